This design comes from an exercise in tuning for small area, a short achievable clock period and few clock cycles on the open sky130 flow, not from production work. The RTL was checked by simulation tests, not by an equivalence proof against the original design. Order is by start time. A run may have started before the one above it ended, and the first run may already hold edits. The series may have gaps, and a smaller design here may also do less where the tests do not look.

==> design.v <==
localparam LUI      = 7'b0110111;
localparam AUIPC    = 7'b0010111;
localparam JAL      = 7'b1101111;
localparam JALR     = 7'b1100111;
localparam BRANCH   = 7'b1100011;
localparam LOAD     = 7'b0000011;
localparam STORE    = 7'b0100011;
localparam IMM_OP   = 7'b0010011;
localparam REG_OP   = 7'b0110011;
localparam ADD = 6'b 000_000;
localparam SUB = 6'b 001_000;
localparam SLL = 6'b 000_001;
localparam SLT = 6'b 000_010;
localparam SLTU= 6'b 000_011;
localparam XOR = 6'b 000_100;
localparam SRL = 6'b 000_101;
localparam SRA = 6'b 001_101;
localparam OR  = 6'b 000_110;
localparam AND = 6'b 000_111;
localparam ANDN= 6'b 001_111;
localparam ORN = 6'b 001_110;
localparam XNOR= 6'b 001_100;
localparam MIN = 6'b 001_010;
localparam MINU= 6'b 001_011;
localparam MAX = 6'b 011_110;
localparam MAXU= 6'b 011_111;
localparam ROR = 6'b 101_100;
localparam ROL = 6'b 101_110;
localparam CLZ   = 6'b 011_000;
localparam CTZ   = 6'b 011_001;
localparam CPOP  = 6'b 011_010;
localparam SEXTB = 6'b 011_100;
localparam SEXTH = 6'b 011_101;
localparam ZEXTH = 6'b 111_101;
localparam ORCB  = 6'b 010_111;
localparam REV8  = 6'b 011_011;
localparam CLMUL = 6'b 100_001;
localparam CLMULH= 6'b 100_011;
localparam CLMULR= 6'b 100_010;
localparam BCLR  = 6'b 101_001;
localparam BEXT  = 6'b 101_101;
localparam BINV  = 6'b 111_001;
localparam BSET  = 6'b 110_001;
    localparam BEQ   = 6'b 000000;
    localparam BNE   = 6'b 000001;
    localparam BLT   = 6'b 000100;
    localparam BGE   = 6'b 000101;
    localparam BLTU  = 6'b 000110;
    localparam BGEU  = 6'b 000111;
    localparam BNONE = 6'b 000010;
function logic [31:0] orcb32(logic [31:0] x);
    logic [31:0] out;
    for(int i =0; i < 32; i+= 8)
        out[i +:8] = x[i +:8] == 0 ? 8'h00 : 8'hff;
    orcb32 = out;
endfunction
function logic [31:0] rev8_32(logic [31:0] x);
    logic [31:0] out;
    for(int i =0; i < 32; i+= 8)
        out[i +:8] = x[24 - i +:8];
    rev8_32 = out;
endfunction
module IF   (
    input logic clk,
    input logic reset_n,
    input logic stall,
    input logic jump,
    input logic[31:0] jumpaddr,
    input logic[31:0] pc_id,
    output logic[31:0] i_addr
);
     localparam LUI      = 7'b0110111;
localparam AUIPC    = 7'b0010111;
localparam JAL      = 7'b1101111;
localparam JALR     = 7'b1100111;
localparam BRANCH   = 7'b1100011;
localparam LOAD     = 7'b0000011;
localparam STORE    = 7'b0100011;
localparam IMM_OP   = 7'b0010011;
localparam REG_OP   = 7'b0110011;
    logic [31:0] PC;
    always @(*)
        if (jump)
            i_addr = jumpaddr;
        else if (stall)
            i_addr = pc_id;
        else
            i_addr = PC;
    always @(posedge clk)
        if(!reset_n)
            PC <= 32'h00000000;
        else begin
            if(!stall)
                PC <= i_addr + 32'd4;
        end
endmodule
module ID   (
    input logic[31:0] instr,
    output logic[4:0] rs1,
    output logic[4:0] rs2,
    output logic[4:0] rd,
    output logic[31:0] imm,
    output logic[6:0] opcode,
    output logic[5:0] op,
    output logic[1:0] barrel_shift,
    output logic [1:0] ldsz,
    output logic       ldsx,
    output logic      ill
);
     localparam LUI      = 7'b0110111;
localparam AUIPC    = 7'b0010111;
localparam JAL      = 7'b1101111;
localparam JALR     = 7'b1100111;
localparam BRANCH   = 7'b1100011;
localparam LOAD     = 7'b0000011;
localparam STORE    = 7'b0100011;
localparam IMM_OP   = 7'b0010011;
localparam REG_OP   = 7'b0110011;
     localparam ADD = 6'b 000_000;
localparam SUB = 6'b 001_000;
localparam SLL = 6'b 000_001;
localparam SLT = 6'b 000_010;
localparam SLTU= 6'b 000_011;
localparam XOR = 6'b 000_100;
localparam SRL = 6'b 000_101;
localparam SRA = 6'b 001_101;
localparam OR  = 6'b 000_110;
localparam AND = 6'b 000_111;
localparam ANDN= 6'b 001_111;
localparam ORN = 6'b 001_110;
localparam XNOR= 6'b 001_100;
localparam MIN = 6'b 001_010;
localparam MINU= 6'b 001_011;
localparam MAX = 6'b 011_110;
localparam MAXU= 6'b 011_111;
localparam ROR = 6'b 101_100;
localparam ROL = 6'b 101_110;
localparam CLZ   = 6'b 011_000;
localparam CTZ   = 6'b 011_001;
localparam CPOP  = 6'b 011_010;
localparam SEXTB = 6'b 011_100;
localparam SEXTH = 6'b 011_101;
localparam ZEXTH = 6'b 111_101;
localparam ORCB  = 6'b 010_111;
localparam REV8  = 6'b 011_011;
localparam CLMUL = 6'b 100_001;
localparam CLMULH= 6'b 100_011;
localparam CLMULR= 6'b 100_010;
localparam BCLR  = 6'b 101_001;
localparam BEXT  = 6'b 101_101;
localparam BINV  = 6'b 111_001;
localparam BSET  = 6'b 110_001;
    assign opcode = instr[6:0];
    wire [2:0] func3 = instr[14:12];
    wire [6:0] func7 = instr[31:25];
    wire [4:0] func5 = instr[24:20];
    always_comb begin
        ill = 0;
        case(opcode)
            LUI   : ;
            AUIPC : ;
            JAL   : ;
            JALR  : ill = (func3 != 3'b0);
            BRANCH: ill = (func3 == 3'b010 || func3 == 3'b011);
            LOAD  : ill = (func3 == 3'b011 || func3 == 3'b111 || func3 == 3'b110);
            STORE : ill = (func3 >  3'b010);
            IMM_OP: begin
                case(func3)
                    3'b001: ill = (func7 != 7'b0000000);
                    3'b101: ill = (func7 != 7'b0000000 && func7 != 7'b0100000);
                    default: ;
                endcase
            end
            REG_OP: begin
                    ill = 1;
                case(func3)
                    3'b000: ill  = (func7 != 7'b0000000 && func7 != 7'b0100000);
                    3'b101: ill  = (func7 != 7'b0000000 && func7 != 7'b0100000);
                    default:ill  = (func7 != 7'b0000000);
                endcase
            end
            default: ill = 1;
        endcase
        barrel_shift = 0;
        if(opcode == REG_OP && func7 == 7'b0010000) begin
            ill = 0;
            case(func3) 
                3'b010: barrel_shift = 1;
                3'b100: barrel_shift = 2;
                3'b110: barrel_shift = 3;
                default: ill = 1;
            endcase
        end
        if(opcode == REG_OP && func7 == 7'b 0100000) begin
            ill = 0;
            case(func3)
                3'b111:   ;
                3'b110:   ;
                3'b100:   ;
                3'b000:   ;
                3'b101:   ;
                default: ill = 1;
            endcase
        end
        else if(opcode == IMM_OP && func3[1:0] == 2'b01) begin
            if(func7 == 7'b 0010100) begin
                ill = 0;
                casez({func5, func3})
                    8'b 00111_101:   ;
                    8'b zzzzz_001:   ;
                    default: ill = 1;
                endcase
            end
            else if(func7 == 7'b 0110100) begin
                ill = 0;
                casez({func5, func3})
                    8'b 11000_101:   ;
                    8'b zzzzz_001:  ;
                    default: ill = 1;
                endcase
            end
            else if(func7 == 7'b 0110000) begin
                ill = 0;
                if(func3 == 3'b 001)
                    case(func5)
                        5'b 00000:  ;
                        5'b 00001:  ;
                        5'b 00010:  ;
                        5'b 00100:  ;
                        5'b 00101:  ;
                        default: ill = 1;
                    endcase
                else if(func3 == 3'b 101)
                    ill = 0; 
                else
                    ill = 1;
            end
            else if(func7 == 7'b 0100100) begin
                ill = 0;
                case(func3)
                    3'b 001:  ;
                    3'b 101:  ;
                    default: ill = 1;
                endcase
            end
        end
        else if(opcode == REG_OP) begin
            if(func7 == 7'b 0000101) begin
                ill = 0;
                case(func3)
                    3'b 001:  ;
                    3'b 011:  ;
                    3'b 010:  ;
                    3'b 110:  ;
                    3'b 111:  ;
                    3'b 100:  ;
                    3'b 101:  ;
                    default: ill = 1;
                endcase
            end
            else if(func7 == 7'b 0100100) begin
                ill = 0;
                case(func3)
                    3'b 001:  ;
                    3'b 101:  ;
                    default: ill = 1;
                endcase 
            end
            else if(func7 == 7'b 0010100) begin
                ill = 0;
                case(func3)
                    3'b 001:  ;
                    default: ill = 1;
                endcase
            end
            else if(func7 == 7'b 0110100) begin
                ill = 0;
                case(func3) 
                    3'b 001:  ;
                    default: ill = 1;
                endcase
            end
            else if(func7 == 7'b 0110000) begin
                ill = 0;
                case(func3) 
                    3'b 001:  ;
                    3'b 101:  ;
                    default: ill = 1;
                endcase
            end
            else if(func7 == 7'b 0000100) begin
                if(func3 == 3'b 100 && rs2 == 5'b0)
                    ill = 0;
                else
                    ill = 1;
            end
        end
    end
    always_comb begin
        case(func3)
            3'b 000:   {ldsx,ldsz} = 3'b1_00;
            3'b 001:   {ldsx,ldsz} = 3'b1_01;
            3'b 010:   {ldsx,ldsz} = 3'b0_11;
            3'b 100:   {ldsx,ldsz} = 3'b0_00;
            3'b 101:   {ldsx,ldsz} = 3'b0_01;
            default: {ldsx,ldsz} = 3'b0_00;
        endcase
    end
    always @(*) begin
        if (opcode == IMM_OP) begin
            if(func3[1:0] == 2'b01)
                op = {1'b0, func7[4], func7[5], func3};
            else
                op = {3'b0, func3};
        end
        else if(opcode == REG_OP) begin
            op = {1'b0, func7[4], func7[5], func3};
        end
        else
            op = {3'b0, func3};
        if((opcode == IMM_OP && func3[1:0] == 2'b01) || opcode == REG_OP) begin
            if(func7 == 7'b 0010000)
                op = 0;  
            else if(func7 == 7'b 0110000) begin
                casez ({opcode == IMM_OP, func3, func5})
                    9'b z_101_zzzzz: op = ROR;  
                    9'b 0_001_zzzzz: op = ROL;  
                    9'b 1_001_00000: op = CLZ;   
                    9'b 1_001_00001: op = CTZ;   
                    9'b 1_001_00010: op = CPOP;  
                    9'b 1_001_00100: op = SEXTB;
                    9'b 1_001_00101: op = SEXTH;
                    default: op = ADD;
                endcase
            end
            else if(func7 == 7'b 0010100) begin
                if(func3[2]) 
                    op[2:0] = 3'b111;
                else begin  
                    op[2:0] = 3'b001;
                    op[5] = 1'b1;
                end
            end
            else if(func7 == 7'b 0110100) begin
                if(func3[2])  
                    op[2:0] = 3'b011;
                else begin 
                    op[2:0] = 3'b001;
                    op[5] = 1'b1;
                end
            end
            else if(func7 == 7'b 0000101) begin
                casez (func3)
                    7'b 001: op = CLMUL;
                    7'b 011: op = CLMULH;
                    7'b 010: op = CLMULR;
                    7'b 110: op = MAX;
                    7'b 111: op = MAXU;
                    7'b 100: op = MIN;
                    7'b 101: op = MINU;
                    default: op = ADD;
                endcase 
            end
            else if(func7 == 7'b 0000100) begin
                op = ZEXTH;
            end
            if(func7 == 7'b 0100100)
                op[5] = 1'b1;  
        end
    end
    always @(*)
        if (!(opcode == LUI || opcode == AUIPC || opcode == JAL))
            rs1 = instr[19:15];
        else
            rs1 = 5'h00;
    always @(*)
        if (opcode == BRANCH || opcode == STORE || opcode == REG_OP)
            rs2 = instr[24:20];
        else
            rs2 = 5'h00;
    always @(*)
        if (!(opcode == BRANCH || opcode == STORE))
            rd = instr[11:7];
        else
            rd = 5'h00;
    always @(*)
        if (opcode == LUI || opcode == AUIPC)
            imm = {instr[31:12], 12'h000};
        else if (opcode == JAL)
            imm = {{12{instr[31]}}, instr[19:12], instr[20], instr[30:21], 1'b0};
        else if (opcode == BRANCH)
            imm = {{20{instr[31]}}, instr[7], instr[30:25], instr[11:8], 1'b0};
        else if (opcode == STORE)
            imm = {{21{instr[31]}}, instr[30:25], instr[11:7]};
        else if (opcode == LOAD || opcode == JALR || opcode == IMM_OP)
            imm = {{21{instr[31]}}, instr[30:20]};
        else
            imm = 32'd0;
endmodule
module clmul(
    input  clk,
    input  resetn,
    input  start,
    input  stall,
    output eoc,
    input [31:0] A, 
    input [31:0] B,
    output [63:0] res
);
wire [63:0] A_ext = {32'b0, A};
logic [63:0] its [0:31];
localparam IT_PER_CYCLE = 8;
localparam STALL_CYC_COUNT = 32 / IT_PER_CYCLE;
localparam STATE_BITS = $clog2(STALL_CYC_COUNT + 1);
wire [63:0] mul_parts [0:IT_PER_CYCLE - 1];
logic [63:0] acc;
logic [63:0] acc_A;
logic [31:0] acc_B;
logic [STATE_BITS - 1:0] state;
generate
    genvar i;
    for(i = 0; i < IT_PER_CYCLE; i++) begin: gen_mul_parts
        assign mul_parts[i] = acc_A << i;
    end
endgenerate
logic [63:0] acc_next;
always_comb begin
    acc_next = acc;
    for(int i = 0; i < IT_PER_CYCLE; i++)
        acc_next = acc_B[i] ? acc_next ^ mul_parts[i] : acc_next;
end
always_ff @(posedge clk)
    if(!resetn) begin
        acc   <= '0;
        acc_A <= '0;
        acc_B <= '0;
        state <= '0;
    end else begin
        if(!stall)  begin
            if(start) begin
                acc   <= '0;
                acc_A <= {32'h0, A};
                acc_B <= B;
                state <= STALL_CYC_COUNT;
            end
            else begin
                acc   <= acc_next;
                acc_A <= acc_A << IT_PER_CYCLE;
                acc_B <= acc_B >> IT_PER_CYCLE;
                if(state != 0)
                    state <= state - 1;
            end
        end
    end
assign eoc = state == 0 && !start;
assign res = acc_next;
endmodule
module cpop(
    input [31:0] x,
    output [5:0] res
);
logic [2:0] add_part0 [0:7];
logic [3:0] add_part1 [0:3];
logic [4:0] add_part2 [0:1];
logic [5:0] bitsum;
wire  [3:0] x_parts  [0:7];
generate
    genvar i;
    for(i = 0; i < 8; i++) begin: gen_x_parts
        assign x_parts[i] = x[4 * i +:4];
    end
endgenerate
assign res = bitsum;
always_comb begin
    for(int i = 0; i < 8; i++)
        add_part0[i] = (x_parts[i][0] + x_parts[i][1])
                     + (x_parts[i][2] + x_parts[i][3]);
    for(int i = 0; i < 4; i++)
        add_part1[i] = add_part0[2 * i]
                     + add_part0[2 * i + 1];
    for(int i = 0; i < 2; i++)
        add_part2[i] = add_part1[2 * i]
                     + add_part1[2 * i + 1];
    bitsum = add_part2[0] + add_part2[1];
end 
endmodule
module ctz(
    input  [31:0] x,
    output [ 5:0] res
);
logic [2:0] ctz0[0: 7];  
logic [3:0] ctz1[0: 3];  
logic [4:0] ctz2[0: 1];  
logic [5:0] ctz3;        
wire  [3:0] x_parts  [0:7];
generate
    genvar i;
    for(i = 0; i < 8; i++) begin: gen_x_parts
        assign x_parts[i] = x[4 * i +:4];
    end
endgenerate
assign res = ctz3;
always_comb begin
    for(int i = 0; i < 8; i++)
        case(x_parts[i])
            4'b 0000:   ctz0[i] = 3'b 100;
            4'b 0001:   ctz0[i] = 3'b 000;
            4'b 0010:   ctz0[i] = 3'b 001;
            4'b 0011:   ctz0[i] = 3'b 000;
            4'b 0100:   ctz0[i] = 3'b 010;
            4'b 0101:   ctz0[i] = 3'b 000;
            4'b 0110:   ctz0[i] = 3'b 001;
            4'b 0111:   ctz0[i] = 3'b 000;
            4'b 1000:   ctz0[i] = 3'b 011;
            4'b 1001:   ctz0[i] = 3'b 000;
            4'b 1010:   ctz0[i] = 3'b 001;
            4'b 1011:   ctz0[i] = 3'b 000;
            4'b 1100:   ctz0[i] = 3'b 010;
            4'b 1101:   ctz0[i] = 3'b 000;
            4'b 1110:   ctz0[i] = 3'b 001;
            4'b 1111:   ctz0[i] = 3'b 000;
        endcase
    for(int i = 0; i < 4; i++)
        if(ctz0[2 * i] == 3'h4)
            ctz1[i] = ctz0[2 * i + 1] + 3'h4;
        else
            ctz1[i] = {1'b0, ctz0[2 * i]};
    for(int i = 0; i < 2; i++)
        if(ctz1[2 * i] == 4'h8)
            ctz2[i] = ctz1[2 * i + 1] + 4'h8;
        else
            ctz2[i] = {1'b0, ctz1[2 * i]};
    if(ctz2[0] == 5'h10)
        ctz3 = ctz2[1] + 5'h10;
    else
        ctz3 = {1'b0, ctz2[0]};
end
endmodule
module EX(
          input clk, reset_n,
          input logic[4:0] rs1,
          input logic[4:0] rs2,
          output logic[31:0] rs1_value,
          output logic[31:0] rs2_value,
          input            ext_stall,
          input logic[4:0] rd_WB,
          input logic[31:0] res_WB,
          input logic[31:0] imm,
          input logic[5:0] op_EX,
          input logic[6:0] opcode_EX,
          input logic[1:0] barrel_shift,
          input logic[31:0] PC,
          input logic[4:0] rd_MEM,  
          input logic[31:0] res_MEM,
          input      [ 1:0] ldsz,
          output     [ 1:0] ldshift,
          output logic[31:0] res,
          output logic[31:0] x2_EX,
          output logic       stall_req,
          output logic       trap
        );
    reg [31:0] regs[31:0];
    logic [31:0] Op1;
    logic [31:0] Op2;
    logic [31:0] x1;
     localparam LUI      = 7'b0110111;
localparam AUIPC    = 7'b0010111;
localparam JAL      = 7'b1101111;
localparam JALR     = 7'b1100111;
localparam BRANCH   = 7'b1100011;
localparam LOAD     = 7'b0000011;
localparam STORE    = 7'b0100011;
localparam IMM_OP   = 7'b0010011;
localparam REG_OP   = 7'b0110011;
function logic [31:0] orcb32(logic [31:0] x);
    logic [31:0] out;
    for(int i =0; i < 32; i+= 8)
        out[i +:8] = x[i +:8] == 0 ? 8'h00 : 8'hff;
    orcb32 = out;
endfunction
function logic [31:0] rev8_32(logic [31:0] x);
    logic [31:0] out;
    for(int i =0; i < 32; i+= 8)
        out[i +:8] = x[24 - i +:8];
    rev8_32 = out;
endfunction
    assign rs1_value = x1;
    assign rs2_value = x2_EX;
    always @(*)
    begin
        if (rs1 != 5'd0)
        begin
            if (rd_MEM == rs1)
                x1 = res_MEM;
            else if (rd_WB == rs1)
                x1 = res_WB;
            else 
                x1 = regs[rs1];
        end
        else 
            x1 = regs[rs1];
        if (rs2 != 5'd0)
        begin
            if (rd_MEM == rs2)
                x2_EX = res_MEM;
            else if (rd_WB == rs2)
                x2_EX = res_WB;
            else 
                x2_EX = regs[rs2];
        end
        else 
            x2_EX = regs[rs2];
    end
    always @(*)
        if(opcode_EX == IMM_OP 
        || opcode_EX == LUI 
        || opcode_EX == AUIPC
        || opcode_EX == JALR 
        || opcode_EX == LOAD 
        || opcode_EX == STORE)
                Op2 = imm;
            else
                Op2 = x2_EX;
    assign Op1 = (opcode_EX == AUIPC) ? PC : x1;
    always @(posedge clk) begin
        if(!reset_n) begin
            int i;
            for(i = 0; i < 32; i++)
                regs [i] <= '0;
        end
        else begin
            if (rd_WB != 0)
            regs [rd_WB] <= res_WB;
        end
    end
    wire [31:0] sum = (Op1 << barrel_shift) + Op2;
         localparam BEQ   = 6'b 000000;
    localparam BNE   = 6'b 000001;
    localparam BLT   = 6'b 000100;
    localparam BGE   = 6'b 000101;
    localparam BLTU  = 6'b 000110;
    localparam BGEU  = 6'b 000111;
    localparam BNONE = 6'b 000010;
     localparam ADD = 6'b 000_000;
localparam SUB = 6'b 001_000;
localparam SLL = 6'b 000_001;
localparam SLT = 6'b 000_010;
localparam SLTU= 6'b 000_011;
localparam XOR = 6'b 000_100;
localparam SRL = 6'b 000_101;
localparam SRA = 6'b 001_101;
localparam OR  = 6'b 000_110;
localparam AND = 6'b 000_111;
localparam ANDN= 6'b 001_111;
localparam ORN = 6'b 001_110;
localparam XNOR= 6'b 001_100;
localparam MIN = 6'b 001_010;
localparam MINU= 6'b 001_011;
localparam MAX = 6'b 011_110;
localparam MAXU= 6'b 011_111;
localparam ROR = 6'b 101_100;
localparam ROL = 6'b 101_110;
localparam CLZ   = 6'b 011_000;
localparam CTZ   = 6'b 011_001;
localparam CPOP  = 6'b 011_010;
localparam SEXTB = 6'b 011_100;
localparam SEXTH = 6'b 011_101;
localparam ZEXTH = 6'b 111_101;
localparam ORCB  = 6'b 010_111;
localparam REV8  = 6'b 011_011;
localparam CLMUL = 6'b 100_001;
localparam CLMULH= 6'b 100_011;
localparam CLMULR= 6'b 100_010;
localparam BCLR  = 6'b 101_001;
localparam BEXT  = 6'b 101_101;
localparam BINV  = 6'b 111_001;
localparam BSET  = 6'b 110_001;
    wire [63:0] clmul;
    wire [ 5:0] cpop;
    wire [ 5:0] ctz;
    wire [ 5:0] clz;
    wire clmul_stall_req;
    wire clmul_comp = opcode_EX == REG_OP && 
                        (op_EX == CLMUL 
                      || op_EX == CLMULH 
                      || op_EX == CLMULR);
    (* keep *) wire clmul_done;
    logic clmul_running;
    always_ff @(posedge clk)
        if(!reset_n)
            clmul_running <= 0;
        else begin
            if(!ext_stall) begin
                if(clmul_comp)
                    clmul_running <= 1;
                if(!clmul_stall_req)
                    clmul_running <= 0;
            end
        end
    wire clmul_start = clmul_comp && !clmul_running;
    assign clmul_stall_req = clmul_comp && !clmul_done;
    clmul clmul_i(
        .clk   (clk    ),
        .resetn(reset_n),
        .start (clmul_start),
        .stall (ext_stall),
        .eoc   (clmul_done),
        .A     (Op1    ),
        .B     (Op2    ),
        .res   (clmul  )
    );
    cpop cpop_i(
        .x  (Op1 ),
        .res(cpop)
    );
    ctz ctz_0(
        .x  (Op1),
        .res(ctz)
    );
    assign stall_req = clmul_stall_req;
    wire [31:0] Op1_rev;
    ctz ctz_1(
        .x  (Op1_rev),  
        .res(clz)
    );
    generate
        genvar i;
        for(i = 0; i < 32; i++) begin: gen_Op1_rev
            assign Op1_rev[i] = Op1[31 - i];
        end
    endgenerate
    wire less          = $signed(Op1) <  $signed(Op2);
    wire greater_or_eq = $signed(Op1) >= $signed(Op2);
    wire less_u          = Op1 <  Op2;
    wire greater_or_eq_u = Op1 >= Op2;
    wire [4:0] shl_op2 = (op_EX == ROR) ? (32 - Op2[4:0]) : Op2[4:0];
    wire [4:0] shr_op2 = (op_EX == ROL) ? (32 - Op2[4:0]) : Op2[4:0];
    wire shr_arithmetic = op_EX == SRA;
    wire [31:0] shl_op1 = (op_EX == BCLR ||
                           op_EX == BINV ||
                           op_EX == BSET) ? 1 : Op1;
    wire [31:0] shl = shl_op1 << shl_op2;
    logic [31:0] shr;
    always_comb
        if(shr_arithmetic)
            shr = $signed(Op1) >>> shr_op2;
        else
            shr = Op1 >> shr_op2;
    always @(*) begin
        trap = 0;
        if (opcode_EX == BRANCH) begin
            res = (op_EX == BEQ && Op1 == Op2 ||
                   op_EX == BNE && Op1 != Op2 ||
                   op_EX == BLT && less  ||
                   op_EX == BGE && greater_or_eq  ||
                   op_EX == BLTU && less_u ||
                   op_EX == BGEU && greater_or_eq_u) ? 1 : 0;
            trap = (imm[1:0] != 0) && res[0];
        end
        else if (opcode_EX == IMM_OP || opcode_EX == REG_OP)
            begin
                case(op_EX)
                    SUB :  res = Op1 - Op2;
                    SLL :  res = shl;
                    SLT :  res = less ? 1 : 0;
                    SLTU:  res = (less_u) ? 1 : 0;
                    XOR :  res = Op1 ^ Op2;
                    SRL :  res = shr;
                    SRA :  res = shr;
                    OR  :  res = Op1 | Op2;
                    AND :  res = Op1 & Op2;
                    ORN  : res = Op1 |~Op2;
                    ANDN : res = Op1 &~Op2;
                    XNOR : res = ~(Op1 ^ Op2);
                    CLZ  : res = {26'h0, clz};
                    CTZ  : res = {26'h0, ctz};
                    CPOP : res = {26'h0, cpop};
                    SEXTB: res = $signed(Op1[ 7:0]);
                    SEXTH: res = $signed(Op1[15:0]);
                    ZEXTH: res = {16'h0, Op1[15:0]};
                    ORCB : res = orcb32(Op1);
                    REV8 : res = rev8_32(Op1);
                    CLMUL: res = clmul[31: 0];
                    CLMULH:res = clmul[63:32];
                    CLMULR:res = clmul[62:31];
                    MAX  : res = less   ? Op2 : Op1;
                    MAXU : res = less_u ? Op2 : Op1;
                    MIN  : res = less   ? Op1 : Op2;
                    MINU : res = less_u ? Op1 : Op2;
                    ROR  : res = shl | shr;
                    ROL  : res = shl | shr;
                    BCLR : res = Op1 & ~shl;
                    BEXT : res = {31'b0, shr[0]};
                    BINV : res = Op1 ^ shl;
                    BSET : res = Op1 | shl;
                    default   : res = sum;
                endcase
            end
        else if(opcode_EX == AUIPC)
            res = sum;
        else if (opcode_EX == LUI)
            begin
                res  = sum;
                trap = res[1:0] != 0;
            end
        else if(opcode_EX == LOAD || opcode_EX == STORE) begin
            res = sum & ~32'b11;
            trap = (ldsz == 2'b01) && (sum[0:0] != 0)   
                || (ldsz == 2'b11) && (sum[1:0] != 0);  
        end
        else if(opcode_EX == JALR)
            begin
                res = sum & ~32'b01;
                trap = res[1:0] != 0;
            end
        else if(opcode_EX == JAL) begin
            res  = imm;
            trap = imm[1:0] != 0;
        end
        else
            res = imm;
    end
    assign ldshift = sum[1:0];
endmodule
module MEM  (
        input logic[31:0] x2,
        input logic[31:0] res,
        input logic[6:0] opcode,
        input [1:0] load_shift,
        output logic[31:0] d_data_write,
        output logic[31:0] d_address,
        output logic d_write_enable
    );
     localparam LUI      = 7'b0110111;
localparam AUIPC    = 7'b0010111;
localparam JAL      = 7'b1101111;
localparam JALR     = 7'b1100111;
localparam BRANCH   = 7'b1100011;
localparam LOAD     = 7'b0000011;
localparam STORE    = 7'b0100011;
localparam IMM_OP   = 7'b0010011;
localparam REG_OP   = 7'b0110011;
    always @(*) begin
        d_data_write = x2 << (8 * load_shift);
        d_address = res;
        d_write_enable = (opcode == STORE);
    end
endmodule
module WB   (
    input [31:0] d_data_read,
    input [31:0] res,
    input [31:0] PC,
    input [6:0] opcode,
    input [1:0] load_shift,
    input [1:0] load_size,
    input       load_sign_extend,
    output logic[31:0] xd
);
     localparam LUI      = 7'b0110111;
localparam AUIPC    = 7'b0010111;
localparam JAL      = 7'b1101111;
localparam JALR     = 7'b1100111;
localparam BRANCH   = 7'b1100011;
localparam LOAD     = 7'b0000011;
localparam STORE    = 7'b0100011;
localparam IMM_OP   = 7'b0010011;
localparam REG_OP   = 7'b0110011;
    (* keep *) wire [31:0] load_val = d_data_read >> ({load_shift, 3'b000});
    (* keep *) wire [31:0] lw_val   = load_val;
    (* keep *) wire [15:0] lh_val   = load_val[15:0];
    (* keep *) wire [ 7:0] lb_val   = load_val[ 7:0];
    always @(*)
        if (opcode == JAL || opcode == JALR)
            xd = PC + 32'd4;
        else if(opcode == LOAD) begin
            casez({load_sign_extend, load_size})
                3'b1_01:   xd = $signed(lh_val);
                3'b0_01:   xd = {16'h0, lh_val};
                3'b1_00:   xd = $signed(lb_val);
                3'b0_00:   xd = {24'h0, lb_val};
                3'bZ_11:   xd =         lw_val ;
                default:   xd =   lw_val ;
            endcase
        end
        else
            xd = res;
endmodule
module RISC (
    input logic            clk,
    input logic            reset_n,
    output logic [31:0] d_address,
    input logic [31:0]  d_data_read,
    output logic [31:0] d_data_write,
    output logic [ 3:0] d_data_wstrb,
    output logic        d_write_enable,
    input logic         d_data_valid,
    output logic [31:0] i_address,
    input logic [31:0]  i_data_read,
    input logic         i_data_valid
    );
localparam NRET = 1;
localparam ILEN = 32;
localparam XLEN = 32;
localparam LUI      = 7'b0110111;
localparam AUIPC    = 7'b0010111;
localparam JAL      = 7'b1101111;
localparam JALR     = 7'b1100111;
localparam BRANCH   = 7'b1100011;
localparam LOAD     = 7'b0000011;
localparam STORE    = 7'b0100011;
localparam IMM_OP   = 7'b0010011;
localparam REG_OP   = 7'b0110011;
    logic kill_to_EX;
    logic kill_to_EX_q;
    wire ex_stall;
    wire ext_ex_stall;
    wire stall_req_EX;
    wire ill_ID;
    logic ill_EX;
    wire trap_EX;
    logic trap;
    wire trap_trigger_EX = (ill_EX || trap_EX) && !ex_stall && !kill_to_EX_q;
    always_ff @(posedge clk) begin
        if(!reset_n)
            trap <= 0;
        else begin
            if(trap_trigger_EX)
                trap <= 1;
        end
    end
    always_ff @(posedge clk) begin
        if(!reset_n)
            kill_to_EX_q <= '0;
        else
            kill_to_EX_q <= kill_to_EX;
    end
    logic started;
    always_ff @(posedge clk) begin
        if(!reset_n)
            started <= 1'b0;
        else
            started <= 1'b1;
    end
    logic[31:0] PC_IF;
    logic[31:0] PC_ID;
    logic[31:0] PC_EX;
    logic[31:0] PC_MEM;
    logic[31:0] PC_WB;
    logic[4:0] rd_ID;
    logic[4:0] rd_EX;
    logic[4:0] rd_MEM;
    logic[4:0] rd_WB;
    logic[6:0] opcode_ID;
    logic[6:0] opcode_EX;
    logic[6:0] opcode_MEM;
    logic[6:0] opcode_WB;
    logic[5:0] op_ID;
    logic[5:0] op_EX;
    wire [1:0] barrel_shift_ID;
    logic[1:0] barrel_shift_EX;
    wire [1:0] ldsz_ID;
    wire       ldsx_ID;
    wire  [1:0] ldshift_EX;
    logic [1:0] ldsz_EX;
    logic       ldsx_EX;
    logic [1:0] ldshift_MEM;
    logic [1:0] ldsz_MEM;
    logic       ldsx_MEM;
    logic [1:0] ldshift_WB;
    logic [1:0] ldsz_WB;
    logic       ldsx_WB;
    always @(posedge clk) begin
        if(!reset_n) begin
            PC_ID  <= '0;
            {ill_EX, opcode_EX, PC_EX,  rd_EX}  <= '0;
            {opcode_MEM, PC_MEM, rd_MEM} <= '0;
            {opcode_WB, PC_WB,  rd_WB}  <= '0;
            {ldsz_EX, ldsx_EX}     <= '0;
            {ldshift_MEM, ldsz_MEM, ldsx_MEM}  <= '0;
            {ldshift_WB, ldsz_WB, ldsx_WB}     <= '0;
        end else begin
            if(!ex_stall) begin
                PC_ID <= PC_IF;
                {ldsz_EX, ldsx_EX}     <= {ldsz_ID, ldsx_ID};
                if(kill_to_EX)
                    {barrel_shift_EX, ill_EX, opcode_EX, op_EX, PC_EX, rd_EX}  <= '0;
                else
                    {barrel_shift_EX, ill_EX, opcode_EX, op_EX, PC_EX, rd_EX} 
                 <= {barrel_shift_ID, ill_ID, opcode_ID, op_ID, PC_ID, rd_ID};
                {opcode_MEM, PC_MEM, rd_MEM} <= {opcode_EX, PC_EX,  rd_EX};
            end
            else
                {opcode_MEM, PC_MEM, rd_MEM} <= '0;
            {ldshift_MEM, ldsz_MEM, ldsx_MEM}  <= {ldshift_EX, ldsz_EX, ldsx_EX};
            {ldshift_WB, ldsz_WB, ldsx_WB}     <= {ldshift_MEM, ldsz_MEM, ldsx_MEM};
            {opcode_WB, PC_WB,  rd_WB}  <= {opcode_MEM, PC_MEM, rd_MEM};
        end
    end
    logic[4:0] rs1_ID;
    logic[4:0] rs1_EX;
    wire [31:0] rs1_value_EX;
    wire [31:0] rs2_value_EX;
    logic[4:0] rs2_ID;
    logic[4:0] rs2_EX;
    logic[31:0] imm_ID;
    logic[31:0] imm_IFEX;
    logic[31:0] x2_EX;
    logic[31:0] x2_MEM;
    logic[31:0] res_EX;
    logic[31:0] res_MEM;
    logic[31:0] res_WB;
    always @(posedge clk) begin
        if(!reset_n) begin
            rs1_EX  <= '0;
            rs2_EX  <= '0;
            imm_IFEX<= '0;
            x2_MEM  <= '0;
            res_MEM <= '0;
            res_WB <= '0;
        end else begin
            if(kill_to_EX)
                {rs1_EX, rs2_EX, imm_IFEX} <= '0;
            else if(!ex_stall) begin
                rs1_EX   <= rs1_ID;
                rs2_EX   <= rs2_ID;
                imm_IFEX <= imm_ID;
            end
            if(!ex_stall)
            {x2_MEM, res_MEM} <= {x2_EX, res_EX};
            else
                {x2_MEM, res_MEM} <= '0;
            res_WB  <= res_MEM;
        end
    end
    wire [31:0] jump_addr_EX;
    wire jump_EX;
    assign jump_addr_EX = (opcode_EX == JALR) ? res_EX : PC_EX + imm_IFEX;
    assign jump_EX = !ex_stall && !trap && (
       opcode_EX == JAL
     || opcode_EX == JALR
     ||(opcode_EX == BRANCH && res_EX[0]));
    logic ex_stall_q;
    always @(posedge clk) begin
        if(!reset_n)
            ex_stall_q <= '0;
        else
            ex_stall_q <= ex_stall;
    end
    assign ext_ex_stall = (opcode_MEM == LOAD) && (rs1_EX == rd_MEM || rs2_EX == rd_MEM);
    assign ex_stall = stall_req_EX || ext_ex_stall;
    assign kill_to_EX = jump_EX || trap || trap_trigger_EX || !started;
    IF IF_module    (
            .clk(clk),
            .reset_n(reset_n),
            .stall(ex_stall),
            .jump(jump_EX),
            .jumpaddr(jump_addr_EX),
            .pc_id(PC_ID),
            .i_addr(PC_IF)
    );
    assign i_address = PC_IF;
    ID ID_module    (
            .instr(i_data_read),
            .rs1(rs1_ID),
            .rs2(rs2_ID),
            .rd(rd_ID),
            .imm(imm_ID),
            .opcode(opcode_ID),
            .op(op_ID),
            .barrel_shift(barrel_shift_ID),
            .ldsz(ldsz_ID), 
            .ldsx(ldsx_ID),
            .ill(ill_ID)
    );
    logic[31:0] xd_WB;
    EX EX_module    (
            .clk(clk),
            .reset_n(reset_n),
            .rs1(rs1_EX),
            .rs2(rs2_EX),
            .rs1_value(rs1_value_EX),
            .rs2_value(rs2_value_EX),
            .ext_stall(ext_ex_stall),
            .barrel_shift(barrel_shift_EX),
            .rd_WB(rd_WB),
            .rd_MEM(rd_MEM),
            .res_MEM(res_MEM),
            .res_WB(xd_WB),
            .imm(imm_IFEX),
            .op_EX(op_EX),
            .opcode_EX(opcode_EX),
            .PC(PC_EX),
            .ldsz(ldsz_EX), 
            .ldshift(ldshift_EX),
            .res(res_EX),
            .x2_EX(x2_EX),
            .stall_req(stall_req_EX),
            .trap(trap_EX)
    );
    MEM MEM_module  (
            .x2(x2_MEM),
            .res(res_MEM),
            .opcode(opcode_MEM),
            .load_shift(ldshift_MEM),
            .d_data_write(d_data_write),
            .d_address(d_address),
            .d_write_enable(d_write_enable)
    );
    WB WB_module    (
            .d_data_read(d_data_read),
            .res(res_WB),
            .PC(PC_WB),
            .opcode(opcode_WB),
            .load_shift(ldshift_WB),
            .load_size(ldsz_WB),
            .load_sign_extend(ldsx_WB),
            .xd(xd_WB)
    );
    assign d_data_wstrb = (opcode_MEM == STORE) ?
        {ldsz_MEM[1], ldsz_MEM[1], ldsz_MEM[0], 1'b1} << ldshift_MEM : 4'b0;
endmodule
==> run.sh <==
#!/bin/bash
# synth_recipe.tcl (not shown) runs the flow's synth.tcl, then flattens the netlist and writes it again
# the make line also repeats each setting of config.mk as NAME=value (left out here)
make -C /OpenROAD-flow-scripts/flow DESIGN_CONFIG=/design/flow/config.mk WORK_HOME=/design/flow/orfs CLKGATE_MAP_FILE= SYNTH_SCRIPT=/design/flow/synth_recipe.tcl finish
==> config.mk <==
export PLATFORM = sky130hd
export DESIGN_NAME = RISC
export DESIGN_NICKNAME = RISC
export VERILOG_FILES = /design/flow/design.v
export SDC_FILE = /design/flow/constraint.sdc
export NUM_CORES = 4
export LEC_CHECK = 0
export CAP_MARGIN = 20
export CORE_MARGIN = 2
export CORE_UTILIZATION = 40
export SLEW_MARGIN = 20
==> constraint.sdc <==
create_clock -name core_clock -period 16.0 [get_ports {clk}]
set_input_delay 3.2000 -clock core_clock [delete_from_list [all_inputs] [get_ports {clk}]]
set_output_delay 3.2000 -clock core_clock [all_outputs]
set_load 0.01 [all_outputs]
==> results of run 1 <==
## metrics by stage
step	util	worst slack, ns
finish	0.4505	1.061
global route	0.4504	0.9536
global placement	0.4265	1.310
CTS	0.4502	1.243
floorplan	-	3.515
detailed placement	0.4266	1.265
## cell type report
| class | count | area [um2] |
|---|---|---|
| fill | 23560 | 135400 |
| clock inverter | 84 | 1003 |
| clock buffer | 239 | 4811 |
| timing repair buffer | 558 | 4718 |
| tap | 3312 | 4144 |
| inverter | 167 | 636.9 |
| antenna | 12 | 30.03 |
| sequential | 1555 | 41500 |
| multi-input combinational | 7773 | 54160 |
## critical path: cells and delay by family
family / cells / cell delay, ns
AND/OR/NAND/NOR: 7 / 1.45
adder cells (fa/ha/maj): 1 / 0.49
multiplexers: 1 / 0.57
AO/OA/AOI/OAI: 14 / 3.66
buffers and inverters: 8 / 2.32
## worst paths after layout
check                  start       endpoint  slack (ns)  cells after the start
max          d_data_read[31]  i_address[22]        1.06                     31
min reg2reg       PC_MEM[30]      PC_WB[30]        0.41                      1
max reg2reg     opcode_WB[2]     res_MEM[1]        3.92                     34
min               PC_MEM[30]      PC_WB[30]        0.41                      1
## layout by cell type (no fill, tap or decap), types with 61 or more instances in the layout
cell type	instances
clkbuf_16	176
and3_1	105
dfxtp_1	506
nor2b_1	62
buf_4	383
inv_1	147
mux4_2	375
mux2i_1	551
a21oi_1	481
a22o_1	70
and2_1	183
o22ai_1	80
a221oi_1	63
nand2_1	1116
o21ai_0	340
a211oi_1	136
clkdlybuf4s50_1	165
xor2_1	159
xnor2_1	464
nand3_1	249
nor2_1	1620
nand4_1	61
nor3_1	155
ha_1	113
o211ai_1	97
edfxtp_1	1032
a22oi_1	285
## per-layer routing
| metal | track usage | routed length (um) | up-vias |
|---|---|---|---|
| li1 | - | - | 37480 |
| met1 | 0.4805 | 181400 | 44870 |
| met2 | 0.5748 | 213100 | 6647 |
| met3 | 0.1125 | 62380 | 1738 |
| met4 | 0.2704 | 43050 | 18 |
| met5 | 0 | 123 | - |
==> flow_metrics.env, run 1 <==
export IMPL_status="timing/DRC/antenna clean"
export IMPL_placedCellCount=13360
export IMPL_tritoncts="done"
export IMPL_criticalPathCategory="in2out"
export IMPL_clk_path_buf_depth=3
export IMPL_slowest_stage="a21oi_1"
export IMPL_fin_cells=13700
export IMPL_cts_clk_slew_worst_paths_ns=0.06
export IMPL_cp_max_fo=33
export IMPL_rsz0062_at_grt="no"
export IMPL_cp_end_kind="output port"
export IMPL_clk_latency_ns=0.89
export IMPL_numPortBuffers=166
export IMPL_crit_path_start_kind="input port"
export IMPL_placed_cell_area_um2=105100
export IMPL_wl_per_cell_um=36.50
export IMPL_clock_sinks=1555
export IMPL_finClkSkew_ns=0.1006
export IMPL_grt_pass1_vias=86480
export IMPL_place_hpwl_mm=341.8
export IMPL_slew_headroom=0.1473
export IMPL_syn_area_um2=99260
export IMPL_totalNegativeSetupSlack_ns=0
export IMPL_area_growth_pct=11.83
export IMPL_largest_register_ffs=1024
export IMPL_dieArea_um2=252100
export IMPL_grt_remaining_overflow=0
export IMPL_crit_top_cell="buf_4"
export IMPL_h_tree_depth=4
export IMPL_grt_max_degree=100
export IMPL_crit_required_ns=12.80
export IMPL_fin_crit_sh=0.9337
export IMPL_vias=90750
export IMPL_cts_resized=0
export IMPL_numCtsBuffers=175
export IMPL_finalSetupViolCount=0
export IMPL_drc=0
export IMPL_tightestPinTransition_ns=1.279
export IMPL_grt_pass1_wl_mm=684.8
export IMPL_fin_area_um2=111000
export IMPL_drtIter0Drc=13700
export IMPL_timing_fmax_mhz=66.94
export IMPL_core_area_um2=246400
export IMPL_hold_buffers=0
export IMPL_maxSlewViolCount=0
export IMPL_holdWs_ns=0.4077
export IMPL_post_cts_buffers=0
export IMPL_fin_crit_ns=14.94
export IMPL_holdCritPathClass="reg2reg"
export IMPL_grt_util_all_layers=0.3861
export IMPL_regMostFlops="EX_module.regs"
export IMPL_gp_congestion=1.082
export IMPL_io_pins=169
export IMPL_synth_cells=10350
export IMPL_rows=182
export IMPL_die_height_um=502.1
export IMPL_cp_arrival_ns=11.74
export IMPL_first_pass_iters=8
export IMPL_hold_violations=0
export IMPL_largestRegisters="EX_module.regs: 1024 flops, EX_module.clmul_i.acc: 64 flops, EX_module.clmul_i.acc_A: 64 flops"
export IMPL_start_util=0.4028
export IMPL_antenna_found_initial=31
export IMPL_final_antenna_net_count=0
export IMPL_wirelength_mm=500.0
export IMPL_syn_avg_cell_area_um2=9.587
export IMPL_avgViaCountPerCell=6.624
export IMPL_drive_above_1_share=0.1250
export IMPL_nets=10440
export IMPL_yosys_warnings=15
export IMPL_cap_violations=0
export IMPL_max_stage_delay_ns=0.83
export IMPL_clock_root_buffer="clkbuf_16"
export IMPL_die_w_um=502.1
Testbench counts, summed over its fixed seeds: cycles 48,445.
Power of run 1 is not shown: the default activity estimate is doubtful for this run.
==> run 2: changes to the inputs <==
==> design.v (replaced) <==
module RISC (
    input  logic        clk,
    input  logic        reset_n,
    output logic [31:0] d_address,
    input  logic [31:0] d_data_read,
    output logic [31:0] d_data_write,
    output logic [ 3:0] d_data_wstrb,
    output logic        d_write_enable,
    input  logic        d_data_valid,
    output logic [31:0] i_address,
    input  logic [31:0] i_data_read,
    input  logic        i_data_valid
);
    localparam logic [6:0] LUI    = 7'b0110111;
    localparam logic [6:0] AUIPC  = 7'b0010111;
    localparam logic [6:0] JAL    = 7'b1101111;
    localparam logic [6:0] JALR   = 7'b1100111;
    localparam logic [6:0] BRANCH = 7'b1100011;
    localparam logic [6:0] LOAD   = 7'b0000011;
    localparam logic [6:0] STORE  = 7'b0100011;
    localparam logic [6:0] IMM_OP = 7'b0010011;
    localparam logic [6:0] REG_OP = 7'b0110011;
    logic [31:0] pc_f;           
    logic [31:0] pc_d;           
    logic        v_d;            
    logic        hold_q;         
    logic [31:0] ir_hold;
    logic        halted;
    logic        v_e;
    logic [31:0] pc_e, imm_e, a_rf, b_rf;
    logic        fa_m, fa_w, fa_w2, fa_rf;
    logic        fb_m, fb_w, fb_w2, fb_rf;
    logic [4:0]  rd_e;
    logic        ld_e, st_e, br_e, jal_e, jalr_e, ill_e;
    logic [2:0]  f3_e;
    logic        a_pc_e, a_zero_e;
    logic [1:0]  a_sh_e;
    logic        b_imm_e, b_four_e, sub_e, sgn_e;
    logic        r_add_e, r_bit0_e, r_logic_e, r_shift_e, r_bitop_e, r_minmax_e;
    logic        r_cnt_e, r_ext_e, r_orcb_e, r_rev8_e, r_clmul_e;
    logic        bit0_lt_e;
    logic [1:0]  lop_e;
    logic        linv_e;
    logic        sh_left_e;
    logic [1:0]  sh_hi_e;        
    logic        sh_rol_e;       
    logic [1:0]  bop_e;          
    logic        mm_max_e;
    logic [1:0]  cnt_sel_e;      
    logic [1:0]  ext_sel_e;      
    logic [1:0]  cl_sel_e;       
    logic [1:0]  cnt;            
    logic [54:0] cl_acc;
    logic [31:0] res_m, st_m;
    logic [3:0]  wstrb_m;
    logic        we_m, ld_m;
    logic [4:0]  rd_m;
    logic [2:0]  f3_m;
    logic [31:0] res_w;
    logic        ld_w;
    logic [4:0]  rd_w;
    logic [2:0]  f3_w;
    logic [31:0] res_w2;
    logic [4:0]  rd_w2;
    logic [31:1][31:0] rf;
    wire [31:0] ins = hold_q ? ir_hold : i_data_read;
    wire [6:0] opc = ins[6:0];
    wire [2:0] f3  = ins[14:12];
    wire [6:0] f7  = ins[31:25];
    wire [4:0] f5  = ins[24:20];
    wire is_lui    = opc == LUI;
    wire is_auipc  = opc == AUIPC;
    wire is_jal    = opc == JAL;
    wire is_jalr   = opc == JALR;
    wire is_branch = opc == BRANCH;
    wire is_load   = opc == LOAD;
    wire is_store  = opc == STORE;
    wire is_opimm  = opc == IMM_OP;
    wire is_op     = opc == REG_OP;
    wire use_rs1 = !(is_lui || is_auipc || is_jal);
    wire use_rs2 = is_branch || is_store || is_op;
    wire wr_rd   = !(is_branch || is_store);
    wire [4:0] rs1_d = use_rs1 ? ins[19:15] : 5'd0;
    wire [4:0] rs2_d = use_rs2 ? ins[24:20] : 5'd0;
    wire [4:0] rd_d  = wr_rd   ? ins[11:7]  : 5'd0;
    logic ill_d;
    always_comb begin
        ill_d = 1'b0;
        case (opc)
            LUI, AUIPC, JAL: ;
            JALR  : ill_d = (f3 != 3'b0);
            BRANCH: ill_d = (f3 == 3'b010 || f3 == 3'b011);
            LOAD  : ill_d = (f3 == 3'b011 || f3 == 3'b111 || f3 == 3'b110);
            STORE : ill_d = (f3 > 3'b010);
            IMM_OP: begin
                case (f3)
                    3'b001: ill_d = (f7 != 7'b0000000);
                    3'b101: ill_d = (f7 != 7'b0000000 && f7 != 7'b0100000);
                    default: ;
                endcase
            end
            REG_OP: begin
                case (f3)
                    3'b000: ill_d = (f7 != 7'b0000000 && f7 != 7'b0100000);
                    3'b101: ill_d = (f7 != 7'b0000000 && f7 != 7'b0100000);
                    default: ill_d = (f7 != 7'b0000000);
                endcase
            end
            default: ill_d = 1'b1;
        endcase
        if (is_op && f7 == 7'b0010000) begin
            ill_d = !(f3 == 3'b010 || f3 == 3'b100 || f3 == 3'b110);
        end
        if (is_op && f7 == 7'b0100000) begin
            ill_d = !(f3 == 3'b111 || f3 == 3'b110 || f3 == 3'b100 ||
                      f3 == 3'b000 || f3 == 3'b101);
        end
        else if (is_opimm && f3[1:0] == 2'b01) begin
            if (f7 == 7'b0010100)
                ill_d = !(f3 == 3'b001 || f5 == 5'b00111);
            else if (f7 == 7'b0110100)
                ill_d = !(f3 == 3'b001 || f5 == 5'b11000);
            else if (f7 == 7'b0110000) begin
                if (f3 == 3'b001)
                    ill_d = !(f5 == 5'b00000 || f5 == 5'b00001 || f5 == 5'b00010 ||
                              f5 == 5'b00100 || f5 == 5'b00101);
                else
                    ill_d = 1'b0;
            end
            else if (f7 == 7'b0100100)
                ill_d = 1'b0;
        end
        else if (is_op) begin
            if (f7 == 7'b0000101)
                ill_d = (f3 == 3'b000);
            else if (f7 == 7'b0100100)
                ill_d = !(f3 == 3'b001 || f3 == 3'b101);
            else if (f7 == 7'b0010100 || f7 == 7'b0110100)
                ill_d = (f3 != 3'b001);
            else if (f7 == 7'b0110000)
                ill_d = !(f3 == 3'b001 || f3 == 3'b101);
            else if (f7 == 7'b0000100)
                ill_d = !(f3 == 3'b100 && f5 == 5'b0);
        end
    end
    logic [31:0] imm_d;
    always_comb begin
        if (is_lui || is_auipc)
            imm_d = {ins[31:12], 12'h000};
        else if (is_jal)
            imm_d = {{12{ins[31]}}, ins[19:12], ins[20], ins[30:21], 1'b0};
        else if (is_branch)
            imm_d = {{20{ins[31]}}, ins[7], ins[30:25], ins[11:8], 1'b0};
        else if (is_store)
            imm_d = {{21{ins[31]}}, ins[30:25], ins[11:7]};
        else
            imm_d = {{21{ins[31]}}, ins[30:20]};
    end
    logic a_pc_d, a_zero_d, b_imm_d, b_four_d, sub_d, sgn_d;
    logic [1:0] a_sh_d;
    logic r_add_d, r_bit0_d, r_logic_d, r_shift_d, r_bitop_d, r_minmax_d;
    logic r_cnt_d, r_ext_d, r_orcb_d, r_rev8_d, r_clmul_d;
    logic bit0_lt_d, linv_d, sh_left_d, sh_rol_d, mm_max_d;
    logic [1:0] lop_d, sh_hi_d, bop_d, cnt_sel_d, ext_sel_d, cl_sel_d;
    always_comb begin
        a_pc_d = 0; a_zero_d = 0; a_sh_d = 0;
        b_imm_d = 0; b_four_d = 0; sub_d = 0; sgn_d = 0;
        r_add_d = 0; r_bit0_d = 0; r_logic_d = 0; r_shift_d = 0; r_bitop_d = 0;
        r_minmax_d = 0; r_cnt_d = 0; r_ext_d = 0; r_orcb_d = 0; r_rev8_d = 0;
        r_clmul_d = 0;
        bit0_lt_d = 0; linv_d = 0; sh_left_d = 0; sh_rol_d = 0; mm_max_d = 0;
        lop_d = 0; sh_hi_d = 0; bop_d = 0; cnt_sel_d = 0; ext_sel_d = 0; cl_sel_d = 0;
        if (is_lui) begin
            a_zero_d = 1; b_imm_d = 1; r_add_d = 1;
        end
        else if (is_auipc) begin
            a_pc_d = 1; b_imm_d = 1; r_add_d = 1;
        end
        else if (is_jal || is_jalr) begin
            a_pc_d = 1; b_four_d = 1; r_add_d = 1;
        end
        else if (is_load || is_store) begin
            b_imm_d = 1; r_add_d = 1;
        end
        else if (is_branch) begin
            sub_d = 1; sgn_d = !f3[1];
        end
        else if (is_opimm || is_op) begin
            b_imm_d = is_opimm;
            case (f3)
                3'b000: begin
                    r_add_d = 1;
                    sub_d = is_op && f7[5];
                end
                3'b010, 3'b011: begin
                    if (is_op && f7 == 7'b0010000) begin
                        r_add_d = 1; a_sh_d = 2'd1;
                    end
                    else if (is_op && f7 == 7'b0000101) begin
                        r_clmul_d = 1; cl_sel_d = f3[0] ? 2'd1 : 2'd2;
                    end
                    else begin
                        r_bit0_d = 1; bit0_lt_d = 1; sub_d = 1; sgn_d = !f3[0];
                    end
                end
                3'b100: begin
                    if (is_op && f7 == 7'b0010000) begin
                        r_add_d = 1; a_sh_d = 2'd2;
                    end
                    else if (is_op && f7 == 7'b0000101) begin
                        r_minmax_d = 1; sub_d = 1; sgn_d = 1;
                    end
                    else if (is_op && f7 == 7'b0000100) begin
                        r_ext_d = 1; ext_sel_d = 2'd2;
                    end
                    else begin
                        r_logic_d = 1; lop_d = 2'd2; linv_d = is_op && f7[5];
                    end
                end
                3'b110: begin
                    if (is_op && f7 == 7'b0010000) begin
                        r_add_d = 1; a_sh_d = 2'd3;
                    end
                    else if (is_op && f7 == 7'b0000101) begin
                        r_minmax_d = 1; sub_d = 1; sgn_d = 1; mm_max_d = 1;
                    end
                    else begin
                        r_logic_d = 1; lop_d = 2'd1; linv_d = is_op && f7[5];
                    end
                end
                3'b111: begin
                    if (is_op && f7 == 7'b0000101) begin
                        r_minmax_d = 1; sub_d = 1; mm_max_d = 1;
                    end
                    else begin
                        r_logic_d = 1; lop_d = 2'd0; linv_d = is_op && f7[5];
                    end
                end
                3'b001: begin
                    if (is_op && f7 == 7'b0000101) begin
                        r_clmul_d = 1; cl_sel_d = 2'd0;
                    end
                    else if (f7 == 7'b0010100) begin
                        r_bitop_d = 1; bop_d = 2'd0;
                    end
                    else if (f7 == 7'b0100100) begin
                        r_bitop_d = 1; bop_d = 2'd1;
                    end
                    else if (f7 == 7'b0110100) begin
                        r_bitop_d = 1; bop_d = 2'd2;
                    end
                    else if (f7 == 7'b0110000 && is_opimm) begin
                        if (f5[2]) begin
                            r_ext_d = 1; ext_sel_d = {1'b0, f5[0]};
                        end
                        else begin
                            r_cnt_d = 1; cnt_sel_d = f5[1:0];
                        end
                    end
                    else begin
                        r_shift_d = 1; sh_left_d = 1; sh_rol_d = f7[5];
                    end
                end
                default: begin  
                    if (is_op && f7 == 7'b0000101) begin
                        r_minmax_d = 1; sub_d = 1;
                    end
                    else if (f7 == 7'b0010100) begin
                        r_orcb_d = 1;
                    end
                    else if (f7 == 7'b0110100) begin
                        r_rev8_d = 1;
                    end
                    else if (f7 == 7'b0100100) begin
                        r_bit0_d = 1; bit0_lt_d = 0;    
                    end
                    else if (f7 == 7'b0110000) begin
                        r_shift_d = 1; sh_hi_d = 2'd2;  
                    end
                    else begin
                        r_shift_d = 1; sh_hi_d = {1'b0, f7[5]};  
                    end
                end
            endcase
        end
    end
    wire rs1_nz = rs1_d != 5'd0;
    wire rs2_nz = rs2_d != 5'd0;
    wire a_e = rs1_nz && rs1_d == rd_e;
    wire a_m = rs1_nz && rs1_d == rd_m;
    wire a_w = rs1_nz && rs1_d == rd_w;
    wire b_e = rs2_nz && rs2_d == rd_e;
    wire b_m = rs2_nz && rs2_d == rd_m;
    wire b_w = rs2_nz && rs2_d == rd_w;
    wire ev       = v_e && !halted;
    wire is_cl_e  = ev && r_clmul_e;
    wire e_busy   = is_cl_e && (cnt != 2'd3);
    wire loaduse  = (a_e && ld_e) || (a_m && ld_m) || (b_e && ld_e) || (b_m && ld_m);
    wire stall_d  = v_d && (loaduse || e_busy);
    logic [31:0] rv1, rv2;
    always_comb begin
        rv1 = '0;
        rv2 = '0;
        for (int r = 1; r < 32; r++) begin
            rv1 = rv1 | ({32{ins[19:15] == r[4:0]}} & rf[r]);
            rv2 = rv2 | ({32{ins[24:20] == r[4:0]}} & rf[r]);
        end
    end
    wire [31:0] A = ({32{fa_m}} & res_m) | ({32{fa_w}} & res_w) |
                    ({32{fa_w2}} & res_w2) | ({32{fa_rf}} & a_rf);
    wire [31:0] B = ({32{fb_m}} & res_m) | ({32{fb_w}} & res_w) |
                    ({32{fb_w2}} & res_w2) | ({32{fb_rf}} & b_rf);
    wire [31:0] B2 = b_imm_e ? imm_e : B;
    logic [31:0] add_a;
    always_comb begin
        if (a_pc_e)
            add_a = pc_e;
        else if (a_zero_e)
            add_a = 32'd0;
        else
            add_a = A << a_sh_e;
    end
    wire [31:0] add_b  = b_four_e ? 32'd4 : B2;
    wire [32:0] add_a33 = {sgn_e & add_a[31], add_a};
    wire [32:0] add_b33 = {sgn_e & add_b[31], add_b} ^ {33{sub_e}};
    wire [32:0] sum33  = add_a33 + add_b33 + {32'd0, sub_e};
    wire [31:0] sum    = sum33[31:0];
    wire        lt     = sum33[32];
    wire        eq     = A == B;
    wire [31:0] lb = linv_e ? ~B2 : B2;
    logic [31:0] logic_res;
    always_comb
        case (lop_e)
            2'd0: logic_res = A & lb;
            2'd1: logic_res = A | lb;
            default: logic_res = A ^ lb;
        endcase
    wire [4:0] shamt = B2[4:0];
    logic [62:0] fsh;
    always_comb begin
        if (sh_left_e)
            fsh = {A, sh_rol_e ? A[31:1] : 31'd0};
        else
            case (sh_hi_e)
                2'd0: fsh = {31'd0, A};
                2'd1: fsh = {{31{A[31]}}, A};
                default: fsh = {A[30:0], A};
            endcase
    end
    wire [4:0]  amt = sh_left_e ? ~shamt : shamt;
    wire [62:0] fsh_s = fsh >> amt;
    wire [31:0] sh_res = fsh_s[31:0];
    wire [31:0] onehot = 32'd1 << shamt;
    logic [31:0] bop_res;
    always_comb
        case (bop_e)
            2'd0: bop_res = A | onehot;
            2'd1: bop_res = A & ~onehot;
            default: bop_res = A ^ onehot;
        endcase
    logic [31:0] cz_in;
    always_comb
        for (int i = 0; i < 32; i++)
            cz_in[i] = (cnt_sel_e == 2'd0) ? A[31 - i] : A[i];
    logic [5:0] ctz_res;
    logic [15:0] y16;
    logic [7:0]  y8;
    logic [3:0]  y4;
    logic [1:0]  y2;
    logic z16, z8, z4, z2, z1;
    always_comb begin
        z16 = cz_in[15:0] == 16'd0;
        y16 = z16 ? cz_in[31:16] : cz_in[15:0];
        z8  = y16[7:0] == 8'd0;
        y8  = z8 ? y16[15:8] : y16[7:0];
        z4  = y8[3:0] == 4'd0;
        y4  = z4 ? y8[7:4] : y8[3:0];
        z2  = y4[1:0] == 2'd0;
        y2  = z2 ? y4[3:2] : y4[1:0];
        z1  = !y2[0];
        ctz_res = (cz_in == 32'd0) ? 6'd32 : {1'b0, z16, z8, z4, z2, z1};
    end
    logic [5:0] pop_res;
    always_comb begin
        pop_res = '0;
        for (int i = 0; i < 32; i++)
            pop_res = pop_res + {5'd0, A[i]};
    end
    wire [5:0] cnt_res = (cnt_sel_e == 2'd2) ? pop_res : ctz_res;
    logic [31:0] ext_res;
    always_comb
        case (ext_sel_e)
            2'd0: ext_res = {{24{A[7]}}, A[7:0]};
            2'd1: ext_res = {{16{A[15]}}, A[15:0]};
            default: ext_res = {16'd0, A[15:0]};
        endcase
    logic [31:0] orcb_res, rev8_res;
    always_comb
        for (int i = 0; i < 4; i++) begin
            orcb_res[8*i +: 8] = (A[8*i +: 8] != 8'd0) ? 8'hff : 8'h00;
            rev8_res[8*i +: 8] = A[24 - 8*i +: 8];
        end
    logic [7:0] chunk;
    always_comb
        case (cnt)
            2'd0: chunk = B[31:24];
            2'd1: chunk = B[23:16];
            2'd2: chunk = B[15:8];
            default: chunk = B[7:0];
        endcase
    logic [38:0] pp;
    always_comb begin
        pp = '0;
        for (int i = 0; i < 8; i++)
            if (chunk[i])
                pp = pp ^ ({7'd0, A} << i);
    end
    wire [54:0] acc_in  = (cnt == 2'd0) ? 55'd0 : cl_acc;
    wire [62:0] acc_nx  = {acc_in, 8'd0} ^ {24'd0, pp};
    logic [31:0] cl_res;
    always_comb
        case (cl_sel_e)
            2'd0: cl_res = acc_nx[31:0];
            2'd1: cl_res = {1'b0, acc_nx[62:32]};
            default: cl_res = acc_nx[62:31];
        endcase
    wire bit0 = bit0_lt_e ? lt : sh_res[0];
    wire mm_pick_a = lt ^ mm_max_e;
    wire [31:0] res_e =
          ({32{r_add_e}}    & sum)
        | ({32{r_bit0_e}}   & {31'd0, bit0})
        | ({32{r_logic_e}}  & logic_res)
        | ({32{r_shift_e}}  & sh_res)
        | ({32{r_bitop_e}}  & bop_res)
        | ({32{r_minmax_e}} & (mm_pick_a ? A : B))
        | ({32{r_cnt_e}}    & {26'd0, cnt_res})
        | ({32{r_ext_e}}    & ext_res)
        | ({32{r_orcb_e}}   & orcb_res)
        | ({32{r_rev8_e}}   & rev8_res)
        | ({32{r_clmul_e}}  & cl_res);
    wire [31:0] tgt_base = jalr_e ? A : pc_e;
    wire [31:0] tgt_sum  = tgt_base + imm_e;
    wire [31:0] target   = {tgt_sum[31:1], 1'b0};
    wire taken_c  = f3_e[2] ? (lt ^ f3_e[0]) : (eq ^ f3_e[0]);
    wire jump_e   = jal_e || jalr_e || (br_e && taken_c);
    wire jmis     = jump_e && (jalr_e ? tgt_sum[1] : imm_e[1]);
    wire lsmis    = (ld_e || st_e) &&
                    ((f3_e[1:0] == 2'b01 && sum[0]) ||
                     (f3_e[1:0] == 2'b10 && sum[1:0] != 2'b00));
    wire trap_e   = ev && (ill_e || jmis || lsmis);
    wire redirect = ev && jump_e && !jmis && !ill_e;
    logic [31:0] st_e_data;
    logic [3:0]  wstrb_e;
    always_comb
        case (f3_e[1:0])
            2'b00: begin
                st_e_data = {4{B[7:0]}};
                wstrb_e   = 4'b0001 << sum[1:0];
            end
            2'b01: begin
                st_e_data = {2{B[15:0]}};
                wstrb_e   = sum[1] ? 4'b1100 : 4'b0011;
            end
            default: begin
                st_e_data = B;
                wstrb_e   = 4'b1111;
            end
        endcase
    wire e_done = ev && !e_busy && !trap_e;    
    logic [31:0] ld_val;
    logic [7:0]  ld_b;
    logic [15:0] ld_h;
    always_comb begin
        case (res_w[1:0])
            2'd0: ld_b = d_data_read[7:0];
            2'd1: ld_b = d_data_read[15:8];
            2'd2: ld_b = d_data_read[23:16];
            default: ld_b = d_data_read[31:24];
        endcase
        ld_h = res_w[1] ? d_data_read[31:16] : d_data_read[15:0];
        case (f3_w[1:0])
            2'b00: ld_val = {{24{ld_b[7] & !f3_w[2]}}, ld_b};
            2'b01: ld_val = {{16{ld_h[15] & !f3_w[2]}}, ld_h};
            default: ld_val = d_data_read;
        endcase
    end
    wire [31:0] wdata = ld_w ? ld_val : res_w;
    assign i_address      = pc_f;
    assign d_address      = res_m;
    assign d_data_write   = st_m;
    assign d_data_wstrb   = wstrb_m;
    assign d_write_enable = we_m;
    always_ff @(posedge clk) begin
        if (!reset_n) begin
            pc_f   <= 32'd0;
            v_d    <= 1'b0;
            hold_q <= 1'b0;
        end
        else if (redirect) begin
            pc_f   <= target;
            v_d    <= 1'b0;
            hold_q <= 1'b0;
        end
        else if (stall_d) begin
            hold_q <= 1'b1;
        end
        else begin
            pc_f   <= pc_f + 32'd4;
            v_d    <= 1'b1;
            hold_q <= 1'b0;
        end
    end
    always_ff @(posedge clk) begin
        ir_hold <= ins;
        if (!stall_d)
            pc_d <= pc_f;
    end
    always_ff @(posedge clk) begin
        if (!reset_n)
            halted <= 1'b0;
        else if (trap_e)
            halted <= 1'b1;
    end
    wire take_d = v_d && !stall_d && !redirect;
    always_ff @(posedge clk) begin
        if (!reset_n) begin
            v_e  <= 1'b0;
            rd_e <= 5'd0;
            ld_e <= 1'b0;
            cnt  <= 2'd0;
        end
        else if (e_busy) begin
            cnt  <= cnt + 2'd1;
        end
        else begin
            cnt  <= 2'd0;
            v_e  <= take_d;
            rd_e <= take_d ? rd_d : 5'd0;
            ld_e <= take_d && is_load;
        end
    end
    always_ff @(posedge clk) begin
        if (e_busy) begin
            a_rf  <= A;
            b_rf  <= B;
            fa_m  <= 1'b0; fa_w <= 1'b0; fa_w2 <= 1'b0; fa_rf <= 1'b1;
            fb_m  <= 1'b0; fb_w <= 1'b0; fb_w2 <= 1'b0; fb_rf <= 1'b1;
            cl_acc <= acc_nx[54:0];
        end
        else begin
            a_rf  <= rv1;
            b_rf  <= rv2;
            fa_m  <= a_e;
            fa_w  <= !a_e && a_m;
            fa_w2 <= !a_e && !a_m && a_w;
            fa_rf <= !a_e && !a_m && !a_w;
            fb_m  <= b_e;
            fb_w  <= !b_e && b_m;
            fb_w2 <= !b_e && !b_m && b_w;
            fb_rf <= !b_e && !b_m && !b_w;
            pc_e   <= pc_d;
            imm_e  <= imm_d;
            st_e   <= is_store;
            br_e   <= is_branch;
            jal_e  <= is_jal;
            jalr_e <= is_jalr;
            ill_e  <= ill_d;
            f3_e   <= f3;
            a_pc_e <= a_pc_d; a_zero_e <= a_zero_d; a_sh_e <= a_sh_d;
            b_imm_e <= b_imm_d; b_four_e <= b_four_d; sub_e <= sub_d; sgn_e <= sgn_d;
            r_add_e <= r_add_d; r_bit0_e <= r_bit0_d; r_logic_e <= r_logic_d;
            r_shift_e <= r_shift_d; r_bitop_e <= r_bitop_d; r_minmax_e <= r_minmax_d;
            r_cnt_e <= r_cnt_d; r_ext_e <= r_ext_d; r_orcb_e <= r_orcb_d;
            r_rev8_e <= r_rev8_d; r_clmul_e <= r_clmul_d;
            bit0_lt_e <= bit0_lt_d; linv_e <= linv_d; sh_left_e <= sh_left_d;
            sh_rol_e <= sh_rol_d; mm_max_e <= mm_max_d;
            lop_e <= lop_d; sh_hi_e <= sh_hi_d; bop_e <= bop_d;
            cnt_sel_e <= cnt_sel_d; ext_sel_e <= ext_sel_d; cl_sel_e <= cl_sel_d;
        end
    end
    always_ff @(posedge clk) begin
        if (!reset_n) begin
            we_m  <= 1'b0;
            ld_m  <= 1'b0;
            rd_m  <= 5'd0;
            ld_w  <= 1'b0;
            rd_w  <= 5'd0;
            rd_w2 <= 5'd0;
        end
        else begin
            we_m  <= e_done && st_e;
            ld_m  <= e_done && ld_e;
            rd_m  <= e_done ? rd_e : 5'd0;
            ld_w  <= ld_m;
            rd_w  <= rd_m;
            rd_w2 <= rd_w;
        end
    end
    always_ff @(posedge clk) begin
        res_m   <= res_e;
        st_m    <= st_e_data;
        wstrb_m <= wstrb_e;
        f3_m    <= f3_e;
        res_w   <= res_m;
        f3_w    <= f3_m;
        res_w2  <= wdata;
    end
    for (genvar r = 1; r < 32; r++) begin : g_rf
        always_ff @(posedge clk)
            if (rd_w == r[4:0])
                rf[r] <= wdata;
    end
endmodule
==> flow_metrics.env, run 2 <==
export IMPL_status="timing/DRC/antenna clean"
export IMPL_tightestPinTransition_ns=1.334
export IMPL_finalSetupViolCount=0
export IMPL_synth_async_sr_flop_share=0
export IMPL_grt_max_degree=94
export IMPL_tritoncts="done"
export IMPL_die_w_um=453.2
export IMPL_largest_register_ffs=992
export IMPL_cp_end_kind="register"
export IMPL_grt_util_all_layers=0.4199
export IMPL_synth_edff_count=1185
export IMPL_synth_flop_cell="edfxtp_1"
export IMPL_final_cell_mix="1185 x edfxtp_1, 618 x nor2_1, 517 x nand2_1, 502 x a22oi_1, 388 x a21oi_1"
export IMPL_vias=76250
export IMPL_ys_types=107
export IMPL_rsz0062_at_grt="no"
export IMPL_place_hpwl_mm=277.2
export IMPL_crit_buf_inv=3
export IMPL_area_growth_pct=14.47
export IMPL_holdCritPathClass="reg2reg"
export IMPL_numPortBuffers=165
export IMPL_synth_top_area_cell="edfxtp_1"
export IMPL_synthXorXnorAreaFrac=0.05052
export IMPL_dieArea_um2=205400
export IMPL_yosys_warnings=1
export IMPL_largestRegisters="rf: 992 flops, cl_acc: 55 flops"
export IMPL_ys_seq_area_frac=0.5148
export IMPL_yosysMostFrequentCell="edfxtp_1"
export IMPL_yosysTopAreaCellShare=0.4409
export IMPL_finClkSkew_ns=0.08349
export IMPL_drc=0
export IMPL_timing_fmax_mhz=121.3
export IMPL_fin_crit_sh=0.5155
export IMPL_syn_area_um2=80710
export IMPL_cts_resized=0
export IMPL_drive_above_1_share=0.1095
export IMPL_crit_top_cell="fa_1"
export IMPL_clk_path_buf_depth=3
export IMPL_reg2reg_depth=22
export IMPL_crit_family="adder cells"
export IMPL_post_cts_buffers=0
export IMPL_final_antenna_net_count=0
export IMPL_wirelength_mm=446.6
export IMPL_synth_area_leaders="edfxtp_1 44%, dfxtp_1 7.4%, a22oi_1 4.7%, a22o_1 3.8%, xnor2_1 3.7%"
export IMPL_totalNegativeSetupSlack_ns=0
export IMPL_io_pins=169
export IMPL_rrSetupSlack_ns=7.75
export IMPL_synth_top_family_by_area="compound AO/OA/AOI/OAI gates"
export IMPL_cp_depth=22
export IMPL_ys_ff_latch=1483
export IMPL_reg2reg_from="res_w[0]"
export IMPL_start_util=0.4034
export IMPL_grt_remaining_overflow=0
export IMPL_syn_avg_cell_area_um2=10.69
export IMPL_slew_headroom=0.1041
export IMPL_h_tree_depth=4
export IMPL_ys_top_cells_by_count="1185 x edfxtp_1, 703 x nor2_1, 520 x nand2_1"
export IMPL_fin_crit_ns=8.247
export IMPL_maxSlewViolCount=0
export IMPL_grt_pass1_wl_mm=593.3
export IMPL_drtIter0Drc=16330
export IMPL_crit_path_start_kind="register"
export IMPL_slowest_stage="dfxtp_1"
export IMPL_clock_sinks=1483
export IMPL_wl_per_cell_um=42.74
export IMPL_synthAdderAreaFrac=0.03776
export IMPL_final_common_cell="edfxtp_1"
export IMPL_crit_chain="a22oi_1 -> nand2_1 -> buf_4 -> clkinv_1 -> fa_1 -> inv_1 -> fa_1 -> fa_1 -> fa_1 -> fa_1 -> fa_1 -> ha_1 -> fa_1 -> xor2_1 -> nand3_1 -> o21ai_0 -> a221oi_1 -> nand3_1 -> a21oi_1 -> o221ai_1 -> a221oi_2 -> nand3_1"
export IMPL_rows=164
export IMPL_core_area_um2=200100
export IMPL_worstHoldPathCells=0
export IMPL_critical_path_endpoint="res_m[2]"
export IMPL_avgViaCountPerCell=7.298
export IMPL_cap_violations=0
export IMPL_crit_required_ns=16.69
export IMPL_cp_arrival_ns=8.94
export IMPL_grt_pass1_vias=69340
export IMPL_nets=7926
export IMPL_regMostFlops="rf"
export IMPL_numCtsBuffers=162
export IMPL_cts_clk_slew_worst_paths_ns=0.07
export IMPL_synthSimpleGateAreaFrac=0.1152
export IMPL_synth_cells=7552
export IMPL_criticalPathCategory="reg2reg"
export IMPL_gp_congestion=1.077
export IMPL_r2r_end="res_m[2]"
export IMPL_synth_mux_area_frac=0.02300
export IMPL_clk_latency_ns=0.86
export IMPL_synth_compound_area_share=0.2200
export IMPL_hold_violations=0
export IMPL_antenna_found_initial=36
export IMPL_cp_max_fo=11
export IMPL_clock_root_buffer="clkbuf_16"
export IMPL_startpoint="res_w[0]"
export IMPL_max_stage_delay_ns=0.90
export IMPL_first_pass_iters=15
export IMPL_hold_buffers=0
export IMPL_die_height_um=453.2
run 2: through the flow:
step | instance area [um2] | utilization | std cells | setup WS (ns) | hold WS, ns
floorplan | 80710 | - | 7552 | 9.438 | 0.3096
global placement | 86560 | 0.4327 | 10120 | 8.239 | 0.3123
detailed placement | 86600 | 0.4329 | 10120 | 8.184 | 0.3147
CTS | 92210 | 0.4609 | 10420 | 8.152 | 0.3283
global route | 92350 | 0.4616 | 10430 | 7.888 | 0.3407
finish | 92390 | 0.4618 | 10450 | 7.753 | 0.3278
run 2: per-layer routing:
layer | wire (um) | vias to the layer above | global-route usage
met5 | 259 | - | 0.002799
met4 | 47920 | 24 | 0.3506
met3 | 65420 | 2298 | 0.1516
met2 | 181900 | 7705 | 0.5992
met1 | 151100 | 36790 | 0.5036
li1 | - | 29430 | -
run 2: worst min path at each step:
stage	startpoint	endpoint	slack [ns]
after floorplan	f3_m[0]	f3_w[0]	0.31
after global placement	f3_m[2]	f3_w[2]	0.31
after detailed placement	f3_m[2]	f3_w[2]	0.31
after CTS	f3_m[2]	f3_w[2]	0.33
after global routing	f3_m[2]	f3_w[2]	0.34
final	f3_m[2]	f3_w[2]	0.33
run 2: cell families after synthesis:
| kind of cell | Yosys count |
|---|---|
| AO/OA/AOI/OAI | 2426 |
| XOR/XNOR | 460 |
| adder cells (fa/ha/maj) | 228 |
| buffers and inverters | 751 |
| flip-flops | 1483 |
| multiplexers | 170 |
| other | 1 |
| AND/OR/NAND/NOR | 2033 |
run 2: final cells by class:
| class | count | area (um2) |
|---|---|---|
| antenna | 26 | 65.06 |
| clock buffer | 222 | 4508 |
| clock inverter | 78 | 1104 |
| fill | 18320 | 107700 |
| inverter | 179 | 680.7 |
| multi-input combinational | 5318 | 37100 |
| sequential | 1483 | 41550 |
| tap | 2656 | 3323 |
| timing repair buffer | 486 | 4063 |
run 2: worst reg2reg max path, stage by stage, from the launching register on:
cell and delay, ns:
dfxtp_1 0.90, a22oi_1 0.48, nand2_1 0.26, buf_4 0.39, clkinv_1 0.21, fa_1 0.56
inv_1 0.05, fa_1 0.54, fa_1 0.45, fa_1 0.50, fa_1 0.53, fa_1 0.51
ha_1 0.25, fa_1 0.46, xor2_1 0.18, nand3_1 0.08, o21ai_0 0.08, a221oi_1 0.22
nand3_1 0.25, a21oi_1 0.59, o221ai_1 0.31, a221oi_2 0.23, nand3_1 0.09
Testbench counts for the RTL of run 2, summed over its fixed seeds: cycles 49,353.
Power of run 2 is not shown: the default activity estimate is doubtful for this run.
==> run 3: changes to the inputs <==
--- a/design.v
+++ b/design.v
@@ -22,2 +22,31 @@
     localparam logic [6:0] REG_OP = 7'b0110011;
+    function automatic [6:0] clmul4(input [3:0] a, input [3:0] b);
+        logic [6:0] r;
+        r = '0;
+        for (int i = 0; i < 4; i++)
+            if (b[i])
+                r = r ^ ({3'd0, a} << i);
+        clmul4 = r;
+    endfunction
+    function automatic [14:0] clmul8(input [7:0] a, input [7:0] b);
+        logic [6:0] lo, hi, mid;
+        lo  = clmul4(a[3:0], b[3:0]);
+        hi  = clmul4(a[7:4], b[7:4]);
+        mid = clmul4(a[3:0] ^ a[7:4], b[3:0] ^ b[7:4]) ^ lo ^ hi;
+        clmul8 = {8'd0, lo} ^ ({8'd0, mid} << 4) ^ ({8'd0, hi} << 8);
+    endfunction
+    function automatic [30:0] clmul16(input [15:0] a, input [15:0] b);
+        logic [14:0] lo, hi, mid;
+        lo  = clmul8(a[7:0], b[7:0]);
+        hi  = clmul8(a[15:8], b[15:8]);
+        mid = clmul8(a[7:0] ^ a[15:8], b[7:0] ^ b[15:8]) ^ lo ^ hi;
+        clmul16 = {16'd0, lo} ^ ({16'd0, mid} << 8) ^ ({16'd0, hi} << 16);
+    endfunction
+    function automatic [62:0] clmul32(input [31:0] a, input [31:0] b);
+        logic [30:0] lo, hi, mid;
+        lo  = clmul16(a[15:0], b[15:0]);
+        hi  = clmul16(a[31:16], b[31:16]);
+        mid = clmul16(a[15:0] ^ a[31:16], b[15:0] ^ b[31:16]) ^ lo ^ hi;
+        clmul32 = {32'd0, lo} ^ ({32'd0, mid} << 16) ^ ({32'd0, hi} << 32);
+    endfunction
     logic [31:0] pc_f;           
@@ -27,2 +56,6 @@
     logic [31:0] ir_hold;
+    logic        p_d;            
+    logic        btb_v;
+    logic [31:2] btb_pc;
+    logic [11:2] btb_tgt;        
     logic        halted;
@@ -30,10 +63,9 @@
     logic [31:0] pc_e, imm_e, a_rf, b_rf;
-    logic        fa_m, fa_w, fa_w2, fa_rf;
-    logic        fb_m, fb_w, fb_w2, fb_rf;
     logic [4:0]  rd_e;
-    logic        ld_e, st_e, br_e, jal_e, jalr_e, ill_e;
+    logic        ld_e, late_e, st_e, br_e, jal_e, jalr_e, ill_e, pred_e;
     logic [2:0]  f3_e;
-    logic        a_pc_e, a_zero_e;
+    logic        r_pc_e;
+    logic [1:0]  pc_sel_e;       
     logic [1:0]  a_sh_e;
-    logic        b_imm_e, b_four_e, sub_e, sgn_e;
+    logic        b_imm_e, sub_e, sgn_e;
     logic        r_add_e, r_bit0_e, r_logic_e, r_shift_e, r_bitop_e, r_minmax_e;
@@ -51,4 +83,2 @@
     logic [1:0]  cl_sel_e;       
-    logic [1:0]  cnt;            
-    logic [54:0] cl_acc;
     logic [31:0] res_m, st_m;
@@ -58,2 +88,3 @@
     logic [2:0]  f3_m;
+    logic        cnt_m, pop_m;
     logic [31:0] res_w;
@@ -62,4 +93,2 @@
     logic [2:0]  f3_w;
-    logic [31:0] res_w2;
-    logic [4:0]  rd_w2;
     logic [31:1][31:0] rf;
@@ -79,22 +108,29 @@
     wire is_op     = opc == REG_OP;
-    wire use_rs1 = !(is_lui || is_auipc || is_jal);
-    wire use_rs2 = is_branch || is_store || is_op;
+    wire use_rs1 = !(opc[2] && (opc[4] || opc[3]));
+    wire use_rs2 = opc[5] && !opc[2];
     wire wr_rd   = !(is_branch || is_store);
-    wire [4:0] rs1_d = use_rs1 ? ins[19:15] : 5'd0;
-    wire [4:0] rs2_d = use_rs2 ? ins[24:20] : 5'd0;
+    wire [4:0] rs1_d = ins[19:15];
+    wire [4:0] rs2_d = ins[24:20];
     wire [4:0] rd_d  = wr_rd   ? ins[11:7]  : 5'd0;
-    logic ill_d;
+    logic legal_d;
     always_comb begin
-        ill_d = 1'b0;
+        legal_d = 1'b0;
         case (opc)
-            LUI, AUIPC, JAL: ;
-            JALR  : ill_d = (f3 != 3'b0);
-            BRANCH: ill_d = (f3 == 3'b010 || f3 == 3'b011);
-            LOAD  : ill_d = (f3 == 3'b011 || f3 == 3'b111 || f3 == 3'b110);
-            STORE : ill_d = (f3 > 3'b010);
+            LUI, AUIPC, JAL: legal_d = 1'b1;
+            JALR  : legal_d = (f3 == 3'b000);
+            BRANCH: legal_d = (f3[2:1] != 2'b01);
+            LOAD  : legal_d = (f3 != 3'b011 && f3 != 3'b110 && f3 != 3'b111);
+            STORE : legal_d = (f3 == 3'b000 || f3 == 3'b001 || f3 == 3'b010);
             IMM_OP: begin
                 case (f3)
-                    3'b001: ill_d = (f7 != 7'b0000000);
-                    3'b101: ill_d = (f7 != 7'b0000000 && f7 != 7'b0100000);
-                    default: ;
+                    3'b001: legal_d = (f7 == 7'b0000000) || (f7 == 7'b0010100) ||
+                                      (f7 == 7'b0110100) || (f7 == 7'b0100100) ||
+                                      (f7 == 7'b0110000 &&
+                                       (f5 == 5'b00000 || f5 == 5'b00001 || f5 == 5'b00010 ||
+                                        f5 == 5'b00100 || f5 == 5'b00101));
+                    3'b101: legal_d = (f7 == 7'b0000000) || (f7 == 7'b0100000) ||
+                                      (f7 == 7'b0110000) || (f7 == 7'b0100100) ||
+                                      (f7 == 7'b0010100 && f5 == 5'b00111) ||
+                                      (f7 == 7'b0110100 && f5 == 5'b11000);
+                    default: legal_d = 1'b1;
                 endcase
@@ -102,45 +138,24 @@
             REG_OP: begin
-                case (f3)
-                    3'b000: ill_d = (f7 != 7'b0000000 && f7 != 7'b0100000);
-                    3'b101: ill_d = (f7 != 7'b0000000 && f7 != 7'b0100000);
-                    default: ill_d = (f7 != 7'b0000000);
+                case (f7)
+                    7'b0000000: legal_d = 1'b1;
+                    7'b0100000: legal_d = (f3 == 3'b000 || f3 == 3'b101 || f3 == 3'b111 ||
+                                           f3 == 3'b110 || f3 == 3'b100);
+                    7'b0010000: legal_d = (f3 == 3'b010 || f3 == 3'b100 || f3 == 3'b110);
+                    7'b0000101: legal_d = (f3 != 3'b000);
+                    7'b0100100: legal_d = (f3 == 3'b001 || f3 == 3'b101);
+                    7'b0010100: legal_d = (f3 == 3'b001);
+                    7'b0110100: legal_d = (f3 == 3'b001);
+                    7'b0110000: legal_d = (f3 == 3'b001 || f3 == 3'b101);
+                    7'b0000100: legal_d = (f3 == 3'b100 && f5 == 5'b00000);
+                    default:    legal_d = 1'b0;
                 endcase
             end
-            default: ill_d = 1'b1;
+            default: legal_d = 1'b0;
         endcase
-        if (is_op && f7 == 7'b0010000) begin
-            ill_d = !(f3 == 3'b010 || f3 == 3'b100 || f3 == 3'b110);
-        end
-        if (is_op && f7 == 7'b0100000) begin
-            ill_d = !(f3 == 3'b111 || f3 == 3'b110 || f3 == 3'b100 ||
-                      f3 == 3'b000 || f3 == 3'b101);
-        end
-        else if (is_opimm && f3[1:0] == 2'b01) begin
-            if (f7 == 7'b0010100)
-                ill_d = !(f3 == 3'b001 || f5 == 5'b00111);
-            else if (f7 == 7'b0110100)
-                ill_d = !(f3 == 3'b001 || f5 == 5'b11000);
-            else if (f7 == 7'b0110000) begin
-                if (f3 == 3'b001)
-                    ill_d = !(f5 == 5'b00000 || f5 == 5'b00001 || f5 == 5'b00010 ||
-                              f5 == 5'b00100 || f5 == 5'b00101);
-                else
-                    ill_d = 1'b0;
-            end
-            else if (f7 == 7'b0100100)
-                ill_d = 1'b0;
-        end
-        else if (is_op) begin
-            if (f7 == 7'b0000101)
-                ill_d = (f3 == 3'b000);
-            else if (f7 == 7'b0100100)
-                ill_d = !(f3 == 3'b001 || f3 == 3'b101);
-            else if (f7 == 7'b0010100 || f7 == 7'b0110100)
-                ill_d = (f3 != 3'b001);
-            else if (f7 == 7'b0110000)
-                ill_d = !(f3 == 3'b001 || f3 == 3'b101);
-            else if (f7 == 7'b0000100)
-                ill_d = !(f3 == 3'b100 && f5 == 5'b0);
-        end
     end
+    wire ill_d = !legal_d;
+    wire jalr_ok  = is_jalr && f3 == 3'b000;
+    wire br_ok    = is_branch && f3[2:1] != 2'b01;
+    wire load_ok  = is_load && f3 != 3'b011 && f3 != 3'b110 && f3 != 3'b111;
+    wire store_ok = is_store && (f3 == 3'b000 || f3 == 3'b001 || f3 == 3'b010);
     logic [31:0] imm_d;
@@ -158,3 +173,4 @@
     end
-    logic a_pc_d, a_zero_d, b_imm_d, b_four_d, sub_d, sgn_d;
+    logic r_pc_d, b_imm_d, sub_d, sgn_d;
+    logic [1:0] pc_sel_d;
     logic [1:0] a_sh_d;
@@ -165,4 +181,4 @@
     always_comb begin
-        a_pc_d = 0; a_zero_d = 0; a_sh_d = 0;
-        b_imm_d = 0; b_four_d = 0; sub_d = 0; sgn_d = 0;
+        r_pc_d = 0; pc_sel_d = 0; a_sh_d = 0;
+        b_imm_d = 0; sub_d = 0; sgn_d = 0;
         r_add_d = 0; r_bit0_d = 0; r_logic_d = 0; r_shift_d = 0; r_bitop_d = 0;
@@ -173,9 +189,9 @@
         if (is_lui) begin
-            a_zero_d = 1; b_imm_d = 1; r_add_d = 1;
+            r_pc_d = 1; pc_sel_d = 2'd0;
         end
         else if (is_auipc) begin
-            a_pc_d = 1; b_imm_d = 1; r_add_d = 1;
+            r_pc_d = 1; pc_sel_d = 2'd1;
         end
         else if (is_jal || is_jalr) begin
-            a_pc_d = 1; b_four_d = 1; r_add_d = 1;
+            r_pc_d = 1; pc_sel_d = 2'd2;
         end
@@ -286,15 +302,13 @@
     end
-    wire rs1_nz = rs1_d != 5'd0;
-    wire rs2_nz = rs2_d != 5'd0;
-    wire a_e = rs1_nz && rs1_d == rd_e;
-    wire a_m = rs1_nz && rs1_d == rd_m;
-    wire a_w = rs1_nz && rs1_d == rd_w;
-    wire b_e = rs2_nz && rs2_d == rd_e;
-    wire b_m = rs2_nz && rs2_d == rd_m;
-    wire b_w = rs2_nz && rs2_d == rd_w;
-    wire ev       = v_e && !halted;
-    wire is_cl_e  = ev && r_clmul_e;
-    wire e_busy   = is_cl_e && (cnt != 2'd3);
-    wire loaduse  = (a_e && ld_e) || (a_m && ld_m) || (b_e && ld_e) || (b_m && ld_m);
-    wire stall_d  = v_d && (loaduse || e_busy);
+    wire a_e = rd_e != 5'd0 && rs1_d == rd_e;
+    wire a_m = rd_m != 5'd0 && rs1_d == rd_m;
+    wire a_w = rd_w != 5'd0 && rs1_d == rd_w;
+    wire b_e = rd_e != 5'd0 && rs2_d == rd_e;
+    wire b_m = rd_m != 5'd0 && rs2_d == rd_m;
+    wire b_w = rd_w != 5'd0 && rs2_d == rd_w;
+    logic kill_q;    
+    wire ev       = v_e && !halted && !kill_q;
+    wire loaduse  = (((a_e && use_rs1) || (b_e && use_rs2)) && late_e) ||
+                    (((a_m && use_rs1) || (b_m && use_rs2)) && ld_m);
+    wire stall_d  = v_d && loaduse;
     logic [31:0] rv1, rv2;
@@ -308,17 +322,7 @@
     end
-    wire [31:0] A = ({32{fa_m}} & res_m) | ({32{fa_w}} & res_w) |
-                    ({32{fa_w2}} & res_w2) | ({32{fa_rf}} & a_rf);
-    wire [31:0] B = ({32{fb_m}} & res_m) | ({32{fb_w}} & res_w) |
-                    ({32{fb_w2}} & res_w2) | ({32{fb_rf}} & b_rf);
+    wire [31:0] A = a_rf;
+    wire [31:0] B = b_rf;
     wire [31:0] B2 = b_imm_e ? imm_e : B;
-    logic [31:0] add_a;
-    always_comb begin
-        if (a_pc_e)
-            add_a = pc_e;
-        else if (a_zero_e)
-            add_a = 32'd0;
-        else
-            add_a = A << a_sh_e;
-    end
-    wire [31:0] add_b  = b_four_e ? 32'd4 : B2;
+    wire [31:0] add_a  = A << a_sh_e;
+    wire [31:0] add_b  = B2;
     wire [32:0] add_a33 = {sgn_e & add_a[31], add_a};
@@ -350,4 +354,7 @@
     wire [4:0]  amt = sh_left_e ? ~shamt : shamt;
-    wire [62:0] fsh_s = fsh >> amt;
-    wire [31:0] sh_res = fsh_s[31:0];
+    wire [46:0] fs16 = amt[4] ? fsh[62:16] : fsh[46:0];
+    wire [38:0] fs8  = amt[3] ? fs16[46:8] : fs16[38:0];
+    wire [34:0] fs4  = amt[2] ? fs8[38:4]  : fs8[34:0];
+    wire [32:0] fs2  = amt[1] ? fs4[34:2]  : fs4[32:0];
+    wire [31:0] sh_res = amt[0] ? fs2[32:1] : fs2[31:0];
     wire [31:0] onehot = 32'd1 << shamt;
@@ -364,27 +371,8 @@
             cz_in[i] = (cnt_sel_e == 2'd0) ? A[31 - i] : A[i];
-    logic [5:0] ctz_res;
-    logic [15:0] y16;
-    logic [7:0]  y8;
-    logic [3:0]  y4;
-    logic [1:0]  y2;
-    logic z16, z8, z4, z2, z1;
-    always_comb begin
-        z16 = cz_in[15:0] == 16'd0;
-        y16 = z16 ? cz_in[31:16] : cz_in[15:0];
-        z8  = y16[7:0] == 8'd0;
-        y8  = z8 ? y16[15:8] : y16[7:0];
-        z4  = y8[3:0] == 4'd0;
-        y4  = z4 ? y8[7:4] : y8[3:0];
-        z2  = y4[1:0] == 2'd0;
-        y2  = z2 ? y4[3:2] : y4[1:0];
-        z1  = !y2[0];
-        ctz_res = (cz_in == 32'd0) ? 6'd32 : {1'b0, z16, z8, z4, z2, z1};
-    end
-    logic [5:0] pop_res;
-    always_comb begin
-        pop_res = '0;
-        for (int i = 0; i < 32; i++)
-            pop_res = pop_res + {5'd0, A[i]};
-    end
-    wire [5:0] cnt_res = (cnt_sel_e == 2'd2) ? pop_res : ctz_res;
+    logic [23:0] pop4;
+    always_comb
+        for (int i = 0; i < 8; i++)
+            pop4[3*i +: 3] = {2'd0, A[4*i]} + {2'd0, A[4*i+1]} +
+                             {2'd0, A[4*i+2]} + {2'd0, A[4*i+3]};
+    wire [31:0] cnt_pre = (cnt_sel_e == 2'd2) ? {8'd0, pop4} : cz_in;
     logic [31:0] ext_res;
@@ -402,19 +390,3 @@
         end
-    logic [7:0] chunk;
-    always_comb
-        case (cnt)
-            2'd0: chunk = B[31:24];
-            2'd1: chunk = B[23:16];
-            2'd2: chunk = B[15:8];
-            default: chunk = B[7:0];
-        endcase
-    logic [38:0] pp;
-    always_comb begin
-        pp = '0;
-        for (int i = 0; i < 8; i++)
-            if (chunk[i])
-                pp = pp ^ ({7'd0, A} << i);
-    end
-    wire [54:0] acc_in  = (cnt == 2'd0) ? 55'd0 : cl_acc;
-    wire [62:0] acc_nx  = {acc_in, 8'd0} ^ {24'd0, pp};
+    wire [62:0] prod = clmul32(A, B);
     logic [31:0] cl_res;
@@ -422,5 +394,5 @@
         case (cl_sel_e)
-            2'd0: cl_res = acc_nx[31:0];
-            2'd1: cl_res = {1'b0, acc_nx[62:32]};
-            default: cl_res = acc_nx[62:31];
+            2'd0: cl_res = prod[31:0];
+            2'd1: cl_res = {1'b0, prod[62:32]};
+            default: cl_res = prod[62:31];
         endcase
@@ -428,4 +400,14 @@
     wire mm_pick_a = lt ^ mm_max_e;
+    wire [31:0] tgt_base = jalr_e ? A : pc_e;
+    wire [31:0] tgt_sum  = tgt_base + imm_e;
+    logic [31:0] pc_res;
+    always_comb
+        case (pc_sel_e)
+            2'd0: pc_res = imm_e;
+            2'd1: pc_res = tgt_sum;
+            default: pc_res = pc_e4;
+        endcase
     wire [31:0] res_e =
           ({32{r_add_e}}    & sum)
+        | ({32{r_pc_e}}     & pc_res)
         | ({32{r_bit0_e}}   & {31'd0, bit0})
@@ -435,3 +417,3 @@
         | ({32{r_minmax_e}} & (mm_pick_a ? A : B))
-        | ({32{r_cnt_e}}    & {26'd0, cnt_res})
+        | ({32{r_cnt_e}}    & cnt_pre)
         | ({32{r_ext_e}}    & ext_res)
@@ -440,5 +422,2 @@
         | ({32{r_clmul_e}}  & cl_res);
-    wire [31:0] tgt_base = jalr_e ? A : pc_e;
-    wire [31:0] tgt_sum  = tgt_base + imm_e;
-    wire [31:0] target   = {tgt_sum[31:1], 1'b0};
     wire taken_c  = f3_e[2] ? (lt ^ f3_e[0]) : (eq ^ f3_e[0]);
@@ -450,3 +429,7 @@
     wire trap_e   = ev && (ill_e || jmis || lsmis);
-    wire redirect = ev && jump_e && !jmis && !ill_e;
+    wire need_ft  = pred_e && !jump_e;
+    wire redirect = ev && !jmis && (need_ft || (jump_e && !(pred_e && br_e)));
+    wire [31:0] pc_e4  = {pc_e[31:2] + 30'd1, 2'b00};
+    wire [31:0] target = need_ft ? pc_e4 : {tgt_sum[31:1], 1'b0};
+    wire btb_rec  = ev && br_e && imm_e[31];    
     logic [31:0] st_e_data;
@@ -468,3 +451,30 @@
         endcase
-    wire e_done = ev && !e_busy && !trap_e;    
+    wire e_done = ev && !trap_e;    
+    logic [5:0] ctz_res;
+    logic [15:0] y16;
+    logic [7:0]  y8;
+    logic [3:0]  y4;
+    logic [1:0]  y2;
+    logic z16, z8, z4, z2, z1;
+    always_comb begin
+        z16 = res_m[15:0] == 16'd0;
+        y16 = z16 ? res_m[31:16] : res_m[15:0];
+        z8  = y16[7:0] == 8'd0;
+        y8  = z8 ? y16[15:8] : y16[7:0];
+        z4  = y8[3:0] == 4'd0;
+        y4  = z4 ? y8[7:4] : y8[3:0];
+        z2  = y4[1:0] == 2'd0;
+        y2  = z2 ? y4[3:2] : y4[1:0];
+        z1  = !y2[0];
+        ctz_res = (res_m == 32'd0) ? 6'd32 : {1'b0, z16, z8, z4, z2, z1};
+    end
+    logic [3:0] pm2 [0:3];
+    logic [5:0] pop_res;
+    always_comb begin
+        for (int i = 0; i < 4; i++)
+            pm2[i] = {1'b0, res_m[6*i +: 3]} + {1'b0, res_m[6*i+3 +: 3]};
+        pop_res = ({2'd0, pm2[0]} + {2'd0, pm2[1]}) + ({2'd0, pm2[2]} + {2'd0, pm2[3]});
+    end
+    wire [5:0] cnt_fin = pop_m ? pop_res : ctz_res;
+    wire [31:0] m_val  = cnt_m ? {26'd0, cnt_fin} : res_m;    
     logic [31:0] ld_val;
@@ -492,2 +502,3 @@
     assign d_write_enable = we_m;
+    wire btb_hit = btb_v && pc_f[31:2] == btb_pc;
     always_ff @(posedge clk) begin
@@ -507,3 +518,3 @@
         else begin
-            pc_f   <= pc_f + 32'd4;
+            pc_f   <= btb_hit ? {pc_f[31:12], btb_tgt, 2'b00} : pc_f + 32'd4;
             v_d    <= 1'b1;
@@ -513,6 +524,18 @@
     always_ff @(posedge clk) begin
+        if (!redirect && !stall_d)
+            p_d <= btb_hit;
+        if (!reset_n)
+            btb_v <= 1'b0;
+        else if (btb_rec)
+            btb_v <= taken_c && !jmis && tgt_sum[31:12] == pc_e[31:12];    
+        if (btb_rec) begin
+            btb_pc  <= pc_e[31:2];
+            btb_tgt <= tgt_sum[11:2];
+        end
+    end
+    always_ff @(posedge clk)
         ir_hold <= ins;
+    always_ff @(posedge clk)
         if (!stall_d)
             pc_d <= pc_f;
-    end
     always_ff @(posedge clk) begin
@@ -523,3 +546,9 @@
     end
-    wire take_d = v_d && !stall_d && !redirect;
+    always_ff @(posedge clk) begin
+        if (!reset_n)
+            kill_q <= 1'b0;
+        else
+            kill_q <= redirect;
+    end
+    wire take_d = v_d && !stall_d;
     always_ff @(posedge clk) begin
@@ -529,12 +558,9 @@
             ld_e <= 1'b0;
-            cnt  <= 2'd0;
-        end
-        else if (e_busy) begin
-            cnt  <= cnt + 2'd1;
+            late_e <= 1'b0;
         end
         else begin
-            cnt  <= 2'd0;
             v_e  <= take_d;
             rd_e <= take_d ? rd_d : 5'd0;
-            ld_e <= take_d && is_load;
+            ld_e <= take_d && load_ok;
+            late_e <= take_d && (load_ok || r_cnt_d);
         end
@@ -542,30 +568,14 @@
     always_ff @(posedge clk) begin
-        if (e_busy) begin
-            a_rf  <= A;
-            b_rf  <= B;
-            fa_m  <= 1'b0; fa_w <= 1'b0; fa_w2 <= 1'b0; fa_rf <= 1'b1;
-            fb_m  <= 1'b0; fb_w <= 1'b0; fb_w2 <= 1'b0; fb_rf <= 1'b1;
-            cl_acc <= acc_nx[54:0];
-        end
-        else begin
-            a_rf  <= rv1;
-            b_rf  <= rv2;
-            fa_m  <= a_e;
-            fa_w  <= !a_e && a_m;
-            fa_w2 <= !a_e && !a_m && a_w;
-            fa_rf <= !a_e && !a_m && !a_w;
-            fb_m  <= b_e;
-            fb_w  <= !b_e && b_m;
-            fb_w2 <= !b_e && !b_m && b_w;
-            fb_rf <= !b_e && !b_m && !b_w;
-            pc_e   <= pc_d;
-            imm_e  <= imm_d;
-            st_e   <= is_store;
-            br_e   <= is_branch;
+        begin
+            a_rf  <= a_e ? res_e : a_m ? m_val : a_w ? wdata : rv1;
+            b_rf  <= b_e ? res_e : b_m ? m_val : b_w ? wdata : rv2;
+            st_e   <= store_ok;
+            br_e   <= br_ok;
             jal_e  <= is_jal;
-            jalr_e <= is_jalr;
+            jalr_e <= jalr_ok;
+            pred_e <= p_d;
             ill_e  <= ill_d;
             f3_e   <= f3;
-            a_pc_e <= a_pc_d; a_zero_e <= a_zero_d; a_sh_e <= a_sh_d;
-            b_imm_e <= b_imm_d; b_four_e <= b_four_d; sub_e <= sub_d; sgn_e <= sgn_d;
+            r_pc_e <= r_pc_d; pc_sel_e <= pc_sel_d; a_sh_e <= a_sh_d;
+            b_imm_e <= b_imm_d; sub_e <= sub_d; sgn_e <= sgn_d;
             r_add_e <= r_add_d; r_bit0_e <= r_bit0_d; r_logic_e <= r_logic_d;
@@ -581,4 +591,9 @@
     always_ff @(posedge clk) begin
+        pc_e   <= pc_d;
+        imm_e  <= imm_d;
+    end
+    always_ff @(posedge clk) begin
         if (!reset_n) begin
             we_m  <= 1'b0;
+            cnt_m <= 1'b0;
             ld_m  <= 1'b0;
@@ -587,3 +602,2 @@
             rd_w  <= 5'd0;
-            rd_w2 <= 5'd0;
         end
@@ -591,2 +605,3 @@
             we_m  <= e_done && st_e;
+            cnt_m <= e_done && r_cnt_e;
             ld_m  <= e_done && ld_e;
@@ -595,3 +610,2 @@
             rd_w  <= rd_m;
-            rd_w2 <= rd_w;
         end
@@ -603,5 +617,5 @@
         f3_m    <= f3_e;
-        res_w   <= res_m;
+        pop_m   <= cnt_sel_e == 2'd2;
+        res_w   <= m_val;
         f3_w    <= f3_m;
-        res_w2  <= wdata;
     end
==> flow/run.sh (new file) <==
#!/bin/bash
# Layout flow: the standard ORFS flow (standard.sh), unchanged except:
#  - timing repair (after CTS and after global routing) aims 11 ns below the
#    16 ns clock, i.e. at a 5 ns period, repairing the worst paths first
#    (SETUP_SLACK_MARGIN, TNS_END_PERCENT); the SDC constraints are unchanged;
#  - the port buffers are sky130_fd_sc_hd__buf_4 instead of the delay cell
#    clkdlybuf4s50_1 that buffer_ports picks by default (every port is still
#    buffered).
# The make output goes to flow.log; ORFS writes each step's log under orfs/logs.
set -euo pipefail
bash standard.sh \
  SETUP_SLACK_MARGIN=11 \
  TNS_END_PERCENT=5 \
  'BUFFER_PORTS_ARGS=-buffer_cell sky130_fd_sc_hd__buf_4' \
  finish > flow.log 2>&1
==> standard.sh (new file) <==
#!/bin/bash
# synth_recipe.tcl (not shown) runs the flow's synth.tcl, then flattens the netlist and writes it again
# the make line also repeats each setting of config.mk as NAME=value (left out here)
make -C /OpenROAD-flow-scripts/flow DESIGN_CONFIG=/design/flow/config.mk WORK_HOME=/design/flow/orfs CLKGATE_MAP_FILE= SYNTH_SCRIPT=/design/flow/synth_recipe.tcl "${@:-finish}"
removed: run.sh
==> flow_metrics.env, run 3 <==
export IMPL_ys_top_cells_by_count="1064 x edfxtp_1, 782 x nor2_1, 642 x xnor2_1"
export IMPL_cap_violations=0
export IMPL_crit_family="buffers and inverters"
export IMPL_place_hpwl_mm=266.3
export IMPL_final_antenna_net_count=0
export IMPL_tritoncts="done"
export IMPL_tightestPinTransition_ns=1.263
export IMPL_cp_max_fo=16
export IMPL_yosys_warnings=2
export IMPL_start_util=0.4027
export IMPL_antenna_found_initial=31
export IMPL_vias=80220
export IMPL_crit_path_start_kind="input port"
export IMPL_cts_clk_slew_worst_paths_ns=0.06
export IMPL_yosysTopAreaCellShare=0.3741
export IMPL_ys_types=100
export IMPL_crit_chain="buf_4 -> nand2_1 -> nor2_1 -> a31oi_4 -> buf_12 -> buf_4 -> nor3_4 -> buf_6 -> a22oi_1 -> nand3_1 -> nor4_1 -> buf_4 -> a21oi_1 -> a21oi_1 -> o21ai_1"
export IMPL_crit_top_cell="buf_4"
export IMPL_placedCellCount=10880
export IMPL_synth_top_area_cell="edfxtp_1"
export IMPL_grt_pass1_vias=73470
export IMPL_clock_root_buffer="clkbuf_16"
export IMPL_cp_end_kind="register"
export IMPL_fin_crit_sh=0.3460
export IMPL_fin_crit_ns=5.536
export IMPL_synth_flop_cell="edfxtp_1"
export IMPL_hold_buffers=0
export IMPL_synth_cells=8194
export IMPL_crit_required_ns=16.73
export IMPL_nets=8807
export IMPL_final_common_cell="edfxtp_1"
export IMPL_grt_remaining_overflow=0
export IMPL_maxSlewViolCount=0
export IMPL_final_cell_mix="1064 x edfxtp_1, 728 x nor2_1, 633 x xnor2_1, 557 x nand2_1, 542 x buf_4"
export IMPL_ys_seq_area_frac=0.4596
export IMPL_finalSetupViolCount=0
export IMPL_startpoint="i_data_read[17]"
export IMPL_yosysMostFrequentCell="edfxtp_1"
export IMPL_num_fill_cells=19090
export IMPL_wl_per_cell_um=39.76
export IMPL_timing_fmax_mhz=180.6
export IMPL_r2r_end="a_rf[25]"
export IMPL_reg2reg_from="jalr_e"
export IMPL_numCtsBuffers=151
export IMPL_slew_headroom=0.1583
export IMPL_max_stage_delay_ns=0.71
export IMPL_rows=169
export IMPL_grt_util_all_layers=0.3950
export IMPL_finClkSkew_ns=0.1001
export IMPL_die_height_um=466.1
export IMPL_dieArea_um2=217200
export IMPL_regMostFlops="rf"
export IMPL_clock_sinks=1429
export IMPL_avgViaCountPerCell=7.012
export IMPL_synth_edff_count=1064
export IMPL_wirelength_mm=454.9
export IMPL_largest_register_ffs=992
export IMPL_critical_path_endpoint="a_rf[21]"
export IMPL_synth_async_sr_flop_share=0
export IMPL_drive_above_1_share=0.1775
export IMPL_grt_pass1_wl_mm=600.2
export IMPL_totalNegativeSetupSlack_ns=0
export IMPL_grt_max_degree=71
export IMPL_slowest_stage="nor3_4"
export IMPL_holdWs_ns=0.3187
export IMPL_clk_path_buf_depth=3
export IMPL_clk_latency_ns=0.89
export IMPL_gp_congestion=1.029
export IMPL_rsz0062_at_grt="yes"
export IMPL_first_pass_iters=13
export IMPL_numPortBuffers=165
export IMPL_rrSetupSlack_ns=10.66
export IMPL_cp_arrival_ns=6.26
export IMPL_die_w_um=466.1
export IMPL_syn_area_um2=85410
export IMPL_h_tree_depth=4
export IMPL_crit_buf_inv=5
export IMPL_ys_ff_latch=1429
export IMPL_core_area_um2=212100
export IMPL_holdCritPathClass="reg2reg"
export IMPL_io_pins=169
export IMPL_area_growth_pct=19.20
export IMPL_drtIter0Drc=16620
export IMPL_criticalPathCategory="in2reg"
export IMPL_drc=0
export IMPL_reg2reg_depth=14
export IMPL_fin_cells=11440
export IMPL_cp_depth=15
export IMPL_hold_violations=0
export IMPL_syn_avg_cell_area_um2=10.42
export IMPL_status="timing/DRC/antenna clean"
export IMPL_synth_area_leaders="edfxtp_1 37%, dfxtp_1 8.6%, xnor2_1 6.6%, a22oi_1 3.8%, ha_1 3.5%"
run 3: cell types whose count changed in the layout (fill, tap and decap cells not counted), moves of 65 or more:
cell             previous run  this run
a221oi_1                  324       206
nor2_1                    618       728
xor2_1                    110       215
edfxtp_1                 1185      1064
a22o_1                    345       254
buf_12                      0        65
a22oi_1                   502       423
inv_1                     146       242
buf_4                     318       542
a221oi_2                    3        71
clkdlybuf4s50_1           165         0
xnor2_1                   343       633
run 3: repair_timing:
action                                  in CTS  in global routing
endpoints found under the setup margin     300                223
buffers inserted                           113                115
resized for setup                          332                206
pin swaps                                   45                 75
gates cloned                                18                 16
run 3: routing by layer:
layer | track usage | up-vias | wire length (um)
li1 | - | 31610 | -
met1 | 0.4714 | 38590 | 153000
met2 | 0.5769 | 7684 | 186700
met3 | 0.1438 | 2319 | 68380
met4 | 0.3056 | 28 | 46460
met5 | 0.0004392 | - | 323
run 3: cells by family (layout without fill, tap and decap cells):
kind of cell,Yosys count,after routing,share of synthesized area
buffers and inverters,840,1244,0.03967
and+or+nand+nor,2135,2135,0.1142
DFF,1429,1429,0.4596
xor gates and xnor gates,939,939,0.1077
other,1,23,0.00004391
adders and majority gates,265,265,0.04119
AOI/OAI and AO/OA,2244,2244,0.1888
muxes,341,341,0.04872
run 3: final cells by class:
type / count / area (um2) / area share
timing repair buffer: 710 / 7421 / 0.07289
multi-input combinational: 5925 / 45300 / 0.4449
tap: 2821 / 3530 / 0.03467
clock inverter: 82 / 1037 / 0.01019
timing repair inverter: 1 / 7.507 / 0.00007374
sequential: 1429 / 39280 / 0.3858
antenna: 22 / 55.05 / 0.0005407
clock buffer: 195 / 4173 / 0.04099
inverter: 256 / 1006 / 0.009881
run 3: per-stage QoR:
stage                     area [um2]  worst slack, ns    util
after floorplan                86500            10.00       -
after global placement         91250            7.892  0.4302
after detailed placement       91290            7.829  0.4304
after CTS                      99570            10.78  0.4695
after global routing          101800            10.52  0.4799
final                         101800            10.46  0.4800
run 3: worst min-delay path by stage:
stage | from | end | slack (ns) | cells past startpoint
floorplan | f3_m[0] | f3_w[0] | 0.31 | 0
global placement | f3_m[2] | f3_w[2] | 0.31 | 0
detailed placement | f3_m[2] | f3_w[2] | 0.32 | 0
CTS | pc_d[23] | pc_e[23] | 0.32 | 0
global route | pc_d[23] | pc_e[23] | 0.34 | 0
finish | pc_d[23] | pc_e[23] | 0.32 | 0
run 3: worst reg2reg max path, stage by stage, from the launching register on:
cell and delay (ns):
dfxtp_1 0.31, buf_4 0.45, mux2_2 0.43, ha_1 0.28
a21o_1 0.10, a21oi_1 0.11, o21a_1 0.22, o21ai_1 0.58
nand3_1 0.41, a211oi_1 0.33, a311o_1 0.31, a211oi_1 0.12
o21ai_0 0.93, and3_1 0.52, o21ai_0 0.16
Testbench counts for the RTL of run 3, summed over its fixed seeds: cycles 42,365.
Power of run 3 is not shown: the default activity estimate is doubtful for this run.
==> run 4: changes to the inputs <==
--- a/design.v
+++ b/design.v
@@ -66,2 +66,5 @@
     logic [2:0]  f3_e;
+    logic [6:0]  ie_opc;         
+    logic [2:0]  ie_f3;
+    logic [11:0] ie_hi;          
     logic        r_pc_e;
@@ -313,3 +316,4 @@
     wire stall_d  = v_d && loaduse;
-    logic [31:0] rv1, rv2;
+    (* keep *) logic [31:0] rv1;
+    (* keep *) logic [31:0] rv2;
     always_comb begin
@@ -322,2 +326,211 @@
     end
+    wire [6:0] opc_x = ie_opc;
+    wire [2:0] f3_x  = ie_f3;
+    wire [6:0] f7_x  = ie_hi[11:5];
+    wire [4:0] f5_x  = ie_hi[4:0];
+    wire isx_lui    = opc_x == LUI;
+    wire isx_auipc  = opc_x == AUIPC;
+    wire isx_jal    = opc_x == JAL;
+    wire isx_jalr   = opc_x == JALR;
+    wire isx_branch = opc_x == BRANCH;
+    wire isx_load   = opc_x == LOAD;
+    wire isx_store  = opc_x == STORE;
+    wire isx_opimm  = opc_x == IMM_OP;
+    wire isx_op     = opc_x == REG_OP;
+    logic legal_x;
+    always_comb begin
+        legal_x = 1'b0;
+        case (opc_x)
+            LUI, AUIPC, JAL: legal_x = 1'b1;
+            JALR  : legal_x = (f3_x == 3'b000);
+            BRANCH: legal_x = (f3_x[2:1] != 2'b01);
+            LOAD  : legal_x = (f3_x != 3'b011 && f3_x != 3'b110 && f3_x != 3'b111);
+            STORE : legal_x = (f3_x == 3'b000 || f3_x == 3'b001 || f3_x == 3'b010);
+            IMM_OP: begin
+                case (f3_x)
+                    3'b001: legal_x = (f7_x == 7'b0000000) || (f7_x == 7'b0010100) ||
+                                      (f7_x == 7'b0110100) || (f7_x == 7'b0100100) ||
+                                      (f7_x == 7'b0110000 &&
+                                       (f5_x == 5'b00000 || f5_x == 5'b00001 || f5_x == 5'b00010 ||
+                                        f5_x == 5'b00100 || f5_x == 5'b00101));
+                    3'b101: legal_x = (f7_x == 7'b0000000) || (f7_x == 7'b0100000) ||
+                                      (f7_x == 7'b0110000) || (f7_x == 7'b0100100) ||
+                                      (f7_x == 7'b0010100 && f5_x == 5'b00111) ||
+                                      (f7_x == 7'b0110100 && f5_x == 5'b11000);
+                    default: legal_x = 1'b1;
+                endcase
+            end
+            REG_OP: begin
+                case (f7_x)
+                    7'b0000000: legal_x = 1'b1;
+                    7'b0100000: legal_x = (f3_x == 3'b000 || f3_x == 3'b101 || f3_x == 3'b111 ||
+                                           f3_x == 3'b110 || f3_x == 3'b100);
+                    7'b0010000: legal_x = (f3_x == 3'b010 || f3_x == 3'b100 || f3_x == 3'b110);
+                    7'b0000101: legal_x = (f3_x != 3'b000);
+                    7'b0100100: legal_x = (f3_x == 3'b001 || f3_x == 3'b101);
+                    7'b0010100: legal_x = (f3_x == 3'b001);
+                    7'b0110100: legal_x = (f3_x == 3'b001);
+                    7'b0110000: legal_x = (f3_x == 3'b001 || f3_x == 3'b101);
+                    7'b0000100: legal_x = (f3_x == 3'b100 && f5_x == 5'b00000);
+                    default:    legal_x = 1'b0;
+                endcase
+            end
+            default: legal_x = 1'b0;
+        endcase
+    end
+    wire ill_x = !legal_x;
+    logic r_pc_x, b_imm_x, sub_x, sgn_x;
+    logic [1:0] pc_sel_x;
+    logic [1:0] a_sh_x;
+    logic r_add_x, r_bit0_x, r_logic_x, r_shift_x, r_bitop_x, r_minmax_x;
+    logic r_cnt_x, r_ext_x, r_orcb_x, r_rev8_x, r_clmul_x;
+    logic bit0_lt_x, linv_x, sh_left_x, sh_rol_x, mm_max_x;
+    logic [1:0] lop_x, sh_hi_x, bop_x, cnt_sel_x, ext_sel_x, cl_sel_x;
+    always_comb begin
+        r_pc_x = 0; pc_sel_x = 0; a_sh_x = 0;
+        b_imm_x = 0; sub_x = 0; sgn_x = 0;
+        r_add_x = 0; r_bit0_x = 0; r_logic_x = 0; r_shift_x = 0; r_bitop_x = 0;
+        r_minmax_x = 0; r_cnt_x = 0; r_ext_x = 0; r_orcb_x = 0; r_rev8_x = 0;
+        r_clmul_x = 0;
+        bit0_lt_x = 0; linv_x = 0; sh_left_x = 0; sh_rol_x = 0; mm_max_x = 0;
+        lop_x = 0; sh_hi_x = 0; bop_x = 0; cnt_sel_x = 0; ext_sel_x = 0; cl_sel_x = 0;
+        if (isx_lui) begin
+            r_pc_x = 1; pc_sel_x = 2'd0;
+        end
+        else if (isx_auipc) begin
+            r_pc_x = 1; pc_sel_x = 2'd1;
+        end
+        else if (isx_jal || isx_jalr) begin
+            r_pc_x = 1; pc_sel_x = 2'd2;
+        end
+        else if (isx_load || isx_store) begin
+            b_imm_x = 1; r_add_x = 1;
+        end
+        else if (isx_branch) begin
+            sub_x = 1; sgn_x = !f3_x[1];
+        end
+        else if (isx_opimm || isx_op) begin
+            b_imm_x = isx_opimm;
+            case (f3_x)
+                3'b000: begin
+                    r_add_x = 1;
+                    sub_x = isx_op && f7_x[5];
+                end
+                3'b010, 3'b011: begin
+                    if (isx_op && f7_x == 7'b0010000) begin
+                        r_add_x = 1; a_sh_x = 2'd1;
+                    end
+                    else if (isx_op && f7_x == 7'b0000101) begin
+                        r_clmul_x = 1; cl_sel_x = f3_x[0] ? 2'd1 : 2'd2;
+                    end
+                    else begin
+                        r_bit0_x = 1; bit0_lt_x = 1; sub_x = 1; sgn_x = !f3_x[0];
+                    end
+                end
+                3'b100: begin
+                    if (isx_op && f7_x == 7'b0010000) begin
+                        r_add_x = 1; a_sh_x = 2'd2;
+                    end
+                    else if (isx_op && f7_x == 7'b0000101) begin
+                        r_minmax_x = 1; sub_x = 1; sgn_x = 1;
+                    end
+                    else if (isx_op && f7_x == 7'b0000100) begin
+                        r_ext_x = 1; ext_sel_x = 2'd2;
+                    end
+                    else begin
+                        r_logic_x = 1; lop_x = 2'd2; linv_x = isx_op && f7_x[5];
+                    end
+                end
+                3'b110: begin
+                    if (isx_op && f7_x == 7'b0010000) begin
+                        r_add_x = 1; a_sh_x = 2'd3;
+                    end
+                    else if (isx_op && f7_x == 7'b0000101) begin
+                        r_minmax_x = 1; sub_x = 1; sgn_x = 1; mm_max_x = 1;
+                    end
+                    else begin
+                        r_logic_x = 1; lop_x = 2'd1; linv_x = isx_op && f7_x[5];
+                    end
+                end
+                3'b111: begin
+                    if (isx_op && f7_x == 7'b0000101) begin
+                        r_minmax_x = 1; sub_x = 1; mm_max_x = 1;
+                    end
+                    else begin
+                        r_logic_x = 1; lop_x = 2'd0; linv_x = isx_op && f7_x[5];
+                    end
+                end
+                3'b001: begin
+                    if (isx_op && f7_x == 7'b0000101) begin
+                        r_clmul_x = 1; cl_sel_x = 2'd0;
+                    end
+                    else if (f7_x == 7'b0010100) begin
+                        r_bitop_x = 1; bop_x = 2'd0;
+                    end
+                    else if (f7_x == 7'b0100100) begin
+                        r_bitop_x = 1; bop_x = 2'd1;
+                    end
+                    else if (f7_x == 7'b0110100) begin
+                        r_bitop_x = 1; bop_x = 2'd2;
+                    end
+                    else if (f7_x == 7'b0110000 && isx_opimm) begin
+                        if (f5_x[2]) begin
+                            r_ext_x = 1; ext_sel_x = {1'b0, f5_x[0]};
+                        end
+                        else begin
+                            r_cnt_x = 1; cnt_sel_x = f5_x[1:0];
+                        end
+                    end
+                    else begin
+                        r_shift_x = 1; sh_left_x = 1; sh_rol_x = f7_x[5];
+                    end
+                end
+                default: begin  
+                    if (isx_op && f7_x == 7'b0000101) begin
+                        r_minmax_x = 1; sub_x = 1;
+                    end
+                    else if (f7_x == 7'b0010100) begin
+                        r_orcb_x = 1;
+                    end
+                    else if (f7_x == 7'b0110100) begin
+                        r_rev8_x = 1;
+                    end
+                    else if (f7_x == 7'b0100100) begin
+                        r_bit0_x = 1; bit0_lt_x = 0;    
+                    end
+                    else if (f7_x == 7'b0110000) begin
+                        r_shift_x = 1; sh_hi_x = 2'd2;  
+                    end
+                    else begin
+                        r_shift_x = 1; sh_hi_x = {1'b0, f7_x[5]};  
+                    end
+                end
+            endcase
+        end
+    end
+    assign r_pc_e = r_pc_x;
+    assign pc_sel_e = pc_sel_x;
+    assign r_add_e = r_add_x;
+    assign r_bit0_e = r_bit0_x;
+    assign r_logic_e = r_logic_x;
+    assign r_shift_e = r_shift_x;
+    assign r_bitop_e = r_bitop_x;
+    assign r_minmax_e = r_minmax_x;
+    assign r_cnt_e = r_cnt_x;
+    assign r_ext_e = r_ext_x;
+    assign r_orcb_e = r_orcb_x;
+    assign r_rev8_e = r_rev8_x;
+    assign r_clmul_e = r_clmul_x;
+    assign bit0_lt_e = bit0_lt_x;
+    assign lop_e = lop_x;
+    assign linv_e = linv_x;
+    assign sh_left_e = sh_left_x;
+    assign sh_hi_e = sh_hi_x;
+    assign sh_rol_e = sh_rol_x;
+    assign bop_e = bop_x;
+    assign mm_max_e = mm_max_x;
+    assign cnt_sel_e = cnt_sel_x;
+    assign ext_sel_e = ext_sel_x;
+    assign cl_sel_e = cl_sel_x;
+    assign ill_e = ill_x;
     wire [31:0] A = a_rf;
@@ -497,2 +710,4 @@
     wire [31:0] wdata = ld_w ? ld_val : res_w;
+    (* keep *) wire [31:0] fa_val = a_e ? res_e : a_m ? m_val : wdata;
+    (* keep *) wire [31:0] fb_val = b_e ? res_e : b_m ? m_val : wdata;
     assign i_address      = pc_f;
@@ -569,4 +784,4 @@
         begin
-            a_rf  <= a_e ? res_e : a_m ? m_val : a_w ? wdata : rv1;
-            b_rf  <= b_e ? res_e : b_m ? m_val : b_w ? wdata : rv2;
+            a_rf  <= (a_e || a_m || a_w) ? fa_val : rv1;
+            b_rf  <= (b_e || b_m || b_w) ? fb_val : rv2;
             st_e   <= store_ok;
@@ -576,14 +791,5 @@
             pred_e <= p_d;
-            ill_e  <= ill_d;
             f3_e   <= f3;
-            r_pc_e <= r_pc_d; pc_sel_e <= pc_sel_d; a_sh_e <= a_sh_d;
-            b_imm_e <= b_imm_d; sub_e <= sub_d; sgn_e <= sgn_d;
-            r_add_e <= r_add_d; r_bit0_e <= r_bit0_d; r_logic_e <= r_logic_d;
-            r_shift_e <= r_shift_d; r_bitop_e <= r_bitop_d; r_minmax_e <= r_minmax_d;
-            r_cnt_e <= r_cnt_d; r_ext_e <= r_ext_d; r_orcb_e <= r_orcb_d;
-            r_rev8_e <= r_rev8_d; r_clmul_e <= r_clmul_d;
-            bit0_lt_e <= bit0_lt_d; linv_e <= linv_d; sh_left_e <= sh_left_d;
-            sh_rol_e <= sh_rol_d; mm_max_e <= mm_max_d;
-            lop_e <= lop_d; sh_hi_e <= sh_hi_d; bop_e <= bop_d;
-            cnt_sel_e <= cnt_sel_d; ext_sel_e <= ext_sel_d; cl_sel_e <= cl_sel_d;
+            a_sh_e <= a_sh_d; b_imm_e <= b_imm_d; sub_e <= sub_d; sgn_e <= sgn_d;
+            ie_opc <= opc; ie_f3 <= f3; ie_hi <= ins[31:20];
         end
==> flow_metrics.env, run 4 <==
export IMPL_cp_end_kind="register"
export IMPL_clock_sinks=1397
export IMPL_drtIter0Drc=18150
export IMPL_drive_above_1_share=0.1837
export IMPL_setup_slack_ns=10.65
export IMPL_hp_start="pc_d[22]"
export IMPL_clk_latency_ns=0.91
export IMPL_crit_buf_inv=2
export IMPL_tritoncts="done"
export IMPL_num_fill_cells=19010
export IMPL_grt_pass1_vias=76060
export IMPL_reg2reg_from="a_rf[16]"
export IMPL_grt_max_degree=70
export IMPL_totalNegativeSetupSlack_ns=0
export IMPL_crit_chain="buf_4 -> buf_4 -> nand2_1 -> xnor3_1 -> xnor3_1 -> xnor3_1 -> xnor2_1 -> xnor2_1 -> xnor2_1 -> a211oi_1 -> a311o_1 -> nor3_1 -> a211oi_2"
export IMPL_rsz0062_at_grt="yes"
export IMPL_io_pins=169
export IMPL_timing_fmax_mhz=187.0
export IMPL_final_cell_mix="1064 x edfxtp_1, 654 x nor2_1, 612 x a22oi_1, 559 x buf_4, 554 x xnor2_1"
export IMPL_crit_family="XOR/XNOR gates"
export IMPL_syn_avg_cell_area_um2=10.52
export IMPL_drc=0
export IMPL_fin_crit_ns=5.347
export IMPL_holdWs_ns=0.3196
export IMPL_criticalPathCategory="reg2reg"
export IMPL_grt_util_all_layers=0.4122
export IMPL_maxSlewViolCount=0
export IMPL_yosys_warnings=2
export IMPL_antenna_found_initial=35
export IMPL_top_layer="met5"
export IMPL_synth_cells=8117
export IMPL_numCtsBuffers=151
export IMPL_die_height_um=466.0
export IMPL_final_antenna_net_count=0
export IMPL_wl_met2_mm=189.2
export IMPL_holdCritPathClass="reg2reg"
export IMPL_crit_required_ns=16.68
export IMPL_numPortBuffers=165
export IMPL_dieArea_um2=217100
export IMPL_fin_area_um2=101800
export IMPL_wl_met3_mm=75.71
export IMPL_fin_crit_sh=0.3342
export IMPL_core_area_um2=212100
export IMPL_placed_cell_area_um2=91470
export IMPL_crit_path_start_kind="register"
export IMPL_first_pass_iters=13
export IMPL_clock_root_buffer="clkbuf_16"
export IMPL_clk_path_buf_depth=3
export IMPL_place_hpwl_mm=285.5
export IMPL_status="timing/DRC/antenna clean"
export IMPL_wirelength_mm=470.4
export IMPL_finalSetupViolCount=0
export IMPL_finClkSkew_ns=0.1399
export IMPL_startpoint="a_rf[16]"
export IMPL_grt_pass1_wl_mm=625.3
export IMPL_regMostFlops="rf"
export IMPL_h_tree_depth=4
export IMPL_tightestPinTransition_ns=1.295
export IMPL_cts_clk_slew_worst_paths_ns=0.06
export IMPL_syn_area_um2=85360
export IMPL_max_stage_delay_ns=0.85
export IMPL_die_w_um=466.0
export IMPL_area_growth_pct=19.25
export IMPL_final_common_cell="edfxtp_1"
export IMPL_slew_headroom=0.1367
export IMPL_wl_per_cell_um=41.33
export IMPL_nets=8724
export IMPL_dp_slack_ns=8.871
export IMPL_grt_remaining_overflow=0
export IMPL_cp_arrival_ns=6.02
export IMPL_slowest_stage="a211oi_1"
export IMPL_start_util=0.4025
export IMPL_hold_violations=0
export IMPL_cp_max_fo=14
export IMPL_vias=83340
export IMPL_rows=169
export IMPL_avgViaCountPerCell=7.323
export IMPL_largest_register_ffs=992
export IMPL_cap_violations=0
export IMPL_met1_length_mm=156.0
export IMPL_gp_congestion=1.087
-- run 4: worst paths after layout --
| kind | end | slack (ns) | cells after the start |
|---|---|---|---|
| min | pc_e[22] | 0.32 | 0 |
| max | a_rf[14] | 10.65 | 13 |
| min reg2reg | pc_e[22] | 0.32 | 0 |
| max reg2reg | a_rf[14] | 10.65 | 13 |
-- run 4: area by class of cell --
class	instances	area [um2]	share of cell area
antenna	40	100.1	0.0009834
clock buffer	184	4026	0.03956
clock inverter	97	1174	0.01153
inverter	202	808.3	0.007941
multi-input combinational	5919	46550	0.4573
sequential	1397	38650	0.3797
tap	2821	3530	0.03468
timing repair buffer	715	6918	0.06796
timing repair inverter	5	35.03	0.0003442
-- run 4: metal layers --
| metal | GRT usage | vias up |
|---|---|---|
| met1 | 0.4852 | 40100 |
| met4 | 0.3111 | 35 |
| met5 | 0.01208 | - |
| met3 | 0.1770 | 2730 |
| met2 | 0.5918 | 8646 |
| li1 | - | 31830 |
-- run 4: stage by stage --
stage | util | std cells
finish | 0.4799 | 11380
global route | 0.4795 | 11350
CTS | 0.4715 | 11260
detailed placement | 0.4313 | 10830
global placement | 0.4311 | 10830
floorplan | - | 8117
-- run 4: worst reg2reg max path, delay by kind of cell, from the launching register on --
family / cells / cell delay, ns
and+or+nand+nor: 2 / 0.27
buffers and inverters: 2 / 0.80
AOI/OAI and AO/OA: 3 / 1.52
DFF: 1 / 0.35
xor gates and xnor gates: 6 / 2.18
-- run 4: what timing repair did --
action | CTS | global route
pin swaps | 64 | 68
endpoints found under the setup margin | 301 | 276
setup buffers | 138 | 66
resized for setup | 403 | 204
hold buffers | 0 | 0
cloned | 14 | 11
Testbench counts for the RTL of run 4, summed over its fixed seeds: cycles 42,365.
Power of run 4 is not shown: the default activity estimate is doubtful for this run.

## what the ideal ports hide
The flow's constraints put no driver on any port. The routed layouts listed below were extracted and timed again, unchanged, in two steps.
Step 1 sets driving cells, clkbuf_16 on the clock port and buf_2 on the other inputs (assumed; they add their load-dependent delay and slew).
Step 2 adds t to the input delays and takes it off the output delays; t is the mean of the earliest and latest rising clock arrival at the registers after step 1. Input paths then give back, and output paths get back, about the clock's delay inside the block.
Three values: ideal, step 1, step 2; two values: the first two.
run | shift t [ns] | setup slack, ns | latest minus earliest clock arrival (ns) | worst register clock-pin slew, ns | worst data-port slew with drivers (ns)
run 1 | 0.941 | 1.061 / 1.022 / 1.022 | 0.103 / 0.102 | 0.07 / 0.07 | 0.07
run 2 | 0.925 | 7.753 / 7.753 / 7.753 | 0.111 / 0.111 | 0.07 / 0.07 | 0.07
run 3 | 0.932 | 10.464 / 10.477 / 9.545 | 0.105 / 0.105 | 0.07 / 0.07 | 0.24
run 4 | 0.923 | 10.653 / 10.653 / 9.898 | 0.141 / 0.142 | 0.07 / 0.07 | 0.14
After both steps every run listed still meets setup and hold. The setup slack of run 3, which loses most, moves by +0.013 ns with the drivers and by -0.919 ns with both steps.
